This is an optimization exercise on Yosys and OpenROAD, whose aim is small area, not a production implementation.
Only simulation tests tie the RTL to the original design; equivalence was not proved.
Runs are listed by start time; runs that overlapped did not see each other's results, and the first one shown may already differ from the original design.
Some runs may be left out. An edit can pass the tests and still lose a function that they never use.
No activity file was given, so power comes from the tool's default toggle rates.

==> flow/design.v <==
module rate_limiter #(
    parameter WB_DATA_WIDTH = 1,
    parameter QUEUE_ID_WIDTH = 1,
    parameter NUM_ENTRIES = 1,
    parameter PACKET_SIZE_WIDTH = 1,
    parameter MAX_BUCKET_SIZE = 4000,
    parameter NUM_ENTRY_BITS = $clog2(NUM_ENTRIES),
    parameter CLOCK_DIVIDER = 1248,
    parameter QUEUE_ID_OFFSET = 3        
)(
    input wire clk_i,
    input wire rst_i,
    input wire			              wb_cyc_i,
    input wire[17-1:0]                 wb_adr_i,
    input wire                          wb_we_i,
    input wire[WB_DATA_WIDTH-1:0]     wb_dat_i, 
    output reg                          wb_ack_o,
    output reg  [WB_DATA_WIDTH-1:0]     wb_dat_o,
    input wire [QUEUE_ID_WIDTH-1:0] id_i,
    input wire                      id_valid_i,
    output reg                      ok_o,
    output reg                      ok_valid_o,
    output reg [QUEUE_ID_WIDTH-1:0] next_id_o,
    input wire                         drop_it_i,
    input wire                         take_it_i,
    input wire [PACKET_SIZE_WIDTH-1:0] update_plen_i
);
reg [17:0] bucket_max_val_config;
localparam MTU = 1600;  
localparam BUCKET_VAL_WIDTH = 15;
localparam TIMESTAMP_WIDTH = 36 - BUCKET_VAL_WIDTH;
localparam RATE_MEM_WIDTH = 18;
localparam BUCKET_VAL_MAX_VAL = 2**BUCKET_VAL_WIDTH - 1;
wire [QUEUE_ID_WIDTH-QUEUE_ID_OFFSET-1:0] id_s = id_i[QUEUE_ID_WIDTH-1:QUEUE_ID_OFFSET];
reg [TIMESTAMP_WIDTH-1:0] local_time_s;
localparam FOO = $clog2(CLOCK_DIVIDER);
reg [FOO-1:0] help_counter_s;
always @(posedge clk_i) begin
    if(rst_i) begin
        local_time_s <= 0;
        help_counter_s <=0;
    end else begin
    help_counter_s <= help_counter_s +1;
    if ( help_counter_s == CLOCK_DIVIDER-1) begin
        help_counter_s <= 0;
        local_time_s <= local_time_s + 1;
    end
    end
end
localparam BUCKET_MEM_WIDTH = BUCKET_VAL_WIDTH+TIMESTAMP_WIDTH;
reg [BUCKET_MEM_WIDTH*NUM_ENTRIES-1:0] bucket_mem;
reg [RATE_MEM_WIDTH*NUM_ENTRIES-1:0] rate_mem;
wire id_s_in_range = (id_s < NUM_ENTRIES);
wire [BUCKET_MEM_WIDTH-1:0] bucket_mem_rd_s = id_s_in_range ? bucket_mem[id_s*BUCKET_MEM_WIDTH +: BUCKET_MEM_WIDTH] : {BUCKET_MEM_WIDTH{1'b0}};
wire [RATE_MEM_WIDTH-1:0] rate_mem_rd_s = id_s_in_range ? rate_mem[id_s*RATE_MEM_WIDTH +: RATE_MEM_WIDTH] : {RATE_MEM_WIDTH{1'b0}};
reg [TIMESTAMP_WIDTH-1:0] local_time_s_reg;
reg [TIMESTAMP_WIDTH-1:0] data_read_timestamp_s;
reg [BUCKET_VAL_WIDTH-1:0] data_read_bucket_val_s;
reg [RATE_MEM_WIDTH-1:0] data_read_rate_mem_s;
reg [QUEUE_ID_WIDTH-QUEUE_ID_OFFSET-1:0] id_s_reg;
reg [18-1:0] new_bucket_val_s, next_new_bucket_val_s, data_write_bucket_val_s;
reg [TIMESTAMP_WIDTH-1:0] next_diff_time_s, diff_time_s;
reg [2:0] state, next_state;
localparam state_idle = 0;
localparam state_compute_new_bucket1 = 1;
localparam state_compute_new_bucket2 = 2;
localparam state_compute_and_decide = 3;
localparam state_decide_and_write  = 4;
reg read_mem_s;
reg write_bucket_s;
reg save_local_time_s;
reg grant_packet_sending_s;
always @(*) begin
    next_state = state_idle;
    read_mem_s = 1'b0;
    write_bucket_s = 1'b0;
    grant_packet_sending_s = 1'b0;
    next_new_bucket_val_s = new_bucket_val_s;
    data_write_bucket_val_s = new_bucket_val_s;
    next_diff_time_s = local_time_s_reg - data_read_timestamp_s;
    save_local_time_s = 1'b0;
    ok_valid_o = 1'b0;
    next_id_o = 0;
    case(state)
        state_idle: begin
            if(id_valid_i) begin
                read_mem_s = 1'b1;
                next_state = state_compute_new_bucket1;
            end
            save_local_time_s = 1'b1;
        end
        state_compute_new_bucket1: begin
            next_diff_time_s = local_time_s_reg - data_read_timestamp_s;
            next_state = state_compute_new_bucket2;
        end
        state_compute_new_bucket2: begin
            next_new_bucket_val_s =  (data_read_rate_mem_s*diff_time_s);  
            next_state = state_compute_and_decide;
        end
        state_compute_and_decide: begin
            next_new_bucket_val_s = data_read_bucket_val_s + new_bucket_val_s;
            data_write_bucket_val_s = next_new_bucket_val_s;
            grant_packet_sending_s = 1'b0;
            next_state = state_decide_and_write;
            write_bucket_s = 1'b1;
            if(next_new_bucket_val_s < data_read_bucket_val_s || next_new_bucket_val_s > bucket_max_val_config) begin
               data_write_bucket_val_s = bucket_max_val_config;
               grant_packet_sending_s = 1'b1;
            end else begin
                if(next_new_bucket_val_s >= MTU)
                    grant_packet_sending_s = 1'b1;
            end
        end
        state_decide_and_write: begin
            next_state = state_decide_and_write;
            ok_valid_o = 1'b1;
            grant_packet_sending_s = ok_o;
            next_id_o = (ok_o && data_read_bucket_val_s > (MTU + update_plen_i) ) ? {id_s_reg, {QUEUE_ID_OFFSET {1'b0}} } : {id_s_reg + 1, {QUEUE_ID_OFFSET {1'b0}}};
            if(take_it_i) begin
                write_bucket_s = 1'b1;
                data_write_bucket_val_s = data_read_bucket_val_s - update_plen_i;
                next_state = state_idle;
            end else if(drop_it_i) begin
                next_state = state_idle;
            end
        end
    endcase
end
always @(posedge clk_i) begin
    if(rst_i) begin
        state <= state_idle;
    end else begin
        state <= next_state;
    end
    if(read_mem_s) begin
        id_s_reg <= id_s;
        {data_read_bucket_val_s, data_read_timestamp_s} <= bucket_mem_rd_s;
        data_read_rate_mem_s <= rate_mem_rd_s;
    end
    if(write_bucket_s) begin
        {data_read_bucket_val_s, data_read_timestamp_s} <=  {data_write_bucket_val_s, local_time_s_reg};
    end
    diff_time_s <= next_diff_time_s;
    new_bucket_val_s <= next_new_bucket_val_s;
    ok_o <= grant_packet_sending_s;
    if(save_local_time_s)
        local_time_s_reg <= local_time_s;
end
reg [WB_DATA_WIDTH-1:0]     wb_dat_i_reg;
reg [17-1:0]                 wb_adr_i_reg;
reg next_wb_ack_o;
reg [1:0] wb_state, next_wb_state;
localparam wb_state_idle = 0;
localparam wb_state_write = 1;
localparam wb_state_read = 2;
localparam wb_state_read_final = 3;
reg take_addr_data_s;
reg write_max_bucket_size_s;
reg write_new_rate_s;
reg read_rate_s;
always @(*) begin
    next_wb_ack_o = 1'b0;
    next_wb_state = wb_state_idle;
    take_addr_data_s = 1'b0;
    write_max_bucket_size_s = 1'b0;
    write_new_rate_s = 1'b0;
    read_rate_s = 1'b0;
    case(wb_state)
        wb_state_idle: begin
            if(wb_cyc_i) begin
                take_addr_data_s = 1'b1;
                if(wb_we_i) begin
                    next_wb_state = wb_state_write;
                    next_wb_ack_o = 1'b1;
                end else begin
                    next_wb_state = wb_state_read;   
                end
            end
        end
        wb_state_write: begin
            if(wb_adr_i_reg == {17{1'b1}}) begin
                write_max_bucket_size_s = 1'b1;
            end else begin
                write_new_rate_s = 1'b1;
            end
        end
        wb_state_read: begin
            next_wb_state = wb_state_read_final;
        end
        wb_state_read_final: begin
            next_wb_ack_o = 1'b1;
            if(wb_adr_i_reg == {17{1'b1}}) begin
                read_rate_s = 1'b0;
            end else begin
                read_rate_s = 1'b1;
            end
        end
    endcase
end
reg [WB_DATA_WIDTH-1:0] tmp1_s, tmp2_s;
always @(posedge clk_i) begin
    if(rst_i) begin
        wb_state <= wb_state_idle;
        bucket_max_val_config <= 2000;
    end else begin
        wb_state <= next_wb_state;
        if(write_max_bucket_size_s) begin
            if(wb_dat_i_reg > BUCKET_VAL_MAX_VAL)
                bucket_max_val_config <= BUCKET_VAL_MAX_VAL;
            else
                bucket_max_val_config <= wb_dat_i_reg;
        end
    end
    wb_ack_o <= next_wb_ack_o;
    if(take_addr_data_s) begin
        wb_dat_i_reg <= wb_dat_i;
        wb_adr_i_reg <= wb_adr_i;
    end
    tmp1_s <= {{WB_DATA_WIDTH-RATE_MEM_WIDTH{1'b0}}, (wb_adr_i_reg < NUM_ENTRIES) ? rate_mem[wb_adr_i_reg*RATE_MEM_WIDTH +: RATE_MEM_WIDTH] : {RATE_MEM_WIDTH{1'b0}}};
    tmp2_s <= { {WB_DATA_WIDTH-18{1'b0}} ,bucket_max_val_config};
    if(read_rate_s) begin
        wb_dat_o <= tmp1_s;
    end else begin
        wb_dat_o <= tmp2_s;  
    end
end
genvar g;
generate
    for (g = 0; g < NUM_ENTRIES; g = g + 1) begin : g_mem
        always @(posedge clk_i) begin
            if (rst_i) begin
                bucket_mem[g*BUCKET_MEM_WIDTH +: BUCKET_MEM_WIDTH] <= {BUCKET_MEM_WIDTH{1'b0}};
                rate_mem[g*RATE_MEM_WIDTH +: RATE_MEM_WIDTH] <= 1;
            end else begin
                if (write_bucket_s && id_s_reg == g)
                    bucket_mem[g*BUCKET_MEM_WIDTH +: BUCKET_MEM_WIDTH] <= {data_write_bucket_val_s[BUCKET_VAL_WIDTH-1:0], local_time_s_reg};
                if (write_new_rate_s && wb_adr_i_reg == g)
                    rate_mem[g*RATE_MEM_WIDTH +: RATE_MEM_WIDTH] <= wb_dat_i_reg[RATE_MEM_WIDTH-1:0];
            end
        end
    end
endgenerate
endmodule
module HierarchicalScheduler #(
    parameter NUM_QUEUES = 1,
    parameter NUM_CUSTOMERS = 1,
    parameter QUEUE_ID_WIDTH = 1,
    parameter AXI_ADDR_WIDTH = 1,
    parameter PACKET_SIZE_WIDTH = 1,
    parameter WB_ADDR_WIDTH = 1,
    parameter WB_DATA_WIDTH = 1,
    parameter OLT_NUM_ENTRIES = 2**9,
    parameter OLT_QUEUE_ID_OFFSET = 9,
    parameter BNG_NUM_ENTRIES = 8,
    parameter BNG_QUEUE_ID_OFFSET = 15,
    parameter CLOCK_DIVIDER = 1248
)(
    input wire clk_i,
    input wire rst_i,
    input wire			              wb_cyc_i,
    input wire[WB_ADDR_WIDTH-1:0]      wb_adr_i,
    input wire                          wb_we_i,
    input wire[WB_DATA_WIDTH-1:0]     wb_dat_i, 
    output reg                          wb_ack_o,
    output reg [WB_DATA_WIDTH-1:0]     wb_dat_o,
    output reg  [QUEUE_ID_WIDTH-1:0 ]         pop_queue_id_base_o,
    output reg                                pop_set_base_queue_id_o,  
    input wire                                pop_set_base_ready_i,
    input wire [QUEUE_ID_WIDTH-1:0 ]        pop_queue_id_i,
    input wire                               id_valid_i,
    output reg                               pop_o,
    input wire [AXI_ADDR_WIDTH-1:0]             pop_addr_i,
    input wire [PACKET_SIZE_WIDTH -1 : 0]   pop_len_i,
    input wire                               valid_i,
    output reg valid_packet_o,
    output reg [QUEUE_ID_WIDTH-1:0 ] queue_id_scheduler_o,
    output reg [AXI_ADDR_WIDTH-1:0] addr_packet_scheduler_o,
    output reg [PACKET_SIZE_WIDTH -1 : 0] length_packet_scheduler_o,
    input wire ack_from_tx_handler_i
);
    wire [19-1:0] inner_address = wb_adr_i[19-1:0];
    wire [2:0] outer_address = wb_adr_i[22-1:19];
    reg 			             wb_rl1_cyc_s;
    wire[17-1:0]                 wb_rl1_adr_s = inner_address;
    reg                          wb_rl1_we_s;
    wire[WB_DATA_WIDTH-1:0]      wb_rl1_dat_r_s;
    wire                         wb_rl1_ack_s;
    wire [WB_DATA_WIDTH-1:0]     wb_rl1_dat_w_s = wb_dat_i;
    reg 			             wb_rl2_cyc_s;
    wire[17-1:0]                 wb_rl2_adr_s = inner_address;
    reg                          wb_rl2_we_s;
    wire[WB_DATA_WIDTH-1:0]      wb_rl2_dat_r_s;
    wire                         wb_rl2_ack_s;
    wire [WB_DATA_WIDTH-1:0]     wb_rl2_dat_w_s = wb_dat_i;
    reg 			             wb_rl3_cyc_s;
    wire[17-1:0]                 wb_rl3_adr_s = inner_address;
    reg                          wb_rl3_we_s;
    wire[WB_DATA_WIDTH-1:0]      wb_rl3_dat_r_s;
    wire                         wb_rl3_ack_s;
    wire [WB_DATA_WIDTH-1:0]     wb_rl3_dat_w_s = wb_dat_i;
    always @(*) begin
        wb_ack_o = 1'b0;
        wb_dat_o = 0;
        wb_rl1_cyc_s = 1'b0;
        wb_rl1_we_s = 1'b0;
        wb_rl2_cyc_s = 1'b0;
        wb_rl2_we_s = 1'b0;
        wb_rl3_cyc_s = 1'b0;
        wb_rl3_we_s = 1'b0;
        case (outer_address)
            0: begin  
            end
            1: begin  
                wb_rl1_cyc_s = wb_cyc_i;
                wb_rl1_we_s = wb_we_i;
                wb_dat_o = wb_rl1_dat_r_s;
                wb_ack_o = wb_rl1_ack_s;
            end
            2: begin  
                wb_rl2_cyc_s = wb_cyc_i;
                wb_rl2_we_s = wb_we_i;
                wb_dat_o = wb_rl2_dat_r_s;
                wb_ack_o = wb_rl2_ack_s;
            end
            3: begin  
                wb_rl3_cyc_s = wb_cyc_i;
                wb_rl3_we_s = wb_we_i;
                wb_dat_o = wb_rl3_dat_r_s;
                wb_ack_o = wb_rl3_ack_s;
            end
        endcase
    end
    reg id_valid_s;
    reg drop_it_s;
    reg take_it_s;
    wire ok1_s, ok1_valid_s;
    wire [QUEUE_ID_WIDTH-1:0] next_id1_s;
    wire ok2_s, ok2_valid_s;
    wire [QUEUE_ID_WIDTH-1:0] next_id2_s;
    wire ok3_s, ok3_valid_s;
    wire [QUEUE_ID_WIDTH-1:0] next_id3_s;
    wire ok_valid_s = ok1_valid_s && ok2_valid_s && ok3_valid_s;
    wire ok_s = ok1_s && ok2_s && ok3_s;
    reg [QUEUE_ID_WIDTH-1:0] next_id_s;
    always @(*) begin
        next_id_s = next_id1_s;
        if(~ok2_s) begin
            next_id_s = next_id2_s;
        end
        if(~ok3_s) begin
            next_id_s = next_id3_s;
        end
        if(next_id_s > NUM_QUEUES) begin
            next_id_s = 0;
        end
    end
    rate_limiter #(
        .WB_DATA_WIDTH(WB_DATA_WIDTH),
        .QUEUE_ID_WIDTH(QUEUE_ID_WIDTH),
        .NUM_ENTRIES(NUM_CUSTOMERS),
        .PACKET_SIZE_WIDTH(PACKET_SIZE_WIDTH),
        .CLOCK_DIVIDER(CLOCK_DIVIDER),
        .QUEUE_ID_OFFSET(3)
    )customer_rate_limiter_inst (
        .wb_cyc_i(wb_rl1_cyc_s),
        .wb_adr_i(wb_rl1_adr_s),
        .wb_we_i(wb_rl1_we_s),
        .wb_dat_i(wb_rl1_dat_w_s),
        .wb_ack_o(wb_rl1_ack_s),
        .wb_dat_o(wb_rl1_dat_r_s),
        .id_i(pop_queue_id_i),
        .id_valid_i(id_valid_s),
        .ok_o(ok1_s),
        .ok_valid_o(ok1_valid_s),
        .next_id_o(next_id1_s),
        .drop_it_i(drop_it_s),
        .take_it_i(take_it_s),
        .update_plen_i(pop_len_i),
        .clk_i(clk_i),
        .rst_i(rst_i)
    );
    rate_limiter #(
        .WB_DATA_WIDTH(WB_DATA_WIDTH),
        .QUEUE_ID_WIDTH(QUEUE_ID_WIDTH),
        .NUM_ENTRIES(OLT_NUM_ENTRIES),
        .PACKET_SIZE_WIDTH(PACKET_SIZE_WIDTH),
        .CLOCK_DIVIDER(CLOCK_DIVIDER),
        .QUEUE_ID_OFFSET(OLT_QUEUE_ID_OFFSET)  
    )olt_rate_limiter_inst (
        .wb_cyc_i(wb_rl2_cyc_s),
        .wb_adr_i(wb_rl2_adr_s),
        .wb_we_i(wb_rl2_we_s),
        .wb_dat_i(wb_rl2_dat_w_s),
        .wb_ack_o(wb_rl2_ack_s),
        .wb_dat_o(wb_rl2_dat_r_s),
        .id_i(pop_queue_id_i),
        .id_valid_i(id_valid_s),
        .ok_o(ok2_s),
        .ok_valid_o(ok2_valid_s),
        .next_id_o(next_id2_s),
        .drop_it_i(drop_it_s),
        .take_it_i(take_it_s),
        .update_plen_i(pop_len_i),
        .clk_i(clk_i),
        .rst_i(rst_i)
    );
    rate_limiter #(
        .WB_DATA_WIDTH(WB_DATA_WIDTH),
        .QUEUE_ID_WIDTH(QUEUE_ID_WIDTH),
        .NUM_ENTRIES(BNG_NUM_ENTRIES),
        .PACKET_SIZE_WIDTH(PACKET_SIZE_WIDTH),
        .CLOCK_DIVIDER(CLOCK_DIVIDER),
        .QUEUE_ID_OFFSET(BNG_QUEUE_ID_OFFSET)  
    )bng_port_rate_limiter_inst (
        .wb_cyc_i(wb_rl3_cyc_s),
        .wb_adr_i(wb_rl3_adr_s),
        .wb_we_i(wb_rl3_we_s),
        .wb_dat_i(wb_rl3_dat_w_s),
        .wb_ack_o(wb_rl3_ack_s),
        .wb_dat_o(wb_rl3_dat_r_s),
        .id_i(pop_queue_id_i),
        .id_valid_i(id_valid_s),
        .ok_o(ok3_s),
        .ok_valid_o(ok3_valid_s),
        .next_id_o(next_id3_s),
        .drop_it_i(drop_it_s),
        .take_it_i(take_it_s),
        .update_plen_i(pop_len_i),
        .clk_i(clk_i),
        .rst_i(rst_i)
    );
   reg [QUEUE_ID_WIDTH-1:0 ]        pop_queue_id_i_reg;
    reg [2:0] scheduler_state, next_scheduler_state;
    localparam state_idle = 0;
    localparam state_wait_for_queue_mem = 1;
    localparam state_wait_for_scheduler = 2;
    localparam state_wait_for_packet_data = 3;
    localparam state_give_to_TX_handler = 4;
    reg store_packet_in_scheduler_s;
    reg [QUEUE_ID_WIDTH-1:0] next_pop_queue_id_base_o ;
    wire sleep_startup_s = 1'b1;  
    always@(*) begin
        next_scheduler_state = state_idle;
        pop_set_base_queue_id_o = 1'b0;
        next_pop_queue_id_base_o = pop_queue_id_base_o;
        pop_o = 1'b0;
        valid_packet_o = 1'b0;
        store_packet_in_scheduler_s = 1'b0;
        id_valid_s = 1'b0;
        drop_it_s = 1'b0;
        take_it_s = 1'b0;
        case(scheduler_state)
            state_idle: begin  
                pop_set_base_queue_id_o = sleep_startup_s; 
                if(pop_set_base_ready_i && sleep_startup_s)
                    next_scheduler_state = state_wait_for_queue_mem;
            end
            state_wait_for_queue_mem: begin
                next_scheduler_state = state_wait_for_queue_mem;
                if(id_valid_i) begin
                    id_valid_s = 1'b1;
                    next_scheduler_state = state_wait_for_scheduler;
                end
            end
            state_wait_for_scheduler: begin
                next_scheduler_state = state_wait_for_scheduler;
                if(ok_valid_s) begin
                    if(ok_s) begin
                        pop_o = 1'b1;
                        next_scheduler_state = state_wait_for_packet_data;
                        next_pop_queue_id_base_o = pop_queue_id_i_reg;
                    end else begin
                        drop_it_s = 1'b1;
                        next_pop_queue_id_base_o = next_id_s;
                        next_scheduler_state = state_idle;
                    end
                end
            end
            state_wait_for_packet_data: begin
                next_scheduler_state = state_wait_for_packet_data;
                pop_o = 1'b1;
                if(valid_i) begin
                     store_packet_in_scheduler_s = 1'b1;
                     take_it_s = 1'b1;
                     next_scheduler_state = state_give_to_TX_handler;
                end
            end
            state_give_to_TX_handler: begin
                next_scheduler_state = state_give_to_TX_handler;
                valid_packet_o = 1'b1;
                if(ack_from_tx_handler_i) begin
                    pop_set_base_queue_id_o = 1'b1; 
                    if(pop_set_base_ready_i)begin
                        next_scheduler_state = state_wait_for_queue_mem;
                    end else begin
                        next_scheduler_state = state_idle;
                    end
                end
            end
        endcase
    end
    always @(posedge clk_i) begin
        if(rst_i) begin
            scheduler_state <= state_idle;
            pop_queue_id_base_o <= 0;
        end else begin
            scheduler_state <= next_scheduler_state;
            pop_queue_id_base_o <= next_pop_queue_id_base_o;
        end
        if(store_packet_in_scheduler_s) begin
            addr_packet_scheduler_o <= pop_addr_i;
            queue_id_scheduler_o <= pop_queue_id_i_reg;
            length_packet_scheduler_o <= pop_len_i;
        end
        if(id_valid_s) begin
                    pop_queue_id_i_reg <= pop_queue_id_i; 
        end
    end 
endmodule
module hqos_sched_top (
    input  wire        clk_i,
    input  wire        rst_i,
    input  wire        wb_cyc_i,
    input  wire [21:0] wb_adr_i,
    input  wire        wb_we_i,
    input  wire [31:0] wb_dat_i,
    output wire        wb_ack_o,
    output wire [31:0] wb_dat_o,
    output wire [6:0]  pop_queue_id_base_o,
    output wire        pop_set_base_queue_id_o,
    input  wire        pop_set_base_ready_i,
    input  wire [6:0]  pop_queue_id_i,
    input  wire        id_valid_i,
    output wire        pop_o,
    input  wire [31:0] pop_addr_i,
    input  wire [10:0] pop_len_i,
    input  wire        valid_i,
    output wire        valid_packet_o,
    output wire [6:0]  queue_id_scheduler_o,
    output wire [31:0] addr_packet_scheduler_o,
    output wire [10:0] length_packet_scheduler_o,
    input  wire        ack_from_tx_handler_i
);
    HierarchicalScheduler #(
        .NUM_QUEUES(128),
        .NUM_CUSTOMERS(16),
        .QUEUE_ID_WIDTH(7),
        .AXI_ADDR_WIDTH(32),
        .PACKET_SIZE_WIDTH(11),
        .WB_ADDR_WIDTH(22),
        .WB_DATA_WIDTH(32),
        .OLT_NUM_ENTRIES(8),
        .OLT_QUEUE_ID_OFFSET(4),
        .BNG_NUM_ENTRIES(4),
        .BNG_QUEUE_ID_OFFSET(5),
        .CLOCK_DIVIDER(2)
    ) sched_inst (
        .clk_i(clk_i),
        .rst_i(rst_i),
        .wb_cyc_i(wb_cyc_i),
        .wb_adr_i(wb_adr_i),
        .wb_we_i(wb_we_i),
        .wb_dat_i(wb_dat_i),
        .wb_ack_o(wb_ack_o),
        .wb_dat_o(wb_dat_o),
        .pop_queue_id_base_o(pop_queue_id_base_o),
        .pop_set_base_queue_id_o(pop_set_base_queue_id_o),
        .pop_set_base_ready_i(pop_set_base_ready_i),
        .pop_queue_id_i(pop_queue_id_i),
        .id_valid_i(id_valid_i),
        .pop_o(pop_o),
        .pop_addr_i(pop_addr_i),
        .pop_len_i(pop_len_i),
        .valid_i(valid_i),
        .valid_packet_o(valid_packet_o),
        .queue_id_scheduler_o(queue_id_scheduler_o),
        .addr_packet_scheduler_o(addr_packet_scheduler_o),
        .length_packet_scheduler_o(length_packet_scheduler_o),
        .ack_from_tx_handler_i(ack_from_tx_handler_i)
    );
endmodule
==> flow/run.sh <==
#!/bin/bash
# synth_recipe.tcl (not shown) runs the flow's synth.tcl, then flattens the netlist and writes it again
# the make line also repeats each setting of config.mk as NAME=value (left out here)
make -C /OpenROAD-flow-scripts/flow DESIGN_CONFIG=/design/flow/config.mk WORK_HOME=/design/flow/orfs CLKGATE_MAP_FILE= SYNTH_SCRIPT=/design/flow/synth_recipe.tcl finish
==> flow/config.mk <==
export PLATFORM = sky130hd
export DESIGN_NAME = hqos_sched_top
export DESIGN_NICKNAME = hqos_sched_top
export VERILOG_FILES = /design/flow/design.v
export SDC_FILE = /design/flow/constraint.sdc
export NUM_CORES = 4
export LEC_CHECK = 0
export CAP_MARGIN = 20
export CORE_MARGIN = 2
export CORE_UTILIZATION = 40
export SLEW_MARGIN = 20
==> flow/constraint.sdc <==
create_clock -name core_clock -period 10.0 [get_ports {clk_i}]
set_input_delay 2.0000 -clock core_clock [delete_from_list [all_inputs] [get_ports {clk_i}]]
set_output_delay 2.0000 -clock core_clock [all_outputs]
set_load 0.01 [all_outputs]
==> flow_summary.json, run 1 <==
{
  "hold_viol_final": 0,
  "post-place-cells": 18319,
  "seqCellArea_sq_um": 50000,
  "synth_area_leaders": "dfxtp_1 27%, mux4_2 11%, edfxtp_1 11%",
  "ios": 205,
  "drt_iter0_drc": 10690,
  "yosys.cell_types.count": 101,
  "core_sq_um": 334000,
  "yosysSeqAreaShare": 0.373,
  "cts_buffer_depth": 4,
  "crit_fanout": 21,
  "rrSetupSlack_ps": 3500,
  "regMostFlops": "sched_inst.customer_rate_limiter_inst.bucket_mem",
  "htree_levels": 5,
  "cts_resized": 0,
  "layout_common_cells": "3040 x nand2_1, 1783 x dfxtp_1, 1467 x a21oi_1",
  "dr.pass1.iters": 7,
  "grt_setup_unrepaired": "no",
  "chipHeight_um": 583,
  "p_leak_nw": 53.5,
  "vias": 107459,
  "rows": 212,
  "yosysTopAreaCellShare": 0.266,
  "clk_latency_ps": 930,
  "die_w_um": 583,
  "cp.required_ps": 8000,
  "clock-root-buffer": "clkbuf_16",
  "drt-vias-per-instance": 5.71,
  "grt_overflow": 0,
  "multi_input_area_sq_um": 77100,
  "largest_register_ffs": 528,
  "slew_viol_final": 0,
  "whs_path_depth": 0,
  "worst_hold_path.endpoint": "sched_inst.customer_rate_limiter_inst.tmp2_s[17]",
  "grt_pass1_wl_um": 653000,
  "ir_drop_mv": 0.989,
  "setup_tns_ps": 0,
  "cts_setup_buffers": 0,
  "netlist_instances": 14686,
  "synth_ff_type": "dfxtp_1",
  "final-instance-count-excl-fill": 18811,
  "yosys.area.top_type": "dfxtp_1",
  "drive_above_1_share": 0.117,
  "avgSynthCellArea_sq_um": 9.13,
  "cp-start-kind": "primary input",
  "grt_pass1_vias": 102091,
  "yosys_warnings": 4,
  "final_common_cell": "nand2_1",
  "powerDensity_nw_per_um2": 317,
  "ys_ff_latch": 2260,
  "io_buffers": 188,
  "cp-end-kind": "primary output",
  "fin_worst_skew_ps": 56.1,
  "die_area_sq_um": 340000,
  "drc_errors": 0,
  "reg2reg_depth": 19,
  "area_delta_synth_final_pct": 10.1,
  "setup_violations": 0,
  "hold_path_class": "reg2reg",
  "max_clock_freq_mhz": 149,
  "status": "timing/DRC/antenna clean",
  "routed_wl_um": 433000,
  "arrival_ps": 4710,
  "post-dp-hpwl_um": 295000,
  "maxSlewHeadroom": 0.175,
  "wl_per_cell_um": 23.0,
  "syn-cell-area_sq_um": 134000,
  "grt_util_all_layers": 0.248,
  "fin_crit_ps": 6710,
  "finalCritPeriodShare": 0.671,
  "ant_nets": 0,
  "start_util": 0.402,
  "synth_edf_count": 477,
  "top_regs": "sched_inst.customer_rate_limiter_inst.bucket_mem x528, sched_inst.customer_rate_limiter_inst.rate_mem x288, sched_inst.olt_rate_limiter_inst.bucket_mem x264",
  "synthArstFlopShare": 0,
  "grt_max_degree": 215,
  "finalNetCount": 15082,
  "cts_made_buffers": 264,
  "hold_ws_ps": 350,
  "worst_pin_slew_ps": 1240,
  "max-cap-violations": 0,
  "cts_hold_buf": 0,
  "routabilityCongestion": 0.963,
  "fillers": 32110,
  "cts_sinks": 2260,
  "path_clk_slew_ps": 60,
  "antenna_found_initial": 14,
  "cts_tree": "built",
  "critPathKind": "in2out"
}
-- metrics by stage --
step                      utilization  power, mW  cell area, sq um  worst slack, ps
after floorplan                     -       30.8            134000             1930
after global placement          0.416       36.8            139000             2860
after detailed placement        0.416       37.0            139000             2820
after CTS                       0.442       47.0            148000             3340
after global routing            0.442       51.1            148000             3070
final                           0.442       46.8            148000             3290
-- kinds of logic after synthesis --
| kind of cell | synth area share |
|---|---|
| AO/OA/AOI/OAI | 0.134 |
| buffers and inverters | 0.0552 |
| XOR/XNOR | 0.0210 |
| adder cells (fa/ha/maj) | 0.0912 |
| AND/OR/NAND/NOR | 0.163 |
| flip-flops | 0.373 |
| other | 0.0000280 |
| multiplexers | 0.162 |
-- cell usage after synthesis, types with 37 or more instances --
| master | instances |
|---|---|
| nand2_1 | 3042 |
| dfxtp_1 | 1783 |
| a21oi_1 | 1468 |
| nor2_1 | 1010 |
| clkbuf_1 | 892 |
| inv_1 | 763 |
| mux4_2 | 673 |
| edfxtp_1 | 477 |
| a211oi_1 | 470 |
| ha_1 | 433 |
| and2_1 | 410 |
| o21ai_0 | 401 |
| mux2i_1 | 385 |
| fa_1 | 339 |
| mux2_2 | 243 |
| xnor2_1 | 217 |
| nor3_1 | 168 |
| buf_1 | 163 |
| nand3_1 | 127 |
| nor2b_1 | 103 |
| xor2_1 | 103 |
| a31oi_1 | 64 |
| a311oi_1 | 63 |
| and3_1 | 61 |
| buf_2 | 57 |
| nand4_1 | 51 |
| o211ai_1 | 49 |
| a21o_1 | 48 |
| nor4_1 | 45 |
| nand2b_1 | 43 |
| a22oi_1 | 41 |
| o21a_1 | 37 |
-- where the power goes --
group	total (mW)	leakage [nW]	switching [mW]	internal [mW]
sequential	11.4	18.9	0.615	10.8
combinational	25.6	30.3	14.7	10.9
clock	9.77	4.30	4.11	5.67
-- area by class of cell --
cell class / instances / share of cell area
diodes: 10 / 0.000169
well taps: 4387 / 0.0372
multi-input cells: 10528 / 0.522
inverters: 770 / 0.0196
repair buffers: 374 / 0.0232
clock inverters: 118 / 0.00842
flip-flops and latches: 2260 / 0.339
clock buffers: 364 / 0.0508
-- per-layer routing --
metal	wire length (um)	up-vias	share of wire	track usage
li1	-	50148	-	-
met1	182000	52551	0.42	0.332
met2	201000	3962	0.46	0.399
met3	31100	786	0.072	0.0407
met4	18600	12	0.043	0.0987
met5	88	-	0.00020	0
-- worst max-delay path, stage by stage --
cell,delay [ps]
clkdlybuf4s50_1,850
nor2b_1,560
buf_4,310
a22oi_1,130
nor2_1,230
clkdlybuf4s50_1,620
-- worst max-delay path by stage --
stage,startpoint,endpoint,slack [ps],depth (start not counted)
after floorplan,wb_adr_i[21],sched_inst.bng_port_rate_limiter_inst.wb_state[0],1930,4
after global placement,valid_i,register,2860,11
after detailed placement,valid_i,register,2820,12
after CTS,wb_adr_i[20],wb_ack_o,3340,6
after global routing,register,register,3070,19
final,wb_adr_i[20],wb_ack_o,3290,6
==> run 2, diff against run 1 <==
==> flow/design.v (replaced) <==
module rate_limiter #(
    parameter N    = 16,
    parameter IW   = 4,
    parameter LATE = 0       
)(
    input  wire          clk_i,
    input  wire          rst_i,
    input  wire [IW-1:0] id_in,      
    input  wire          ld,         
    input  wire [IW-1:0] id_r,       
    output wire [17:0]   ts_o,       
    output wire [14:0]   bk_o,       
    output reg  [17:0]   rate_o,     
    input  wire [17:0]   sum,        
    input  wire          dec,        
    input  wire          take,       
    input  wire [10:0]   plen,
    input  wire [17:0]   now,        
    output wire          ok,
    input  wire          cyc,
    input  wire          we,
    input  wire [17:0]   d1_dat,     
    input  wire          d1_ao,      
    input  wire          d1_inr,     
    input  wire [IW-1:0] d1_idx,
    input  wire          d2_ao,
    input  wire          d2_inr,
    input  wire [IW-1:0] d2_idx,
    output reg           ack,
    output wire [17:0]   dat
);
    localparam MTU = 1600;
    reg [15*N-1:0] bk;
    reg [18*N-1:0] ts;
    reg [18*N-1:0] rt;
    reg [N-1:0]    vb, vr;
    wire [N-1:0] oh_r = {{(N-1){1'b0}}, 1'b1} << id_r;
    reg  [14:0]  bk_acc;
    reg  [17:0]  ts_acc;
    integer i;
    always @(*) begin
        bk_acc = 15'd0;
        ts_acc = 18'd0;
        for (i = 0; i < N; i = i + 1) begin
            bk_acc = bk_acc | (bk[i*15 +: 15] & {15{oh_r[i] & vb[i]}});
            ts_acc = ts_acc | (ts[i*18 +: 18] & {18{oh_r[i] & vb[i]}});
        end
    end
    assign bk_o = bk_acc;
    assign ts_o = ts_acc;
    reg [1:0]  ws;
    reg        rdack;
    reg [14:0] bm, bm_old;
    reg        wbm1, wbm2;
    wire       wr   = (ws == 2'd1) && !rst_i;
    wire       wbm  = wr && d1_ao;
    wire       wrt  = wr && !d1_ao && d1_inr;
    always @(posedge clk_i) begin
        if (rst_i) ws <= 2'd0;
        else case (ws)
            2'd0: if (cyc) ws <= we ? 2'd1 : 2'd2;
            2'd1: ws <= 2'd0;
            2'd2: ws <= 2'd3;
            2'd3: ws <= 2'd0;
        endcase
        ack   <= (ws == 2'd0 && cyc && we) || ws == 2'd3;
        rdack <= (ws == 2'd3);
        if (rst_i) bm <= 15'd2000;
        else if (wbm) bm <= d1_dat[14:0];
        if (wbm) bm_old <= bm;
        wbm1 <= wbm;
        wbm2 <= wbm1;
    end
    reg  [17:0]   wbr;
    reg           rd_ao;
    wire          rsel = (ws == 2'd2);
    wire [IW-1:0] ridx = ld ? id_in : rsel ? d1_idx : d2_idx;
    wire [N-1:0]  oh_x = {{(N-1){1'b0}}, 1'b1} << ridx;
    reg  [17:0]   rt_acc;
    integer j;
    always @(*) begin
        rt_acc = 18'd0;
        for (j = 0; j < N; j = j + 1)
            rt_acc = rt_acc | ((vr[j] ? rt[j*18 +: 18] : 18'd1) & {18{oh_x[j]}});
    end
    wire [17:0]   rt_rd = rt_acc;
    always @(posedge clk_i) begin
        if (!ld && (ws == 2'd2 || ws == 2'd3))
            wbr <= (rsel ? d1_inr : d2_inr) ? rt_rd : 18'd0;
        if (ws == 2'd3) rd_ao <= d2_ao;
    end
    assign dat = (rdack && !rd_ao) ? wbr : {3'd0, (!rdack && wbm2) ? bm_old : bm};
    wire [14:0] bm_d = (LATE && wbm1) ? bm_old : bm;
    wire        full = (sum < {3'd0, bk_o}) || (sum > {3'd0, bm_d});
    wire        grant = full || (sum >= MTU);
    wire [14:0] nbk  = full ? bm_d : sum[14:0];
    reg         ok_r;
    assign ok = LATE ? grant : ok_r;
    wire [14:0] wbk  = dec ? nbk : (bk_o - plen);
    always @(posedge clk_i) begin
        if (ld) rate_o <= rt_rd;
        if (dec) ok_r <= grant;
    end
    genvar g;
    generate
        for (g = 0; g < N; g = g + 1) begin : g_e
            always @(posedge clk_i) begin
                if ((dec || take) && id_r == g) bk[g*15 +: 15] <= wbk;
                if (dec && id_r == g) ts[g*18 +: 18] <= now;
                if (wrt && d1_idx == g) rt[g*18 +: 18] <= d1_dat;
                if (rst_i) begin
                    vb[g] <= 1'b0;
                    vr[g] <= 1'b0;
                end else begin
                    if (dec && id_r == g) vb[g] <= 1'b1;
                    if (wrt && d1_idx == g) vr[g] <= 1'b1;
                end
            end
        end
    endgenerate
endmodule
module hqos_sched_top (
    input  wire        clk_i,
    input  wire        rst_i,
    input  wire        wb_cyc_i,
    input  wire [21:0] wb_adr_i,
    input  wire        wb_we_i,
    input  wire [31:0] wb_dat_i,
    output wire        wb_ack_o,
    output wire [31:0] wb_dat_o,
    output reg  [6:0]  pop_queue_id_base_o,
    output wire        pop_set_base_queue_id_o,
    input  wire        pop_set_base_ready_i,
    input  wire [6:0]  pop_queue_id_i,
    input  wire        id_valid_i,
    output wire        pop_o,
    input  wire [31:0] pop_addr_i,
    input  wire [10:0] pop_len_i,
    input  wire        valid_i,
    output wire        valid_packet_o,
    output wire [6:0]  queue_id_scheduler_o,
    output reg  [31:0] addr_packet_scheduler_o,
    output reg  [10:0] length_packet_scheduler_o,
    input  wire        ack_from_tx_handler_i
);
    reg        hc;
    reg [17:0] lt;
    always @(posedge clk_i) begin
        if (rst_i) begin
            hc <= 1'b0;
            lt <= 18'd0;
        end else begin
            hc <= ~hc;
            if (hc) lt <= lt + 18'd1;
        end
    end
    localparam S_IDLE = 3'd0, S_WQM = 3'd1, S_C1 = 3'd2, S_C2 = 3'd3,
               S_C3 = 3'd4, S_C4 = 3'd5, S_WPD = 3'd6, S_TX = 3'd7;
    reg [2:0] st;
    reg [6:0] id_r;
    reg [17:0] lt_r;
    wire ok1, ok2, ok3;
    wire ok = ok1 && ok2 && ok3;
    wire ld   = (st == S_WQM) && id_valid_i;
    wire take = (st == S_WPD) && valid_i;
    wire dec  = (st == S_C3);      
    wire decl = (st == S_C4);      
    assign pop_set_base_queue_id_o = (st == S_IDLE) || (st == S_TX && ack_from_tx_handler_i);
    assign pop_o = (st == S_WPD) || (st == S_C4 && ok);
    assign valid_packet_o = (st == S_TX);
    assign queue_id_scheduler_o = id_r;
    wire [6:0] next_id = !ok3 ? {id_r[6:5] + 2'd1, 5'd0} :
                         !ok2 ? {id_r[6:4] + 3'd1, 4'd0} :
                                {id_r[6:3] + 4'd1, 3'd0};
    always @(posedge clk_i) begin
        if (rst_i) begin
            st <= S_IDLE;
            pop_queue_id_base_o <= 7'd0;
        end else begin
            case (st)
                S_IDLE: if (pop_set_base_ready_i) st <= S_WQM;
                S_WQM:  if (id_valid_i) st <= S_C1;
                S_C1:   st <= S_C2;
                S_C2:   st <= S_C3;
                S_C3:   st <= S_C4;
                S_C4: begin
                    st <= ok ? S_WPD : S_IDLE;
                    pop_queue_id_base_o <= ok ? id_r : next_id;
                end
                S_WPD:  if (valid_i) st <= S_TX;
                S_TX:   if (ack_from_tx_handler_i) st <= pop_set_base_ready_i ? S_WQM : S_IDLE;
            endcase
        end
        if (ld) id_r <= pop_queue_id_i;
        if (st == S_WQM) lt_r <= lt;
        if (take) begin
            addr_packet_scheduler_o <= pop_addr_i;
            length_packet_scheduler_o <= pop_len_i;
        end
    end
    wire [17:0] ts1, ts2, ts3, rate1, rate2, rate3;
    wire [14:0] bk1, bk2, bk3;
    reg  [17:0] ts_s, rate_s;
    reg  [14:0] bk_s;
    always @(*) begin
        case (st)
            S_C1:    begin ts_s = ts1; rate_s = rate1; bk_s = bk1; end
            S_C2:    begin ts_s = ts2; rate_s = rate2; bk_s = bk2; end
            default: begin ts_s = ts3; rate_s = rate3; bk_s = bk3; end
        endcase
    end
    wire [17:0] diff = lt_r - ts_s;
    wire [17:0] sum  = rate_s * diff + {3'd0, bk_s};
    reg  [17:0] s_a, s_b;
    always @(posedge clk_i) begin
        s_b <= sum;
        s_a <= s_b;
    end
    wire [2:0] outer = wb_adr_i[21:19];
    wire ovf = |wb_dat_i[31:15];
    wire ao  = &wb_adr_i[16:0];
    reg [17:0] d1_dat;
    reg        d1_ao, d2_ao;
    reg        d1_z, d2_z;
    reg [3:0]  d1_idx, d2_idx;
    always @(posedge clk_i) begin
        d1_dat <= {wb_dat_i[17:15], wb_dat_i[14:0] | {15{ovf && ao}}};
        d1_ao  <= ao;
        d1_z   <= ~|wb_adr_i[16:4];
        d1_idx <= wb_adr_i[3:0];
        d2_ao  <= d1_ao;
        d2_z   <= d1_z;
        d2_idx <= d1_idx;
    end
    wire ack1, ack2, ack3;
    wire [17:0] dat1, dat2, dat3;
    assign wb_ack_o = (outer == 3'd1) ? ack1 : (outer == 3'd2) ? ack2 : (outer == 3'd3) ? ack3 : 1'b0;
    assign wb_dat_o = {14'd0, outer[1] ? (outer[0] ? dat3 : dat2) : dat1};
    rate_limiter #(.N(16), .IW(4)) rl_cust (
        .clk_i(clk_i), .rst_i(rst_i),
        .id_in(pop_queue_id_i[6:3]), .ld(ld), .id_r(id_r[6:3]),
        .ts_o(ts1), .bk_o(bk1), .rate_o(rate1), .sum(s_a), .dec(dec), .take(take),
        .plen(pop_len_i), .now(lt_r), .ok(ok1),
        .cyc(wb_cyc_i && outer == 3'd1), .we(wb_we_i),
        .d1_dat(d1_dat), .d1_ao(d1_ao), .d1_inr(d1_z), .d1_idx(d1_idx),
        .d2_ao(d2_ao), .d2_inr(d2_z), .d2_idx(d2_idx),
        .ack(ack1), .dat(dat1)
    );
    rate_limiter #(.N(8), .IW(3)) rl_olt (
        .clk_i(clk_i), .rst_i(rst_i),
        .id_in(pop_queue_id_i[6:4]), .ld(ld), .id_r(id_r[6:4]),
        .ts_o(ts2), .bk_o(bk2), .rate_o(rate2), .sum(s_b), .dec(dec), .take(take),
        .plen(pop_len_i), .now(lt_r), .ok(ok2),
        .cyc(wb_cyc_i && outer == 3'd2), .we(wb_we_i),
        .d1_dat(d1_dat), .d1_ao(d1_ao), .d1_inr(d1_z && !d1_idx[3]), .d1_idx(d1_idx[2:0]),
        .d2_ao(d2_ao), .d2_inr(d2_z && !d2_idx[3]), .d2_idx(d2_idx[2:0]),
        .ack(ack2), .dat(dat2)
    );
    rate_limiter #(.N(4), .IW(2), .LATE(1)) rl_bng (
        .clk_i(clk_i), .rst_i(rst_i),
        .id_in(pop_queue_id_i[6:5]), .ld(ld), .id_r(id_r[6:5]),
        .ts_o(ts3), .bk_o(bk3), .rate_o(rate3), .sum(s_b), .dec(decl), .take(take),
        .plen(pop_len_i), .now(lt_r), .ok(ok3),
        .cyc(wb_cyc_i && outer == 3'd3), .we(wb_we_i),
        .d1_dat(d1_dat), .d1_ao(d1_ao), .d1_inr(d1_z && d1_idx[3:2] == 2'd0), .d1_idx(d1_idx[1:0]),
        .d2_ao(d2_ao), .d2_inr(d2_z && d2_idx[3:2] == 2'd0), .d2_idx(d2_idx[1:0]),
        .ack(ack3), .dat(dat3)
    );
endmodule
--- a/flow/config.mk
+++ b/flow/config.mk
@@ -9,3 +9,4 @@
 export CORE_MARGIN = 2
-export CORE_UTILIZATION = 40
+export CORE_UTILIZATION = 62
+export PLACE_DENSITY = 0.72
 export SLEW_MARGIN = 20
==> run 2 against run 1 <==
  * Synthesized cell count shrank 62%
  * Hold slack got worse by 15 ps
  * Synthesized area down 41%
  * Fmax shrank 30%
  * Global-route usage increased by 8.5 points
  * Final cell count shrank 59%
  * Via count shrank 53%
  * Count of clock-buffer cells in the layout is 141 lower
  * First-iteration DRC count down 35%
  * Final area fell by 39%
  * Clock power fell by 31%
  * Critical path type is now reg2reg
  * Largest cell class is now sequential cells
  * Highest routed layer unchanged
==> flow_summary.json, run 2 <==
{
  "status": "timing/DRC/antenna clean",
  "hold_path_class": "reg2reg",
  "p_sw_mw": 8.79,
  "routed_wl_um": 218000,
  "yosys-top-cells-count": "1654 x edfxtp_1, 465 x nor2_1, 329 x inv_1",
  "wl_per_cell_um": 28.5,
  "cp-start-kind": "register",
  "synth-simple-area-share": 0.0749,
  "powerDensity_nw_per_um2": 296,
  "rrSetupSlack_ps": 350,
  "synthMuxAreaShare": 0.0150,
  "vias": 50260,
  "arrival_ps": 10350,
  "ir_drop_mv": 0.980,
  "grt_pass1_vias": 48850,
  "ys_ff_latch": 1868,
  "fin_worst_skew_ps": 30.7,
  "layout_common_cells": "1654 x edfxtp_1, 436 x nor2_1, 326 x inv_1",
  "r2r-end": "s_b[17]",
  "fin_crit_ps": 9650,
  "drt-vias-per-instance": 6.56,
  "hold_ws_ps": 336,
  "drc_errors": 0,
  "finalNetCount": 6307,
  "htree_levels": 4,
  "reg2reg_depth": 39,
  "max_clock_freq_mhz": 104,
  "yosys.cell_types.count": 87,
  "area_delta_synth_final_pct": 13.9,
  "post-dp-hpwl_um": 143000,
  "ios": 205,
  "yosysSeqAreaShare": 0.683,
  "core_sq_um": 126000,
  "chipHeight_um": 361,
  "hp-start": "rl_olt.wbm1",
  "p_int_mw": 17.8,
  "netlist_instances": 5524,
  "syn-cell-area_sq_um": 79000,
  "crit_family": "adder cells",
  "p_seq_frac": 0.346,
  "slew_viol_final": 0,
  "synth_ff_type": "edfxtp_1",
  "top_regs": "rl_cust.rt x288, rl_cust.ts x288, rl_cust.bk x240",
  "yosysTopAreaCellShare": 0.628,
  "synth_top_family_by_area": "compound AO/OA/AOI/OAI gates",
  "cts_tree": "built",
  "worst-path-buf-inv": 3,
  "cp.required_ps": 10710,
  "synth.most_common_cell": "edfxtp_1",
  "finalCritPeriodShare": 0.965,
  "start_util": 0.627,
  "grt_pass1_wl_um": 317000,
  "synth_edf_count": 1654,
  "synth_area_leaders": "edfxtp_1 63%, dfxtp_1 5.4%, ha_1 3.5%",
  "routabilityCongestion": 0.936,
  "setup_violations": 0,
  "ant_nets": 0,
  "dr.pass1.iters": 9,
  "crit_top_cell": "xnor2_1",
  "antenna_found_initial": 6,
  "cts_hold_buf": 0,
  "pwr-share-comb": 0.402,
  "yosys.area.top_type": "edfxtp_1",
  "clk_latency_ps": 820,
  "synthAdderAreaFrac": 0.0662,
  "hold_viol_final": 0,
  "cts_made_buffers": 181,
  "final_common_cell": "edfxtp_1",
  "cts_sinks": 1868,
  "path_clk_slew_ps": 60,
  "endpoint": "s_b[17]",
  "drt_iter0_drc": 6983,
  "max_stage_delay_ps": 520,
  "r2r-start": "id_r[4]",
  "synth-xor-area-share": 0.0126,
  "critPathKind": "reg2reg",
  "worst_pin_slew_ps": 1210,
  "rows": 130,
  "die_w_um": 361,
  "yosys_warnings": 4,
  "grt_overflow": 0,
  "synthArstFlopShare": 0,
  "p_clk_frac": 0.252,
  "max-cap-violations": 0,
  "die_area_sq_um": 130000,
  "cts_buffer_depth": 3,
  "avgSynthCellArea_sq_um": 14.3,
  "crit_start": "id_r[4]",
  "setup_tns_ps": 0,
  "cp-end-kind": "register",
  "drive_above_1_share": 0.118,
  "crit_fanout": 6,
  "grt_util_all_layers": 0.333,
  "clock-root-buffer": "clkbuf_16",
  "sw_frac_of_total": 0.330,
  "grt_max_degree": 79,
  "p_leak_nw": 31.9,
  "synth_compound_area_frac": 0.117,
  "critical_path_depth": 39,
  "critPathSlowestCell": "fa_1",
  "maxSlewHeadroom": 0.194,
  "io_buffers": 188
}
run 2: cell count changes after synthesis, sizes merged, moves of 673 or more:
cell / before / now
a21oi: 1477 / 235
clkbuf: 892 / 215
dfxtp: 1783 / 214
edfxtp: 477 / 1654
mux4: 673 / 0
nand2: 3043 / 216
run 2: cells by family after synthesis:
group | count (synthesis)
adder cells (fa/ha/maj) | 343
other | 1
flip-flops | 1868
AND/OR/NAND/NOR | 1222
AO/OA/AOI/OAI | 1228
buffers and inverters | 636
XOR/XNOR | 109
multiplexers | 117
run 2: what timing repair did:
item / 4_1_cts / 5_1_grt
buffers inserted: 1 / 11
endpoints found under the setup margin: 1 / 1
gates resized for setup: 1 / 29
hold endpoints to repair: 0 / 0
pin swaps: 1 / 21
run 2: layout make-up:
type                    instances  area [sq um]
well taps                    1650          2060
clock buffers                 223          4800
repair buffers                436          3850
multi-input cells            3033         23100
flip-flops and latches       1868         54000
clock inverters               119          1060
fillers                      8135         36000
diodes                          2          5.00
inverters                     332          1250
run 2: worst min path at each step:
stage	end	slack, ps	depth (start not counted)
2_1_floorplan	rl_cust.wbm2	310	0
5_1_grt	rl_olt.wbm2	350	0
3_5_place_dp	rl_olt.wbm2	320	0
6_report	rl_olt.wbm2	340	0
4_1_cts	rl_olt.wbm2	340	0
3_3_place_gp	rl_cust.wbm2	310	0
run 2: power groups by stage:
| stage | clock network [mW] | logic [mW] | registers [mW] |
|---|---|---|---|
| 6_report | 6.71 | 10.7 | 9.21 |
| 5_1_grt | 7.06 | 11.9 | 9.22 |
| 4_1_cts | 6.76 | 10.6 | 9.21 |
| 3_5_place_dp | 0 | 10.6 | 9.37 |
| 3_3_place_gp | 0 | 10.3 | 9.36 |
| 2_1_floorplan | 0 | 7.88 | 9.26 |
run 2: per-stage QoR:
step | total power, mW | instance area, sq um | util | setup slack (ps) | instances
finish | 26.6 | 90000 | 0.714 | 354 | 7663
global route | 28.1 | 90000 | 0.714 | -23.6 | 7662
CTS | 26.6 | 89700 | 0.711 | 26.8 | 7646
detailed placement | 20.0 | 83800 | 0.665 | -22.8 | 7303
global placement | 19.7 | 83800 | 0.664 | 71.5 | 7300
floorplan | 17.1 | 79100 | - | 548 | 5537
run 2: metal layers:
metal,vias up,track usage,wire length [um]
met5,-,0,25
li1,21768,-,-
met1,25073,0.445,82800
met3,514,0.0554,20800
met4,4,0.152,10400
met2,2901,0.542,104000
==> run 3, diff against run 2 <==
--- a/flow/design.v
+++ b/flow/design.v
@@ -3,3 +3,4 @@
     parameter IW   = 4,
-    parameter LATE = 0       
+    parameter LATE = 0,      
+    parameter DEFER = 1      
 )(
@@ -12,3 +13,3 @@
     output wire [14:0]   bk_o,       
-    output reg  [17:0]   rate_o,     
+    output wire [17:0]   rate_o,     
     input  wire [17:0]   sum,        
@@ -25,5 +26,8 @@
     input  wire [IW-1:0] d1_idx,
-    input  wire          d2_ao,
+    input  wire          d2_ao,      
     input  wire          d2_inr,
     input  wire [IW-1:0] d2_idx,
+    input  wire          d3_ao,      
+    input  wire          d3_inr,
+    input  wire [IW-1:0] d3_idx,
     output reg           ack,
@@ -73,6 +77,4 @@
     end
-    reg  [17:0]   wbr;
-    reg           rd_ao;
-    wire          rsel = (ws == 2'd2);
-    wire [IW-1:0] ridx = ld ? id_in : rsel ? d1_idx : d2_idx;
+    reg  [17:0]   rate_r;
+    reg  [IW-1:0] ridx;
     wire [N-1:0]  oh_x = {{(N-1){1'b0}}, 1'b1} << ridx;
@@ -86,10 +88,32 @@
     wire [17:0]   rt_rd = rt_acc;
-    always @(posedge clk_i) begin
-        if (!ld && (ws == 2'd2 || ws == 2'd3))
-            wbr <= (rsel ? d1_inr : d2_inr) ? rt_rd : 18'd0;
-        if (ws == 2'd3) rd_ao <= d2_ao;
-    end
-    assign dat = (rdack && !rd_ao) ? wbr : {3'd0, (!rdack && wbm2) ? bm_old : bm};
+    assign rate_o = rate_r;
+    generate
+        if (DEFER) begin : g_defer
+            reg defer;
+            always @(*) ridx = rdack ? d3_idx : ld ? id_in : id_r;
+            always @(posedge clk_i) begin
+                if ((ld && !rdack) || defer) rate_r <= rt_rd;
+                defer <= ld && rdack;
+            end
+            assign dat = (rdack && !d3_ao) ? (d3_inr ? rt_rd : 18'd0)
+                                           : {3'd0, (!rdack && wbm2) ? bm_old : bm};
+        end else begin : g_latch
+            reg  [17:0] wbr;
+            reg         rd_ao;
+            wire        rsel = (ws == 2'd2);
+            always @(*) ridx = ld ? id_in : rsel ? d1_idx : d2_idx;
+            always @(posedge clk_i) begin
+                if (ld) rate_r <= rt_rd;
+                if (!ld && (ws == 2'd2 || ws == 2'd3))
+                    wbr <= (rsel ? d1_inr : d2_inr) ? rt_rd : 18'd0;
+                if (ws == 2'd3) rd_ao <= d2_ao;
+            end
+            assign dat = (rdack && !rd_ao) ? wbr : {3'd0, (!rdack && wbm2) ? bm_old : bm};
+        end
+    endgenerate
     wire [14:0] bm_d = (LATE && wbm1) ? bm_old : bm;
-    wire        full = (sum < {3'd0, bk_o}) || (sum > {3'd0, bm_d});
+    wire        wrap, over;
+    rc_lt #(.W(18)) u_wrap (.a(sum), .b({3'd0, bk_o}), .y(wrap));
+    rc_lt #(.W(18)) u_over (.a({3'd0, bm_d}), .b(sum), .y(over));
+    wire        full = wrap || over;
     wire        grant = full || (sum >= MTU);
@@ -98,5 +122,6 @@
     assign ok = LATE ? grant : ok_r;
-    wire [14:0] wbk  = dec ? nbk : (bk_o - plen);
+    wire [14:0] bk_take;
+    rc_sub #(.W(15)) u_take (.a(bk_o), .b({4'd0, plen}), .y(bk_take));
+    wire [14:0] wbk  = dec ? nbk : bk_take;
     always @(posedge clk_i) begin
-        if (ld) rate_o <= rt_rd;
         if (dec) ok_r <= grant;
@@ -121,2 +146,404 @@
 endmodule
+module rc_lt #(parameter W = 8) (
+    input  wire [W-1:0] a,
+    input  wire [W-1:0] b,
+    output wire         y
+);
+    reg [W:0] c;
+    integer i;
+    always @(*) begin
+        c[0] = 1'b0;
+        for (i = 0; i < W; i = i + 1)
+            c[i+1] = (~a[i] & b[i]) | (~(a[i] ^ b[i]) & c[i]);
+    end
+    assign y = c[W];
+endmodule
+module rc_sub #(parameter W = 8) (
+    input  wire [W-1:0] a,
+    input  wire [W-1:0] b,
+    output reg  [W-1:0] y
+);
+    reg [W:0] c;
+    integer i;
+    always @(*) begin
+        c[0] = 1'b1;
+        for (i = 0; i < W; i = i + 1) begin
+            y[i]   = a[i] ^ ~b[i] ^ c[i];
+            c[i+1] = (a[i] & ~b[i]) | (a[i] & c[i]) | (~b[i] & c[i]);
+        end
+    end
+endmodule
+module mac18 (input wire [17:0] a, input wire [17:0] b, input wire [14:0] c, output wire [17:0] p);
+    wire one0 = b[0] ^ 1'b0;
+    wire two0 = (b[1] & ~b[0] & ~1'b0) | (~b[1] & b[0] & 1'b0);
+    wire neg0 = b[1] & ~(b[0] & 1'b0);
+    wire t1 = ((one0 & a[0]) | (two0 & 1'b0)) ^ neg0;
+    wire t2 = ((one0 & a[1]) | (two0 & a[0])) ^ neg0;
+    wire t3 = ((one0 & a[2]) | (two0 & a[1])) ^ neg0;
+    wire t4 = ((one0 & a[3]) | (two0 & a[2])) ^ neg0;
+    wire t5 = ((one0 & a[4]) | (two0 & a[3])) ^ neg0;
+    wire t6 = ((one0 & a[5]) | (two0 & a[4])) ^ neg0;
+    wire t7 = ((one0 & a[6]) | (two0 & a[5])) ^ neg0;
+    wire t8 = ((one0 & a[7]) | (two0 & a[6])) ^ neg0;
+    wire t9 = ((one0 & a[8]) | (two0 & a[7])) ^ neg0;
+    wire t10 = ((one0 & a[9]) | (two0 & a[8])) ^ neg0;
+    wire t11 = ((one0 & a[10]) | (two0 & a[9])) ^ neg0;
+    wire t12 = ((one0 & a[11]) | (two0 & a[10])) ^ neg0;
+    wire t13 = ((one0 & a[12]) | (two0 & a[11])) ^ neg0;
+    wire t14 = ((one0 & a[13]) | (two0 & a[12])) ^ neg0;
+    wire t15 = ((one0 & a[14]) | (two0 & a[13])) ^ neg0;
+    wire t16 = ((one0 & a[15]) | (two0 & a[14])) ^ neg0;
+    wire t17 = ((one0 & a[16]) | (two0 & a[15])) ^ neg0;
+    wire t18 = ((one0 & a[17]) | (two0 & a[16])) ^ neg0;
+    wire one1 = b[2] ^ b[1];
+    wire two1 = (b[3] & ~b[2] & ~b[1]) | (~b[3] & b[2] & b[1]);
+    wire neg1 = b[3] & ~(b[2] & b[1]);
+    wire t19 = ((one1 & a[0]) | (two1 & 1'b0)) ^ neg1;
+    wire t20 = ((one1 & a[1]) | (two1 & a[0])) ^ neg1;
+    wire t21 = ((one1 & a[2]) | (two1 & a[1])) ^ neg1;
+    wire t22 = ((one1 & a[3]) | (two1 & a[2])) ^ neg1;
+    wire t23 = ((one1 & a[4]) | (two1 & a[3])) ^ neg1;
+    wire t24 = ((one1 & a[5]) | (two1 & a[4])) ^ neg1;
+    wire t25 = ((one1 & a[6]) | (two1 & a[5])) ^ neg1;
+    wire t26 = ((one1 & a[7]) | (two1 & a[6])) ^ neg1;
+    wire t27 = ((one1 & a[8]) | (two1 & a[7])) ^ neg1;
+    wire t28 = ((one1 & a[9]) | (two1 & a[8])) ^ neg1;
+    wire t29 = ((one1 & a[10]) | (two1 & a[9])) ^ neg1;
+    wire t30 = ((one1 & a[11]) | (two1 & a[10])) ^ neg1;
+    wire t31 = ((one1 & a[12]) | (two1 & a[11])) ^ neg1;
+    wire t32 = ((one1 & a[13]) | (two1 & a[12])) ^ neg1;
+    wire t33 = ((one1 & a[14]) | (two1 & a[13])) ^ neg1;
+    wire t34 = ((one1 & a[15]) | (two1 & a[14])) ^ neg1;
+    wire one2 = b[4] ^ b[3];
+    wire two2 = (b[5] & ~b[4] & ~b[3]) | (~b[5] & b[4] & b[3]);
+    wire neg2 = b[5] & ~(b[4] & b[3]);
+    wire t35 = ((one2 & a[0]) | (two2 & 1'b0)) ^ neg2;
+    wire t36 = ((one2 & a[1]) | (two2 & a[0])) ^ neg2;
+    wire t37 = ((one2 & a[2]) | (two2 & a[1])) ^ neg2;
+    wire t38 = ((one2 & a[3]) | (two2 & a[2])) ^ neg2;
+    wire t39 = ((one2 & a[4]) | (two2 & a[3])) ^ neg2;
+    wire t40 = ((one2 & a[5]) | (two2 & a[4])) ^ neg2;
+    wire t41 = ((one2 & a[6]) | (two2 & a[5])) ^ neg2;
+    wire t42 = ((one2 & a[7]) | (two2 & a[6])) ^ neg2;
+    wire t43 = ((one2 & a[8]) | (two2 & a[7])) ^ neg2;
+    wire t44 = ((one2 & a[9]) | (two2 & a[8])) ^ neg2;
+    wire t45 = ((one2 & a[10]) | (two2 & a[9])) ^ neg2;
+    wire t46 = ((one2 & a[11]) | (two2 & a[10])) ^ neg2;
+    wire t47 = ((one2 & a[12]) | (two2 & a[11])) ^ neg2;
+    wire t48 = ((one2 & a[13]) | (two2 & a[12])) ^ neg2;
+    wire one3 = b[6] ^ b[5];
+    wire two3 = (b[7] & ~b[6] & ~b[5]) | (~b[7] & b[6] & b[5]);
+    wire neg3 = b[7] & ~(b[6] & b[5]);
+    wire t49 = ((one3 & a[0]) | (two3 & 1'b0)) ^ neg3;
+    wire t50 = ((one3 & a[1]) | (two3 & a[0])) ^ neg3;
+    wire t51 = ((one3 & a[2]) | (two3 & a[1])) ^ neg3;
+    wire t52 = ((one3 & a[3]) | (two3 & a[2])) ^ neg3;
+    wire t53 = ((one3 & a[4]) | (two3 & a[3])) ^ neg3;
+    wire t54 = ((one3 & a[5]) | (two3 & a[4])) ^ neg3;
+    wire t55 = ((one3 & a[6]) | (two3 & a[5])) ^ neg3;
+    wire t56 = ((one3 & a[7]) | (two3 & a[6])) ^ neg3;
+    wire t57 = ((one3 & a[8]) | (two3 & a[7])) ^ neg3;
+    wire t58 = ((one3 & a[9]) | (two3 & a[8])) ^ neg3;
+    wire t59 = ((one3 & a[10]) | (two3 & a[9])) ^ neg3;
+    wire t60 = ((one3 & a[11]) | (two3 & a[10])) ^ neg3;
+    wire one4 = b[8] ^ b[7];
+    wire two4 = (b[9] & ~b[8] & ~b[7]) | (~b[9] & b[8] & b[7]);
+    wire neg4 = b[9] & ~(b[8] & b[7]);
+    wire t61 = ((one4 & a[0]) | (two4 & 1'b0)) ^ neg4;
+    wire t62 = ((one4 & a[1]) | (two4 & a[0])) ^ neg4;
+    wire t63 = ((one4 & a[2]) | (two4 & a[1])) ^ neg4;
+    wire t64 = ((one4 & a[3]) | (two4 & a[2])) ^ neg4;
+    wire t65 = ((one4 & a[4]) | (two4 & a[3])) ^ neg4;
+    wire t66 = ((one4 & a[5]) | (two4 & a[4])) ^ neg4;
+    wire t67 = ((one4 & a[6]) | (two4 & a[5])) ^ neg4;
+    wire t68 = ((one4 & a[7]) | (two4 & a[6])) ^ neg4;
+    wire t69 = ((one4 & a[8]) | (two4 & a[7])) ^ neg4;
+    wire t70 = ((one4 & a[9]) | (two4 & a[8])) ^ neg4;
+    wire one5 = b[10] ^ b[9];
+    wire two5 = (b[11] & ~b[10] & ~b[9]) | (~b[11] & b[10] & b[9]);
+    wire neg5 = b[11] & ~(b[10] & b[9]);
+    wire t71 = ((one5 & a[0]) | (two5 & 1'b0)) ^ neg5;
+    wire t72 = ((one5 & a[1]) | (two5 & a[0])) ^ neg5;
+    wire t73 = ((one5 & a[2]) | (two5 & a[1])) ^ neg5;
+    wire t74 = ((one5 & a[3]) | (two5 & a[2])) ^ neg5;
+    wire t75 = ((one5 & a[4]) | (two5 & a[3])) ^ neg5;
+    wire t76 = ((one5 & a[5]) | (two5 & a[4])) ^ neg5;
+    wire t77 = ((one5 & a[6]) | (two5 & a[5])) ^ neg5;
+    wire t78 = ((one5 & a[7]) | (two5 & a[6])) ^ neg5;
+    wire one6 = b[12] ^ b[11];
+    wire two6 = (b[13] & ~b[12] & ~b[11]) | (~b[13] & b[12] & b[11]);
+    wire neg6 = b[13] & ~(b[12] & b[11]);
+    wire t79 = ((one6 & a[0]) | (two6 & 1'b0)) ^ neg6;
+    wire t80 = ((one6 & a[1]) | (two6 & a[0])) ^ neg6;
+    wire t81 = ((one6 & a[2]) | (two6 & a[1])) ^ neg6;
+    wire t82 = ((one6 & a[3]) | (two6 & a[2])) ^ neg6;
+    wire t83 = ((one6 & a[4]) | (two6 & a[3])) ^ neg6;
+    wire t84 = ((one6 & a[5]) | (two6 & a[4])) ^ neg6;
+    wire one7 = b[14] ^ b[13];
+    wire two7 = (b[15] & ~b[14] & ~b[13]) | (~b[15] & b[14] & b[13]);
+    wire neg7 = b[15] & ~(b[14] & b[13]);
+    wire t85 = ((one7 & a[0]) | (two7 & 1'b0)) ^ neg7;
+    wire t86 = ((one7 & a[1]) | (two7 & a[0])) ^ neg7;
+    wire t87 = ((one7 & a[2]) | (two7 & a[1])) ^ neg7;
+    wire t88 = ((one7 & a[3]) | (two7 & a[2])) ^ neg7;
+    wire one8 = b[16] ^ b[15];
+    wire two8 = (b[17] & ~b[16] & ~b[15]) | (~b[17] & b[16] & b[15]);
+    wire neg8 = b[17] & ~(b[16] & b[15]);
+    wire t89 = ((one8 & a[0]) | (two8 & 1'b0)) ^ neg8;
+    wire t90 = ((one8 & a[1]) | (two8 & a[0])) ^ neg8;
+    wire t91 = t15 ^ t31;
+    wire t92 = t15 & t31;
+    wire t93 = t17 ^ t33;
+    wire t94 = t17 & t33;
+    wire t95 = t18 ^ t34;
+    wire t96 = t18 & t34;
+    wire t97 = t9 ^ t25;
+    wire t98 = t9 & t25;
+    wire t99 = t10 ^ t26;
+    wire t100 = t10 & t26;
+    wire t101 = t11 ^ t27 ^ t41;
+    wire t102 = (t11 & t27) | (t11 & t41) | (t27 & t41);
+    wire t103 = t53 ^ t63;
+    wire t104 = t53 & t63;
+    wire t105 = t12 ^ t28 ^ t42;
+    wire t106 = (t12 & t28) | (t12 & t42) | (t28 & t42);
+    wire t107 = t54 ^ t64;
+    wire t108 = t54 & t64;
+    wire t109 = t13 ^ t29 ^ t43;
+    wire t110 = (t13 & t29) | (t13 & t43) | (t29 & t43);
+    wire t111 = t55 ^ t65 ^ t73;
+    wire t112 = (t55 & t65) | (t55 & t73) | (t65 & t73);
+    wire t113 = t79 ^ neg6;
+    wire t114 = t79 & neg6;
+    wire t115 = t14 ^ t30 ^ t44;
+    wire t116 = (t14 & t30) | (t14 & t44) | (t30 & t44);
+    wire t117 = t56 ^ t66 ^ t74;
+    wire t118 = (t56 & t66) | (t56 & t74) | (t66 & t74);
+    wire t119 = t80 ^ c[13];
+    wire t120 = t80 & c[13];
+    wire t121 = t91 ^ t45 ^ t57;
+    wire t122 = (t91 & t45) | (t91 & t57) | (t45 & t57);
+    wire t123 = t67 ^ t75 ^ t81;
+    wire t124 = (t67 & t75) | (t67 & t81) | (t75 & t81);
+    wire t125 = t85 ^ neg7 ^ c[14];
+    wire t126 = (t85 & neg7) | (t85 & c[14]) | (neg7 & c[14]);
+    wire t127 = t92 ^ t16 ^ t32;
+    wire t128 = (t92 & t16) | (t92 & t32) | (t16 & t32);
+    wire t129 = t46 ^ t58 ^ t68;
+    wire t130 = (t46 & t58) | (t46 & t68) | (t58 & t68);
+    wire t131 = t76 ^ t82 ^ t86;
+    wire t132 = (t76 & t82) | (t76 & t86) | (t82 & t86);
+    wire t133 = t93 ^ t47 ^ t59;
+    wire t134 = (t93 & t47) | (t93 & t59) | (t47 & t59);
+    wire t135 = t69 ^ t77 ^ t83;
+    wire t136 = (t69 & t77) | (t69 & t83) | (t77 & t83);
+    wire t137 = t87 ^ t89 ^ neg8;
+    wire t138 = (t87 & t89) | (t87 & neg8) | (t89 & neg8);
+    wire t139 = t94 ^ t95 ^ t48;
+    wire t140 = (t94 & t95) | (t94 & t48) | (t95 & t48);
+    wire t141 = t60 ^ t70 ^ t78;
+    wire t142 = (t60 & t70) | (t60 & t78) | (t70 & t78);
+    wire t143 = t84 ^ t88 ^ t90;
+    wire t144 = (t84 & t88) | (t84 & t90) | (t88 & t90);
+    wire t145 = t5 ^ t21;
+    wire t146 = t5 & t21;
+    wire t147 = t6 ^ t22;
+    wire t148 = t6 & t22;
+    wire t149 = t7 ^ t23 ^ t37;
+    wire t150 = (t7 & t23) | (t7 & t37) | (t23 & t37);
+    wire t151 = t49 ^ neg3;
+    wire t152 = t49 & neg3;
+    wire t153 = t8 ^ t24 ^ t38;
+    wire t154 = (t8 & t24) | (t8 & t38) | (t24 & t38);
+    wire t155 = t50 ^ c[7];
+    wire t156 = t50 & c[7];
+    wire t157 = t97 ^ t39 ^ t51;
+    wire t158 = (t97 & t39) | (t97 & t51) | (t39 & t51);
+    wire t159 = t61 ^ neg4 ^ c[8];
+    wire t160 = (t61 & neg4) | (t61 & c[8]) | (neg4 & c[8]);
+    wire t161 = t98 ^ t99 ^ t40;
+    wire t162 = (t98 & t99) | (t98 & t40) | (t99 & t40);
+    wire t163 = t52 ^ t62 ^ c[9];
+    wire t164 = (t52 & t62) | (t52 & c[9]) | (t62 & c[9]);
+    wire t165 = t100 ^ t101 ^ t103;
+    wire t166 = (t100 & t101) | (t100 & t103) | (t101 & t103);
+    wire t167 = t71 ^ neg5 ^ c[10];
+    wire t168 = (t71 & neg5) | (t71 & c[10]) | (neg5 & c[10]);
+    wire t169 = t102 ^ t104 ^ t105;
+    wire t170 = (t102 & t104) | (t102 & t105) | (t104 & t105);
+    wire t171 = t107 ^ t72 ^ c[11];
+    wire t172 = (t107 & t72) | (t107 & c[11]) | (t72 & c[11]);
+    wire t173 = t106 ^ t108 ^ t109;
+    wire t174 = (t106 & t108) | (t106 & t109) | (t108 & t109);
+    wire t175 = t111 ^ t113 ^ c[12];
+    wire t176 = (t111 & t113) | (t111 & c[12]) | (t113 & c[12]);
+    wire t177 = t110 ^ t112 ^ t114;
+    wire t178 = (t110 & t112) | (t110 & t114) | (t112 & t114);
+    wire t179 = t115 ^ t117 ^ t119;
+    wire t180 = (t115 & t117) | (t115 & t119) | (t117 & t119);
+    wire t181 = t116 ^ t118 ^ t120;
+    wire t182 = (t116 & t118) | (t116 & t120) | (t118 & t120);
+    wire t183 = t121 ^ t123 ^ t125;
+    wire t184 = (t121 & t123) | (t121 & t125) | (t123 & t125);
+    wire t185 = t122 ^ t124 ^ t126;
+    wire t186 = (t122 & t124) | (t122 & t126) | (t124 & t126);
+    wire t187 = t127 ^ t129 ^ t131;
+    wire t188 = (t127 & t129) | (t127 & t131) | (t129 & t131);
+    wire t189 = t128 ^ t130 ^ t132;
+    wire t190 = (t128 & t130) | (t128 & t132) | (t130 & t132);
+    wire t191 = t133 ^ t135 ^ t137;
+    wire t192 = (t133 & t135) | (t133 & t137) | (t135 & t137);
+    wire t193 = t134 ^ t136 ^ t138;
+    wire t194 = (t134 & t136) | (t134 & t138) | (t136 & t138);
+    wire t195 = t139 ^ t141 ^ t143;
+    wire t196 = (t139 & t141) | (t139 & t143) | (t141 & t143);
+    wire t197 = t3 ^ t19;
+    wire t198 = t3 & t19;
+    wire t199 = t4 ^ t20;
+    wire t200 = t4 & t20;
+    wire t201 = t145 ^ t35 ^ neg2;
+    wire t202 = (t145 & t35) | (t145 & neg2) | (t35 & neg2);
+    wire t203 = t146 ^ t147 ^ t36;
+    wire t204 = (t146 & t147) | (t146 & t36) | (t147 & t36);
+    wire t205 = t148 ^ t149 ^ t151;
+    wire t206 = (t148 & t149) | (t148 & t151) | (t149 & t151);
+    wire t207 = t150 ^ t152 ^ t153;
+    wire t208 = (t150 & t152) | (t150 & t153) | (t152 & t153);
+    wire t209 = t154 ^ t156 ^ t157;
+    wire t210 = (t154 & t156) | (t154 & t157) | (t156 & t157);
+    wire t211 = t158 ^ t160 ^ t161;
+    wire t212 = (t158 & t160) | (t158 & t161) | (t160 & t161);
+    wire t213 = t162 ^ t164 ^ t165;
+    wire t214 = (t162 & t164) | (t162 & t165) | (t164 & t165);
+    wire t215 = t166 ^ t168 ^ t169;
+    wire t216 = (t166 & t168) | (t166 & t169) | (t168 & t169);
+    wire t217 = t170 ^ t172 ^ t173;
+    wire t218 = (t170 & t172) | (t170 & t173) | (t172 & t173);
+    wire t219 = t174 ^ t176 ^ t177;
+    wire t220 = (t174 & t176) | (t174 & t177) | (t176 & t177);
+    wire t221 = t178 ^ t180 ^ t181;
+    wire t222 = (t178 & t180) | (t178 & t181) | (t180 & t181);
+    wire t223 = t182 ^ t184 ^ t185;
+    wire t224 = (t182 & t184) | (t182 & t185) | (t184 & t185);
+    wire t225 = t186 ^ t188 ^ t189;
+    wire t226 = (t186 & t188) | (t186 & t189) | (t188 & t189);
+    wire t227 = t190 ^ t192 ^ t193;
+    wire t228 = (t190 & t192) | (t190 & t193) | (t192 & t193);
+    wire t229 = t1 ^ neg0;
+    wire t230 = t1 & neg0;
+    wire t231 = t2 ^ c[1];
+    wire t232 = t2 & c[1];
+    wire t233 = t197 ^ neg1 ^ c[2];
+    wire t234 = (t197 & neg1) | (t197 & c[2]) | (neg1 & c[2]);
+    wire t235 = t198 ^ t199 ^ c[3];
+    wire t236 = (t198 & t199) | (t198 & c[3]) | (t199 & c[3]);
+    wire t237 = t200 ^ t201 ^ c[4];
+    wire t238 = (t200 & t201) | (t200 & c[4]) | (t201 & c[4]);
+    wire t239 = t202 ^ t203 ^ c[5];
+    wire t240 = (t202 & t203) | (t202 & c[5]) | (t203 & c[5]);
+    wire t241 = t204 ^ t205 ^ c[6];
+    wire t242 = (t204 & t205) | (t204 & c[6]) | (t205 & c[6]);
+    wire t243 = t206 ^ t207 ^ t155;
+    wire t244 = (t206 & t207) | (t206 & t155) | (t207 & t155);
+    wire t245 = t208 ^ t209 ^ t159;
+    wire t246 = (t208 & t209) | (t208 & t159) | (t209 & t159);
+    wire t247 = t210 ^ t211 ^ t163;
+    wire t248 = (t210 & t211) | (t210 & t163) | (t211 & t163);
+    wire t249 = t212 ^ t213 ^ t167;
+    wire t250 = (t212 & t213) | (t212 & t167) | (t213 & t167);
+    wire t251 = t214 ^ t215 ^ t171;
+    wire t252 = (t214 & t215) | (t214 & t171) | (t215 & t171);
+    wire t253 = t216 ^ t217 ^ t175;
+    wire t254 = (t216 & t217) | (t216 & t175) | (t217 & t175);
+    wire t255 = t218 ^ t219 ^ t179;
+    wire t256 = (t218 & t219) | (t218 & t179) | (t219 & t179);
+    wire t257 = t220 ^ t221 ^ t183;
+    wire t258 = (t220 & t221) | (t220 & t183) | (t221 & t183);
+    wire t259 = t222 ^ t223 ^ t187;
+    wire t260 = (t222 & t223) | (t222 & t187) | (t223 & t187);
+    wire t261 = t224 ^ t225 ^ t191;
+    wire t262 = (t224 & t225) | (t224 & t191) | (t225 & t191);
+    wire t263 = t226 ^ t227 ^ t195;
+    wire t264 = (t226 & t227) | (t226 & t195) | (t227 & t195);
+    wire [17:0] r0 = {t262, t260, t258, t256, t254, t252, t250, t248, t246, t244, t242, t240, t238, t236, t234, t232, t230, t229};
+    wire [17:0] r1 = {t263, t261, t259, t257, t255, t253, t251, t249, t247, t245, t243, t241, t239, t237, t235, t233, t231, c[0]};
+    wire [17:0] g0 = r0 & r1;
+    wire [17:0] p0 = r0 ^ r1;
+    wire t265 = g0[1] | (p0[1] & g0[0]);
+    wire t266 = p0[1] & p0[0];
+    wire t267 = g0[3] | (p0[3] & g0[2]);
+    wire t268 = p0[3] & p0[2];
+    wire t269 = g0[5] | (p0[5] & g0[4]);
+    wire t270 = p0[5] & p0[4];
+    wire t271 = g0[7] | (p0[7] & g0[6]);
+    wire t272 = p0[7] & p0[6];
+    wire t273 = g0[9] | (p0[9] & g0[8]);
+    wire t274 = p0[9] & p0[8];
+    wire t275 = g0[11] | (p0[11] & g0[10]);
+    wire t276 = p0[11] & p0[10];
+    wire t277 = g0[13] | (p0[13] & g0[12]);
+    wire t278 = p0[13] & p0[12];
+    wire t279 = g0[15] | (p0[15] & g0[14]);
+    wire t280 = p0[15] & p0[14];
+    wire t281 = g0[17] | (p0[17] & g0[16]);
+    wire t282 = p0[17] & p0[16];
+    wire t283 = t267 | (t268 & t265);
+    wire t284 = t268 & t266;
+    wire t285 = t271 | (t272 & t269);
+    wire t286 = t272 & t270;
+    wire t287 = t275 | (t276 & t273);
+    wire t288 = t276 & t274;
+    wire t289 = t279 | (t280 & t277);
+    wire t290 = t280 & t278;
+    wire t291 = t285 | (t286 & t283);
+    wire t292 = t286 & t284;
+    wire t293 = t289 | (t290 & t287);
+    wire t294 = t290 & t288;
+    wire t295 = t293 | (t294 & t291);
+    wire t296 = t294 & t292;
+    wire t297 = t287 | (t288 & t291);
+    wire t298 = t288 & t292;
+    wire t299 = t269 | (t270 & t283);
+    wire t300 = t270 & t284;
+    wire t301 = t273 | (t274 & t291);
+    wire t302 = t274 & t292;
+    wire t303 = t277 | (t278 & t297);
+    wire t304 = t278 & t298;
+    wire t305 = t281 | (t282 & t295);
+    wire t306 = t282 & t296;
+    wire t307 = g0[2] | (p0[2] & t265);
+    wire t308 = p0[2] & t266;
+    wire t309 = g0[4] | (p0[4] & t283);
+    wire t310 = p0[4] & t284;
+    wire t311 = g0[6] | (p0[6] & t299);
+    wire t312 = p0[6] & t300;
+    wire t313 = g0[8] | (p0[8] & t291);
+    wire t314 = p0[8] & t292;
+    wire t315 = g0[10] | (p0[10] & t301);
+    wire t316 = p0[10] & t302;
+    wire t317 = g0[12] | (p0[12] & t297);
+    wire t318 = p0[12] & t298;
+    wire t319 = g0[14] | (p0[14] & t303);
+    wire t320 = p0[14] & t304;
+    wire t321 = g0[16] | (p0[16] & t295);
+    wire t322 = p0[16] & t296;
+    assign p[0] = p0[0] ^ 1'b0;
+    assign p[1] = p0[1] ^ g0[0];
+    assign p[2] = p0[2] ^ t265;
+    assign p[3] = p0[3] ^ t307;
+    assign p[4] = p0[4] ^ t283;
+    assign p[5] = p0[5] ^ t309;
+    assign p[6] = p0[6] ^ t299;
+    assign p[7] = p0[7] ^ t311;
+    assign p[8] = p0[8] ^ t291;
+    assign p[9] = p0[9] ^ t313;
+    assign p[10] = p0[10] ^ t301;
+    assign p[11] = p0[11] ^ t315;
+    assign p[12] = p0[12] ^ t297;
+    assign p[13] = p0[13] ^ t317;
+    assign p[14] = p0[14] ^ t303;
+    assign p[15] = p0[15] ^ t319;
+    assign p[16] = p0[16] ^ t295;
+    assign p[17] = p0[17] ^ t321;
+endmodule
 module hqos_sched_top (
@@ -212,3 +639,4 @@
     wire [17:0] diff = lt_r - ts_s;
-    wire [17:0] sum  = rate_s * diff + {3'd0, bk_s};
+    wire [17:0] sum;           
+    mac18 u_mac (.a(diff), .b(rate_s), .c(bk_s), .p(sum));
     reg  [17:0] s_a, s_b;
@@ -222,5 +650,5 @@
     reg [17:0] d1_dat;
-    reg        d1_ao, d2_ao;
-    reg        d1_z, d2_z;
-    reg [3:0]  d1_idx, d2_idx;
+    reg        d1_ao, d2_ao, d3_ao;
+    reg        d1_z, d2_z, d3_z;
+    reg [3:0]  d1_idx, d2_idx, d3_idx;
     always @(posedge clk_i) begin
@@ -230,5 +658,5 @@
         d1_idx <= wb_adr_i[3:0];
-        d2_ao  <= d1_ao;
-        d2_z   <= d1_z;
-        d2_idx <= d1_idx;
+        d2_ao  <= d1_ao;  d3_ao  <= d2_ao;
+        d2_z   <= d1_z;   d3_z   <= d2_z;
+        d2_idx <= d1_idx; d3_idx <= d2_idx;
     end
@@ -238,3 +666,3 @@
     assign wb_dat_o = {14'd0, outer[1] ? (outer[0] ? dat3 : dat2) : dat1};
-    rate_limiter #(.N(16), .IW(4)) rl_cust (
+    rate_limiter #(.N(16), .IW(4), .DEFER(0)) rl_cust (
         .clk_i(clk_i), .rst_i(rst_i),
@@ -246,2 +674,3 @@
         .d2_ao(d2_ao), .d2_inr(d2_z), .d2_idx(d2_idx),
+        .d3_ao(d3_ao), .d3_inr(d3_z), .d3_idx(d3_idx),
         .ack(ack1), .dat(dat1)
@@ -256,2 +685,3 @@
         .d2_ao(d2_ao), .d2_inr(d2_z && !d2_idx[3]), .d2_idx(d2_idx[2:0]),
+        .d3_ao(d3_ao), .d3_inr(d3_z && !d3_idx[3]), .d3_idx(d3_idx[2:0]),
         .ack(ack2), .dat(dat2)
@@ -266,2 +696,3 @@
         .d2_ao(d2_ao), .d2_inr(d2_z && d2_idx[3:2] == 2'd0), .d2_idx(d2_idx[1:0]),
+        .d3_ao(d3_ao), .d3_inr(d3_z && d3_idx[3:2] == 2'd0), .d3_idx(d3_idx[1:0]),
         .ack(ack3), .dat(dat3)
--- a/flow/config.mk
+++ b/flow/config.mk
@@ -9,4 +9,6 @@
 export CORE_MARGIN = 2
-export CORE_UTILIZATION = 62
-export PLACE_DENSITY = 0.72
+export CORE_UTILIZATION = 66
+export CTS_CLUSTER_DIAMETER = 100
+export CTS_CLUSTER_SIZE = 24
+export PLACE_DENSITY = 0.75
 export SLEW_MARGIN = 20
==> run 3 against run 2 <==
  * Critical endpoint unchanged
  * Largest cell class unchanged
  * Sequential share of layout area increased by 2.9 points
  * Critical path type unchanged
  * Final area decreased by 6.3%
  * Hold slack got worse by 8.4 ps
==> flow_summary.json, run 3 <==
{
  "status": "timing/DRC/antenna clean",
  "rows": 124,
  "final-instance-count-excl-fill": 7077,
  "fin_ws_ps": 323,
  "yosys_warnings": 6,
  "synth.most_common_cell": "edfxtp_1",
  "met1_usage": 0.482,
  "antenna_found_initial": 8,
  "grt_overflow": 0,
  "drt_iter0_drc": 7062,
  "cts_made_buffers": 87,
  "rrSetupSlack_ps": 320,
  "grt_pass1_vias": 45721,
  "die_w_um": 343,
  "cp-end-kind": "register",
  "yosys-top-cells-count": "1616 x edfxtp_1, 407 x a22oi_1, 308 x nor2_1",
  "io_buffers": 188,
  "yosys.cell_types.count": 89,
  "arrival_ps": 10240,
  "r2r-end": "s_b[17]",
  "netlist_instances": 5153,
  "endpoint": "s_b[17]",
  "setup_tns_ps": 0,
  "post-place-cells": 6898,
  "crit_start": "id_r[4]",
  "fin_worst_skew_ps": 39.2,
  "drive_above_1_share": 0.117,
  "cts_hold_buf": 0,
  "vias": 48030,
  "post-dp-hpwl_um": 139000,
  "fin_crit_ps": 9680,
  "chipHeight_um": 343,
  "routabilityCongestion": 0.943,
  "cp.required_ps": 10560,
  "slew_viol_final": 0,
  "synth_edf_count": 1616,
  "path_clk_slew_ps": 110,
  "cts_buffer_depth": 3,
  "finalCritPeriodShare": 0.968,
  "synth_ff_type": "edfxtp_1",
  "cp-start-kind": "register",
  "ys_ff_latch": 1838,
  "maxSlewHeadroom": 0.184,
  "max_stage_delay_ps": 540,
  "powerDensity_nw_per_um2": 283,
  "synthArstFlopShare": 0,
  "ant_nets": 0,
  "routed_wl_um": 209000,
  "crit_fanout": 6,
  "use_met3": 0.0638,
  "p_leak_nw": 29.2,
  "power_mw": 23.9,
  "yosysSeqAreaShare": 0.699,
  "final_common_cell": "edfxtp_1",
  "avgSynthCellArea_sq_um": 14.7,
  "setup_violations": 0,
  "max_clock_freq_mhz": 103,
  "wl_per_cell_um": 29.5,
  "htree_levels": 3,
  "core_sq_um": 114000,
  "yosys.area.top_type": "edfxtp_1",
  "clk_latency_ps": 730,
  "syn-cell-area_sq_um": 75700,
  "cts_tree": "built",
  "dr.pass1.iters": 11,
  "grt_pass1_wl_um": 301000,
  "layout_common_cells": "1616 x edfxtp_1, 405 x a22oi_1, 342 x buf_4",
  "ir_drop_mv": 1.09,
  "reg2reg_depth": 48,
  "hold_viol_final": 0,
  "grt_max_degree": 80,
  "grt_util_all_layers": 0.353,
  "busiest_layer": "met2",
  "cts_sinks": 1838,
  "design_area_sq_um": 84400,
  "ios": 205,
  "finalNetCount": 5878,
  "r2r-start": "id_r[4]",
  "use_met2": 0.566,
  "drc_errors": 0,
  "worst_pin_slew_ps": 1210,
  "clock-root-buffer": "clkbuf_16",
  "max-cap-violations": 0,
  "crit_top_cell": "xnor2_1",
  "drt-vias-per-instance": 6.79,
  "whs_path_depth": 0,
  "yosysTopAreaCellShare": 0.641,
  "start_util": 0.664,
  "synth_area_leaders": "edfxtp_1 64%, dfxtp_1 5.9%, a22oi_1 4.0%",
  "critPathKind": "reg2reg",
  "top_regs": "rl_cust.rt x288, rl_cust.ts x288, rl_cust.bk x240",
  "dp_worst_setup_slack_ps": -280,
  "dpl_cell_area_sq_um": 81200,
  "hold_path_class": "reg2reg",
  "critPathSlowestCell": "fa_1",
  "area_delta_synth_final_pct": 11.4,
  "die_area_sq_um": 117000
}
-- run 3: changes by cell type after synthesis, sizes merged, moves of 40 or more --
cell	before	now
a21oi	235	157
a22o	175	135
ha	218	169
inv	332	225
a221oi	154	113
buf	89	48
a22oi	253	407
nand2	216	273
clkbuf	215	255
or2	63	17
nor2	465	312
-- run 3: layout make-up --
class | instances | area (sq um)
flip-flops and latches | 1838 | 53000
fillers | 7182 | 29700
clock buffers | 147 | 2470
inverters | 227 | 853
multi-input cells | 2798 | 21400
diodes | 2 | 5.00
clock inverters | 6 | 73.8
well taps | 1512 | 1890
repair buffers | 547 | 4740
-- run 3: what timing repair did --
action	CTS	global route
endpoints found under the hold margin	0	0
setup endpoints to repair	1	1
resized for setup	15	70
buffers inserted	1	15
pin swaps	5	32
-- run 3: how the worst min path moves through the flow --
stage / startpoint / slack, ps / endpoint
after CTS: rl_cust.wbm1 / 330 / rl_cust.wbm2
after global placement: rl_cust.wbm1 / 310 / rl_cust.wbm2
after detailed placement: rl_cust.wbm1 / 310 / rl_cust.wbm2
final: rl_cust.wbm1 / 330 / rl_cust.wbm2
after floorplan: rl_cust.wbm1 / 310 / rl_cust.wbm2
after global routing: rl_cust.wbm1 / 340 / rl_cust.wbm2
-- run 3: logic make-up after synthesis --
| group | share of synthesized area |
|---|---|
| flip-flops | 0.699 |
| other | 0.0000495 |
| AND/OR/NAND/NOR | 0.0671 |
| buffers and inverters | 0.0278 |
| AO/OA/AOI/OAI | 0.121 |
| multiplexers | 0.0152 |
| XOR/XNOR | 0.0156 |
| adder cells (fa/ha/maj) | 0.0538 |
-- run 3: per-stage QoR --
stage | util | hold slack [ps]
finish | 0.740 | 327
global route | 0.740 | 339
CTS | 0.735 | 333
detailed placement | 0.712 | 312
global placement | 0.711 | 310
floorplan | - | 310
-- run 3: report_power, final --
part / switching, mW / internal, mW / total, mW
Sequential: 0.257 / 8.83 / 9.09
Combinational: 5.33 / 5.42 / 10.8
Clock: 2.32 / 1.71 / 4.03
Total: 7.91 / 16.0 / 23.9
-- run 3: worst max-delay path: cells and delay by family, from the launching register on --
kind                     cells  cell delay (ps)
buffers and inverters       13             1560
multiplexers                 1              330
AO/OA/AOI/OAI               10             1480
XOR/XNOR                    11             1540
flip-flops                   1              520
adder cells (fa/ha/maj)      8             3210
AND/OR/NAND/NOR              5              850
-- run 3: layer usage --
layer | share of wire | vias up
li1 | - | 20584
met4 | 0.044 | 4
met3 | 0.11 | 446
met5 | 0.00011 | -
met2 | 0.47 | 3054
met1 | 0.37 | 23942
==> run 4, diff against run 3 <==
--- a/flow/design.v
+++ b/flow/design.v
@@ -3,3 +3,2 @@
     parameter IW   = 4,
-    parameter LATE = 0,      
     parameter DEFER = 1      
@@ -14,8 +13,8 @@
     output wire [17:0]   rate_o,     
-    input  wire [17:0]   sum,        
-    input  wire          dec,        
-    input  wire          take,       
-    input  wire [10:0]   plen,
+    output wire [14:0]   bm_o,       
+    output wire [14:0]   bm_p,       
+    input  wire          bk_we,      
+    input  wire          ts_we,      
+    input  wire [14:0]   bk_wd,
     input  wire [17:0]   now,        
-    output wire          ok,
     input  wire          cyc,
@@ -35,3 +34,2 @@
 );
-    localparam MTU = 1600;
     reg [15*N-1:0] bk;
@@ -113,17 +111,4 @@
     endgenerate
-    wire [14:0] bm_d = (LATE && wbm1) ? bm_old : bm;
-    wire        wrap, over;
-    rc_lt #(.W(18)) u_wrap (.a(sum), .b({3'd0, bk_o}), .y(wrap));
-    rc_lt #(.W(18)) u_over (.a({3'd0, bm_d}), .b(sum), .y(over));
-    wire        full = wrap || over;
-    wire        grant = full || (sum >= MTU);
-    wire [14:0] nbk  = full ? bm_d : sum[14:0];
-    reg         ok_r;
-    assign ok = LATE ? grant : ok_r;
-    wire [14:0] bk_take;
-    rc_sub #(.W(15)) u_take (.a(bk_o), .b({4'd0, plen}), .y(bk_take));
-    wire [14:0] wbk  = dec ? nbk : bk_take;
-    always @(posedge clk_i) begin
-        if (dec) ok_r <= grant;
-    end
+    assign bm_o = bm;
+    assign bm_p = wbm1 ? bm_old : bm;
     genvar g;
@@ -132,4 +117,4 @@
             always @(posedge clk_i) begin
-                if ((dec || take) && id_r == g) bk[g*15 +: 15] <= wbk;
-                if (dec && id_r == g) ts[g*18 +: 18] <= now;
+                if (bk_we && id_r == g) bk[g*15 +: 15] <= bk_wd;
+                if (ts_we && id_r == g) ts[g*18 +: 18] <= now;
                 if (wrt && d1_idx == g) rt[g*18 +: 18] <= d1_dat;
@@ -139,3 +124,3 @@
                 end else begin
-                    if (dec && id_r == g) vb[g] <= 1'b1;
+                    if (ts_we && id_r == g) vb[g] <= 1'b1;
                     if (wrt && d1_idx == g) vr[g] <= 1'b1;
@@ -175,2 +160,17 @@
 endmodule
+module rl_decide (
+    input  wire [17:0] sum,
+    input  wire [14:0] bk,
+    input  wire [14:0] bm,
+    output wire        grant,
+    output wire [14:0] nbk
+);
+    localparam MTU = 1600;
+    wire wrap, over;
+    rc_lt #(.W(18)) u_wrap (.a(sum), .b({3'd0, bk}), .y(wrap));
+    rc_lt #(.W(18)) u_over (.a({3'd0, bm}), .b(sum), .y(over));
+    wire full = wrap || over;
+    assign grant = full || (sum >= MTU);
+    assign nbk   = full ? bm : sum[14:0];
+endmodule
 module mac18 (input wire [17:0] a, input wire [17:0] b, input wire [14:0] c, output wire [17:0] p);
@@ -592,4 +592,4 @@
     wire take = (st == S_WPD) && valid_i;
-    wire dec  = (st == S_C3);      
-    wire decl = (st == S_C4);      
+    wire c3   = (st == S_C3);      
+    wire c4   = (st == S_C4);      
     assign pop_set_base_queue_id_o = (st == S_IDLE) || (st == S_TX && ack_from_tx_handler_i);
@@ -628,3 +628,2 @@
     wire [17:0] ts1, ts2, ts3, rate1, rate2, rate3;
-    wire [14:0] bk1, bk2, bk3;
     reg  [17:0] ts_s, rate_s;
@@ -646,2 +645,28 @@
     end
+    wire [14:0] bk1, bk2, bk3;
+    wire [14:0] bm1, bm2, bm3, bm3p;
+    wire        g_ac, g_b;
+    wire [14:0] nbk_ac, nbk_b;
+    rl_decide u_dec_ac (.sum(c4 ? s_b : s_a), .bk(c4 ? bk3 : bk1), .bm(c4 ? bm3p : bm1),
+                        .grant(g_ac), .nbk(nbk_ac));
+    rl_decide u_dec_b  (.sum(s_b), .bk(bk2), .bm(bm2), .grant(g_b), .nbk(nbk_b));
+    reg ok1_r, ok2_r;
+    always @(posedge clk_i) begin
+        if (c3) begin
+            ok1_r <= g_ac;
+            ok2_r <= g_b;
+        end
+    end
+    assign ok1 = ok1_r;
+    assign ok2 = ok2_r;
+    assign ok3 = g_ac;
+    reg take1, take2;
+    always @(posedge clk_i) begin
+        take1 <= take;
+        take2 <= take1;
+    end
+    wire [14:0] bk_tk = (st == S_WPD) ? bk1 : take1 ? bk2 : bk3;
+    wire [10:0] len_tk = (st == S_WPD) ? pop_len_i : length_packet_scheduler_o;
+    wire [14:0] bk_sub;
+    rc_sub #(.W(15)) u_take (.a(bk_tk), .b({4'd0, len_tk}), .y(bk_sub));
     wire [2:0] outer = wb_adr_i[21:19];
@@ -669,4 +694,4 @@
         .id_in(pop_queue_id_i[6:3]), .ld(ld), .id_r(id_r[6:3]),
-        .ts_o(ts1), .bk_o(bk1), .rate_o(rate1), .sum(s_a), .dec(dec), .take(take),
-        .plen(pop_len_i), .now(lt_r), .ok(ok1),
+        .ts_o(ts1), .bk_o(bk1), .rate_o(rate1), .bm_o(bm1), .bm_p(),
+        .bk_we(c3 || take), .ts_we(c3), .bk_wd(c3 ? nbk_ac : bk_sub), .now(lt_r),
         .cyc(wb_cyc_i && outer == 3'd1), .we(wb_we_i),
@@ -680,4 +705,4 @@
         .id_in(pop_queue_id_i[6:4]), .ld(ld), .id_r(id_r[6:4]),
-        .ts_o(ts2), .bk_o(bk2), .rate_o(rate2), .sum(s_b), .dec(dec), .take(take),
-        .plen(pop_len_i), .now(lt_r), .ok(ok2),
+        .ts_o(ts2), .bk_o(bk2), .rate_o(rate2), .bm_o(bm2), .bm_p(),
+        .bk_we(c3 || take1), .ts_we(c3), .bk_wd(c3 ? nbk_b : bk_sub), .now(lt_r),
         .cyc(wb_cyc_i && outer == 3'd2), .we(wb_we_i),
@@ -688,7 +713,7 @@
     );
-    rate_limiter #(.N(4), .IW(2), .LATE(1)) rl_bng (
+    rate_limiter #(.N(4), .IW(2)) rl_bng (
         .clk_i(clk_i), .rst_i(rst_i),
         .id_in(pop_queue_id_i[6:5]), .ld(ld), .id_r(id_r[6:5]),
-        .ts_o(ts3), .bk_o(bk3), .rate_o(rate3), .sum(s_b), .dec(decl), .take(take),
-        .plen(pop_len_i), .now(lt_r), .ok(ok3),
+        .ts_o(ts3), .bk_o(bk3), .rate_o(rate3), .bm_o(bm3), .bm_p(bm3p),
+        .bk_we(c4 || take2), .ts_we(c4), .bk_wd(c4 ? nbk_ac : bk_sub), .now(lt_r),
         .cyc(wb_cyc_i && outer == 3'd3), .we(wb_we_i),
==> flow/flow/run.sh (new file) <==
#!/bin/bash
# The standard layout, with three changes:
#  - synthesis maps logic with ORFS's own ABC script minus its final
#    buffer/upsize/downsize steps (flow/abc_speed.script): the layout's own
#    repair sizes and buffers the cells that need it, with placement known;
#  - ports are buffered with the smallest buffer (buf_1) instead of the
#    default choice; repair_design still upsizes where a port needs it;
#  - clock tree: larger sink clusters (24 sinks, 100 um) and no dummy loads.
set -euo pipefail
export BUFFER_PORTS_ARGS="-buffer_cell sky130_fd_sc_hd__buf_1"
export CTS_ARGS="-sink_clustering_enable -repair_clock_nets -dont_use_dummy_load -sink_clustering_size 24 -sink_clustering_max_diameter 100"
rm -rf scripts_abc
cp -r "$FLOW_HOME/scripts" scripts_abc
cp flow/abc_speed.script scripts_abc/abc_speed.script
bash standard.sh SCRIPTS_DIR="$PWD/scripts_abc" finish > standard.log 2>&1
==> flow/flow/abc_speed.script (new file) <==
&get -n
&st
&dch
&nf
&st
&syn2
&if -g -K 6
&synch2
&nf
&st
&syn2
&if -g -K 6
&synch2
&nf
&st
&syn2
&if -g -K 6
&synch2
&nf
&st
&syn2
&if -g -K 6
&synch2
&nf
&st
&syn2
&if -g -K 6
&synch2
&nf
&put
==> flow/standard.sh (new file) <==
#!/bin/bash
# synth_recipe.tcl (not shown) runs the flow's synth.tcl, then flattens the netlist and writes it again
# the make line also repeats each setting of config.mk as NAME=value (left out here)
make -C /OpenROAD-flow-scripts/flow DESIGN_CONFIG=/design/flow/config.mk WORK_HOME=/design/flow/orfs CLKGATE_MAP_FILE= SYNTH_SCRIPT=/design/flow/synth_recipe.tcl "${@:-finish}"
--- a/flow/config.mk
+++ b/flow/config.mk
@@ -10,4 +10,2 @@
 export CORE_UTILIZATION = 66
-export CTS_CLUSTER_DIAMETER = 100
-export CTS_CLUSTER_SIZE = 24
 export PLACE_DENSITY = 0.75
removed: flow/run.sh
==> run 4 against run 3 <==
  * Now fails the layout checks on negative setup slack
  * Final cell count hardly changed
  * Via count is 0.29% higher
  * Largest cell class unchanged
  * Wire length is 0.45% lower
  * Critical path type unchanged
  * Critical endpoint unchanged
==> flow_summary.json, run 4 <==
{
  "status": "complete, but fails checks",
  "so.violations": "negative setup slack",
  "arrival_ps": 10590,
  "critPathKind": "reg2reg",
  "netlist_instances": 4900,
  "max-cap-violations": 0,
  "ant_nets": 0,
  "worst_pin_slew_ps": 1210,
  "grt_setup_unrepaired": "yes",
  "drt-vias-per-instance": 6.80,
  "grt_overflow": 0,
  "design_area_sq_um": 82900,
  "yosysSeqAreaShare": 0.715,
  "dr.pass1.iters": 10,
  "chipHeight_um": 339,
  "core_sq_um": 111000,
  "critPathSlowestCell": "fa_1",
  "start_util": 0.667,
  "dpl_cell_area_sq_um": 80000,
  "hold_ws_ps": 316,
  "yosys.area.top_type": "edfxtp_1",
  "ys_ff_latch": 1840,
  "grt_pass1_vias": 46201,
  "syn-cell-area_sq_um": 74100,
  "crit_fanout": 10,
  "area_delta_synth_final_pct": 11.9,
  "clk_latency_ps": 730,
  "post-dp-hpwl_um": 138000,
  "routed_wl_um": 208000,
  "vias": 48167,
  "routabilityCongestion": 0.948,
  "htree_levels": 3,
  "synth_area_leaders": "edfxtp_1 65%, dfxtp_1 6.0%, a22oi_1 4.5%",
  "hold_viol_final": 0,
  "fillers": 6898,
  "drc_errors": 0,
  "final_common_cell": "edfxtp_1",
  "path_clk_slew_ps": 90,
  "cts_sinks": 1840,
  "yosysTopAreaCellShare": 0.654,
  "grt_max_degree": 74,
  "finalNetCount": 5915,
  "synth_ff_type": "edfxtp_1",
  "cp-end-kind": "register",
  "grt_pass1_wl_um": 303000,
  "cts_tree": "built",
  "drt_iter0_drc": 7193,
  "grt_util_all_layers": 0.359,
  "synthArstFlopShare": 0,
  "max_clock_freq_mhz": 99.4,
  "ios": 205,
  "yosys.cell_types.count": 62,
  "antenna_found_initial": 3,
  "io_buffers": 188,
  "rows": 122,
  "yosys_warnings": 6,
  "layout_common_cells": "1616 x edfxtp_1, 436 x a22oi_1, 385 x buf_4",
  "synth_edf_count": 1616,
  "fin_worst_skew_ps": 87.6,
  "fin_ws_ps": -58.7,
  "die_area_sq_um": 115000,
  "wl_per_cell_um": 29.4,
  "die_w_um": 339,
  "setup_violations": 1,
  "drive_above_1_share": 0.120,
  "cts_buffer_depth": 3,
  "slew_viol_final": 0,
  "synth.most_common_cell": "edfxtp_1",
  "yosys-top-cells-count": "1616 x edfxtp_1, 440 x a22oi_1, 329 x nor2_1",
  "avgSynthCellArea_sq_um": 15.1,
  "hold_path_class": "reg2reg",
  "cp.required_ps": 10530,
  "clock-root-buffer": "clkbuf_16",
  "final_core_util": 0.746,
  "crit_top_cell": "xnor2_1",
  "cts_hold_buf": 0,
  "cts_made_buffers": 87,
  "cp-start-kind": "register",
  "top_regs": "rl_cust.rt x288, rl_cust.ts x288, rl_cust.bk x240",
  "fin_crit_ps": 10060,
  "max_stage_delay_ps": 520,
  "maxSlewHeadroom": 0.184,
  "finalCritPeriodShare": 1.01
}
## run 4: logic make-up (layout without fill, tap and decap cells)
kind of cell             Yosys count  in the layout  synth area share
XOR/XNOR                         125            125            0.0151
buffers and inverters            212            889            0.0114
multiplexers                     133            133            0.0183
AND/OR/NAND/NOR                 1113           1113            0.0727
other                              1             15         0.0000506
flip-flops                      1840           1840             0.715
AO/OA/AOI/OAI                   1265           1265             0.124
adder cells (fa/ha/maj)          211            211            0.0435
## run 4: layer usage
metal,track usage,wire (um),part of all wire
met3,0.0615,23800,0.11
met5,0,28,0.00013
met1,0.498,77000,0.37
met4,0.160,10600,0.051
met2,0.566,96400,0.46
## run 4: stage by stage
step                instances  setup slack (ps)  TNS [ps]
detailed placement       6962              -768      -768
finish                   7079             -58.7     -58.7
global route             7079              -336      -336
CTS                      7070              1.44         0
global placement         6962              -756      -756
floorplan                4913               111         0
## run 4: final timing paths
| kind | start | to | slack (ps) | depth (start not counted) |
|---|---|---|---|---|
| worst max-delay path | id_r[4] | s_b[17] | -60 | 50 |
| worst min-delay path | s_b[16] | s_a[16] | 320 | 0 |
| worst max register to register | id_r[4] | s_b[17] | -60 | 50 |
| worst min register to register | s_b[16] | s_a[16] | 320 | 0 |
## run 4: critical path, delay by kind of cell (launching register included)
family | cells | cell delay (ps)
fa+ha+maj | 8 | 2970
xor+xnor | 13 | 2430
flops | 1 | 410
buf+inv | 11 | 1290
compound gates | 10 | 1400
simple gates | 8 | 1340
## run 4: layout make-up
type | count | area [sq um] | share of cell area
sequential | 1840 | 53000 | 0.639
tap | 1488 | 1860 | 0.0224
antenna | 1 | 2.50 | 0.0000302
clock buffer | 87 | 2180 | 0.0262
inverter | 198 | 759 | 0.00916
multi-input combinational | 2861 | 21100 | 0.254
timing repair buffer | 604 | 4050 | 0.0488
## run 4: timing repair
action | 4_1_cts | 5_1_grt
resized for setup | 96 | 26
hold endpoints to repair | 0 | 0
pin swaps | 77 | 38
setup endpoints to repair | 1 | 1
setup buffers | 24 | 6
Power of run 4 is not shown: the default activity estimate is doubtful for this run.

[port drivers added, routing unchanged]
Ports are ideal in the flow. The routed layouts listed here were re-timed in OpenROAD.
Step 1: set_driving_cell puts a clkbuf_16 on clk_i and a buf_2 on each other input, an assumption about the parent block.
Step 2, shift: input delay + t, output delay - t, t = (earliest + latest rising clock arrival at the registers) / 2. This alone moves slack from input paths to output paths.
a / b / c = no drivers / after step 1 / after step 2; a / b = the first two.
run	t, ns	setup slack, ns	worst setup path at the end	worst register clock-pin slew, ns	pins driven straight from the clock port
run 1	0.997	3.288 / 3.222 / 2.864	input to register	0.07 / 0.07	1
run 2	0.899	0.354 / 0.354 / 0.354	register to register	0.07 / 0.07	1
run 3	0.787	0.323 / 0.323 / 0.323	register to register	0.11 / 0.11	1
run 4	0.767	-0.059 / -0.059 / -0.059	register to register	0.10 / 0.10	1
The setup slack of run 1, which loses most, moves by -0.066 ns with the drivers and by -0.424 ns with both steps.
